Source: an optimization exercise on an open RTL-to-GDS flow (aim: small area). Production flows keep margins and buffers that such runs may drop. The RTL was checked by simulation tests, not by an equivalence proof against the original design. Order is by start time. A run may have started before the one above it ended, and the first run may already hold edits. Not every run is shown, and edits may drop behaviour that the tests do not exercise. The clock port is modelled as an ideal driver; clocking choices that lean on that would not hold on a real chip.

File: design/flow/config.mk
export PLATFORM = sky130hd
export DESIGN_NAME = uart_apb_master
export DESIGN_NICKNAME = uart_apb_master
export VERILOG_FILES = /design/flow/design.v
export SDC_FILE = /design/flow/constraint.sdc
export NUM_CORES = 4
export LEC_CHECK = 0
export CAP_MARGIN = 20
export CORE_MARGIN = 2
export CORE_UTILIZATION = 40
export SLEW_MARGIN = 20
File: design/flow/constraint.sdc
create_clock -name core_clock -period 20.0 [get_ports {PCLK}]
set_input_delay 4.0000 -clock core_clock [delete_from_list [all_inputs] [get_ports {PCLK}]]
set_output_delay 4.0000 -clock core_clock [all_outputs]
set_load 0.01 [all_outputs]
File: design/flow/design.v
module uart_rx #(
    parameter  FIFO_EA   = 0              
) (
    input  wire        rstn,
    input  wire        clk,
    input  wire        i_uart_rx,
    input  wire        o_tready,
    output reg         o_tvalid,
    output reg  [ 7:0] o_tdata,
    output reg         o_overflow
);
localparam uart_baud    = 50000000 / 115200;
localparam S_IDLE       = 4'b0001;
localparam S_START      = 4'b0010;
localparam S_SEND_BYTE  = 4'b0100;
localparam S_STOP       = 4'b1000;
reg[3:0]                state;
reg[3:0]                next_state;
reg                     rx_q0;
reg                     rx_q1;
wire                    rx_negedge;
reg                     rx_start;                        
reg[3:0]                rx_clk_edge_cnt;          		 
reg                     rx_clk_edge_level;               
reg                     rx_done;
reg[15:0]               rx_clk_cnt;
reg[15:0]               rx_div_cnt;
reg[7:0]                rx_data;
reg                     rx_over;
reg                     rx_rcv_ing;
always @ (posedge clk or negedge rstn) begin
    if (!rstn) begin
        state <= S_IDLE;
    end else begin
        state <= next_state;
    end
end
always @ (*) begin
    case (state)
        S_IDLE: begin
            if (rx_negedge) begin
                next_state = S_START;
            end else begin
                next_state = S_IDLE;
            end
        end
        S_START: begin
            if (rx_clk_edge_cnt == 4'd9) begin
                next_state = S_STOP;
            end else begin
                next_state = S_START;
            end
        end
        S_STOP: begin
            if (rx_over) begin
                next_state = S_IDLE;
            end else begin
                next_state = S_STOP;
            end
        end
        default: begin
            next_state = S_IDLE;
        end
    endcase
end
always @ (posedge clk or negedge rstn) begin
    if (!rstn) begin
        rx_q0 <= 1'b0;
        rx_q1 <= 1'b0;	
    end else begin
        rx_q0 <= i_uart_rx;
        rx_q1 <= rx_q0;
    end
end
assign rx_negedge = rx_q1 & (~rx_q0);
always @ (posedge clk or negedge rstn) begin
    if (!rstn) begin
        rx_start <= 1'b0;
    end else begin
        if (state==S_IDLE && rx_negedge) begin
            rx_start <= 1'b1;
        end else if (state==S_START && rx_clk_edge_cnt == 4'd9) begin
            rx_start <= 1'b0;
        end else if(state==S_STOP) begin
            rx_start <= 1'b0;
        end
    end
end
always @ (posedge clk or negedge rstn) begin
    if (!rstn) begin
        rx_div_cnt <= 16'h0;
    end else begin
        if (rx_start == 1'b1 && rx_clk_edge_cnt == 4'h0) begin
            rx_div_cnt <= {1'b0, uart_baud[15:1]};
        end else begin
            rx_div_cnt <= uart_baud[15:0];
        end
    end
end
always @ (posedge clk or negedge rstn) begin
    if (!rstn) begin
        rx_clk_cnt <= 16'h0;
    end else if (rx_start == 1'b1) begin
        if (rx_clk_cnt == rx_div_cnt) begin
            rx_clk_cnt <= 16'h0;
        end else begin
            rx_clk_cnt <= rx_clk_cnt + 16'h1;
        end
    end else begin
        rx_clk_cnt <= 16'h0;
    end
end
always @ (posedge clk or negedge rstn) begin
    if (!rstn) begin
        rx_clk_edge_cnt <= 4'h0;
        rx_clk_edge_level <= 1'b0;
    end else if (rx_start == 1'b1) begin
        if (rx_clk_cnt == rx_div_cnt) begin
            if (rx_clk_edge_cnt == 4'd9) begin
                rx_clk_edge_cnt <= 4'h0;
                rx_clk_edge_level <= 1'b0;
            end else begin
                rx_clk_edge_cnt <= rx_clk_edge_cnt + 4'h1;
                rx_clk_edge_level <= 1'b1;
            end
        end else begin
            rx_clk_edge_level <= 1'b0;
        end
    end else begin
        rx_clk_edge_cnt <= 4'h0;
        rx_clk_edge_level <= 1'b0;
    end
end
always @ (posedge clk or negedge rstn) begin
    if (!rstn) begin
        rx_data <= 8'h0;
        rx_over <= 1'b0;
    end else begin
        if (rx_start == 1'b1) begin
            if (rx_clk_edge_level == 1'b1) begin
                case (rx_clk_edge_cnt)
                    1: begin
                    end
                    2: begin
                        if (i_uart_rx) begin
                            rx_data <= 8'h80;
                        end else begin
                            rx_data <= 8'h0;
                        end
                    end
                    3, 4, 5, 6, 7, 8, 9: begin
                        rx_data <= {i_uart_rx, rx_data[7:1]};
                        if (rx_clk_edge_cnt == 4'h9) begin
                            rx_over <= 1'b1;
                        end
                    end
                endcase
            end
        end else begin
            rx_data <= 8'h0;
            rx_over <= 1'b0;
        end
    end
end
wire                     f_tvalid = rx_over;
wire [7:0]               f_tdata  = rx_data;
wire f_tready;
generate if (FIFO_EA <= 0) begin           
    assign       f_tready = o_tready;
    always @ (*) o_tvalid = f_tvalid;
    always @ (*) o_tdata  = f_tdata;
end else begin                             
    localparam        EA     = (FIFO_EA <= 2) ? 2 : FIFO_EA;
    reg  [7:0] buffer [ ((1<<EA)-1) : 0 ];
    localparam [EA:0] A_ZERO = {{EA{1'b0}}, 1'b0};
    localparam [EA:0] A_ONE  = {{EA{1'b0}}, 1'b1};
    reg  [EA:0] wptr;
    reg  [EA:0] wptr_d1;
    reg  [EA:0] wptr_d2;
    reg  [EA:0] rptr;
    wire [EA:0] rptr_next = (o_tvalid & o_tready) ? (rptr+A_ONE) : rptr;
    assign f_tready = ( wptr != {~rptr[EA], rptr[EA-1:0]} );
    always @ (posedge clk or negedge rstn)
        if (~rstn) begin
            wptr    <= A_ZERO;
            wptr_d1 <= A_ZERO;
            wptr_d2 <= A_ZERO;
        end else begin
            if (f_tvalid & f_tready)
                wptr <= wptr + A_ONE;
            wptr_d1 <= wptr;
            wptr_d2 <= wptr_d1;
        end
    always @ (posedge clk)
        if (f_tvalid & f_tready)
            buffer[wptr[EA-1:0]] <= f_tdata;
    always @ (posedge clk or negedge rstn)
        if (~rstn) begin
            rptr <= A_ZERO;
            o_tvalid <= 1'b0;
        end else begin
            rptr <= rptr_next;
            o_tvalid <= (rptr_next != wptr_d2);
        end
    always @ (posedge clk)
        o_tdata <= buffer[rptr_next[EA-1:0]];
end endgenerate
always @ (posedge clk or negedge rstn)
    if (~rstn)
        o_overflow <= 1'b0;
    else
        o_overflow <= (f_tvalid & (~f_tready));
endmodule
module uart_tx #(
    parameter  FIFO_EA                   = 0            
) (
    input  wire                    rstn,
    input  wire                    clk,
    output wire                    o_tready,
    input  wire                    i_tvalid,
    input  wire [8-1:0]            i_tdata,
    input  wire [1-1:0]            i_tkeep,
    input  wire                    i_tlast,
    output wire                    o_uart_tx
);
wire                    f_tready;
reg                     f_tvalid;
reg  [8-1:0]            f_tdata;
reg  [  1-1:0]          f_tkeep;
reg                     f_tlast;
generate if (FIFO_EA <= 0) begin           
    assign       o_tready = f_tready;
    always @ (*) f_tvalid = i_tvalid;
    always @ (*) f_tdata  = i_tdata;
    always @ (*) f_tkeep  = i_tkeep;
    always @ (*) f_tlast  = i_tlast;
end else begin                             
    localparam        EA     = (FIFO_EA<=2) ? 2 : FIFO_EA;
    localparam        DW     = ( 1 + 1 + 8 );      
    reg  [DW-1:0] buffer [ ((1<<EA)-1) : 0 ];
    localparam [EA:0] A_ZERO = {{EA{1'b0}}, 1'b0};
    localparam [EA:0] A_ONE  = {{EA{1'b0}}, 1'b1};
    reg  [EA:0] wptr;
    reg  [EA:0] wptr_d1;
    reg  [EA:0] wptr_d2;
    reg  [EA:0] rptr;
    wire [EA:0] rptr_next = (f_tvalid & f_tready) ? (rptr+A_ONE) : rptr;
    assign o_tready = ( wptr != {~rptr[EA], rptr[EA-1:0]} );
    always @ (posedge clk or negedge rstn)
        if (~rstn) begin
            wptr    <= A_ZERO;
            wptr_d1 <= A_ZERO;
            wptr_d2 <= A_ZERO;
        end else begin
            if (i_tvalid & o_tready)
                wptr <= wptr + A_ONE;
            wptr_d1 <= wptr;
            wptr_d2 <= wptr_d1;
        end
    always @ (posedge clk)
        if (i_tvalid & o_tready)
            buffer[wptr[EA-1:0]] <= {i_tlast, i_tkeep, i_tdata};
    always @ (posedge clk or negedge rstn)
        if (~rstn) begin
            rptr <= A_ZERO;
            f_tvalid <= 1'b0;
        end else begin
            rptr <= rptr_next;
            f_tvalid <= (rptr_next != wptr_d2);
        end
    always @ (posedge clk)
        {f_tlast, f_tkeep, f_tdata} <= buffer[rptr_next[EA-1:0]];
end endgenerate
localparam uart_baud    = 50000000 / 115200;
localparam S_IDLE       = 4'b0001;
localparam S_START      = 4'b0010;
localparam S_SEND_BYTE  = 4'b0100;
localparam S_STOP       = 4'b1000;
reg[3:0]                state;
reg[3:0]                next_state;
reg[15:0]               cycle_cnt;
reg                     tx_bit;
reg[3:0]                bit_cnt;
assign f_tready = state==S_STOP && next_state==S_IDLE;
always @ (posedge clk or negedge rstn) begin
    if (!rstn) begin
        state <= S_IDLE;
    end else begin
        state <= next_state;
    end
end
always @ (*) begin
    case (state)
        S_IDLE: begin
            if (f_tvalid) begin
                next_state = S_START;
            end else begin
                next_state = S_IDLE;
            end
        end
        S_START: begin
            if (cycle_cnt == uart_baud[15:0]) begin
                next_state = S_SEND_BYTE;
            end else begin
                next_state = S_START;
            end
        end
        S_SEND_BYTE: begin
            if ((cycle_cnt == uart_baud[15:0]) & (bit_cnt == 4'd7)) begin
                next_state = S_STOP;
            end else begin
                next_state = S_SEND_BYTE;
            end
        end
        S_STOP: begin
            if (cycle_cnt == uart_baud[15:0]) begin
                next_state = S_IDLE;
            end else begin
                next_state = S_STOP;
            end
        end
        default: begin
            next_state = S_IDLE;
        end
    endcase
end
always @ (posedge clk or negedge rstn) begin
    if (!rstn) begin
        cycle_cnt <= 16'h0;
    end else begin
        if (state == S_IDLE) begin
            cycle_cnt <= 16'h0;
        end else begin
            if (cycle_cnt == uart_baud[15:0]) begin
                cycle_cnt <= 16'h0;
            end else begin
                cycle_cnt <= cycle_cnt + 16'h1;
            end
        end
    end
end
always @ (posedge clk or negedge rstn) begin
    if (!rstn) begin
        bit_cnt <= 4'h0;
    end else begin
        case (state)
            S_IDLE: begin
                bit_cnt <= 4'h0;
            end
            S_SEND_BYTE: begin
                if (cycle_cnt == uart_baud[15:0]) begin
                    bit_cnt <= bit_cnt + 4'h1;
                end
            end
        endcase
    end
end
always @ (posedge clk or negedge rstn) begin
    if (!rstn) begin
        tx_bit <= 1'b0;
    end else begin
        case (state)
            S_IDLE, S_STOP: begin
                tx_bit <= 1'b1;
            end
            S_START: begin
                tx_bit <= 1'b0;
            end
            S_SEND_BYTE: begin
                tx_bit <= f_tdata[bit_cnt];
            end
        endcase
    end
end
assign o_uart_tx = tx_bit;
endmodule
module uart_apb_master(
input wire PCLK,
input wire PRESETn,
output wire o_uart_tx,
input wire i_uart_rx,
output reg PSEL,
output reg PENABLE,
output reg PWRITE,
input wire PREADY,
input wire PSLVERR,
output reg [31:0] PADDR,
output reg [31:0] PWDATA,
input wire [31:0] PRDATA
);
        parameter MASTER_RESPONCE_CNT = 9;   
            localparam      [ 1:0] APB_IDLE     = 2'd0;
            localparam      [ 1:0] APB_SETUP  	= 2'd1;
            localparam      [ 1:0] APB_ENABLE 	= 2'd2;
            localparam      [ 1:0] APB_FINISH   = 2'd3;
        wire                    rx_valid;
        wire [ 7:0]             rx_byte;
        wire                    rx_char_w  = (rx_valid && (rx_byte == 8'h57 || rx_byte == 8'h77));     
        wire                    rx_char_r  = (rx_valid && (rx_byte == 8'h52 || rx_byte == 8'h72));     
        wire                    rx_is_hex  = (rx_valid && ((rx_byte>=8'h30 && rx_byte<=8'h39) || (rx_byte>=8'h41 && rx_byte<=8'h46) || (rx_byte>=8'h61 && rx_byte<=8'h66)));     
        wire [3:0] 		   	    rx_hex     = (rx_byte>=8'h30 && rx_byte<=8'h39) ? rx_byte[3:0] : (rx_byte[3:0] + 4'd9);        
        reg             [ 2:0]  apb_c_state,apb_n_state  ;
        reg                   user_w;		     
        reg                   user_r;  	         
        reg  [31:0]           user_addr;	     
        reg  [31:0]           user_wdata;	     
        reg  [31:0]           user_rdata;        
        reg  [31:0] 		  user_wcnt;	     
        reg  [3 :0]           maseter_rcnt;      
          wire user_valid = apb_c_state == APB_IDLE;
            always @(posedge PCLK or negedge PRESETn) begin
                if (!PRESETn) begin
                    user_wcnt <= 0;
                end else if(apb_c_state==APB_FINISH) begin
                    user_wcnt <= 0;
                end else if(rx_valid) begin	
                    user_wcnt <= user_wcnt + 1;
                end else begin
                    user_wcnt <= user_wcnt;  
                end
            end
            always @(posedge PCLK or negedge PRESETn) begin
                if (!PRESETn) begin
                    user_w <= 0;
                end else if(apb_c_state==APB_FINISH && maseter_rcnt == MASTER_RESPONCE_CNT) begin
                    user_w <= 0;
                end else if(apb_c_state==APB_IDLE && rx_char_w) begin
                    user_w <= 1;
                end	else begin
                    user_w <= user_w;  
                end
            end
            always @(posedge PCLK or negedge PRESETn) begin
                if (!PRESETn) begin
                    user_r <= 0;
                end else if(apb_c_state==APB_FINISH && maseter_rcnt == MASTER_RESPONCE_CNT) begin
                    user_r <= 0;
                end else if(apb_c_state==APB_IDLE && rx_char_r) begin
                    user_r <= 1;
                end else begin
                    user_r <= user_r;  
                end
            end
            always @(posedge PCLK or negedge PRESETn) begin
                if (!PRESETn) begin
                    user_addr <= 0;
                end else if(apb_c_state==APB_FINISH && maseter_rcnt == MASTER_RESPONCE_CNT) begin
                    user_addr <= 0;
                end else if(user_wcnt>=1 && user_wcnt<9 && rx_is_hex) begin
                    user_addr <= user_addr<<4 | {28'b0,rx_hex[3:0]};
                end	else begin
                    user_addr <= user_addr;	 
                end
            end
            always @(posedge PCLK or negedge PRESETn) begin
                if (!PRESETn) begin
                    user_wdata <= 0;
                end else if(apb_c_state==APB_FINISH && maseter_rcnt == MASTER_RESPONCE_CNT) begin
                    user_wdata <= 0;
                end else if(user_w && user_wcnt>=9 && user_wcnt<17 && rx_is_hex) begin
                    user_wdata <= user_wdata<<4 | {28'b0,rx_hex[3:0]};		
                end else begin
                    user_wdata <= user_wdata;  
                end
            end
            wire rx_w_rcv_end = user_w && user_wcnt==17;
            wire rx_r_rcv_end = user_r && user_wcnt==9;
            always @(posedge PCLK or negedge PRESETn) begin
                if (!PRESETn) begin
                    apb_c_state <= APB_IDLE;
                end else begin
                    apb_c_state <= apb_n_state;
                end
            end
            always @(*) begin
                case (apb_c_state)
                    APB_IDLE: begin
                        if (rx_w_rcv_end | rx_r_rcv_end) begin
                            apb_n_state = APB_SETUP;
                        end else begin
                            apb_n_state = APB_IDLE;
                        end
                    end
                    APB_SETUP: begin
                        apb_n_state = APB_ENABLE;
                    end
                    APB_ENABLE: begin
                        if (PENABLE && PREADY) begin
                            apb_n_state = APB_FINISH;
                        end else begin
                            apb_n_state = APB_ENABLE;
                        end
                    end
                    APB_FINISH: begin				 
                        if(maseter_rcnt == MASTER_RESPONCE_CNT)   apb_n_state = APB_IDLE;
                        else                    apb_n_state = APB_FINISH;
                    end
                    default: begin
                        apb_n_state = APB_IDLE;
                    end
                endcase
            end
            always @(posedge PCLK) begin
                if (!PRESETn) begin
                    PSEL     <= 0;
                    PENABLE  <= 0;
                    PWRITE   <= 0;
                    PADDR    <= 0;
                    PWDATA   <= 0;
                end else begin
                    case (apb_c_state)
                        APB_IDLE: begin
                            PSEL    <= 0;
                            PENABLE <= 0;
                        end
                        APB_SETUP: begin
                            PSEL   <= 1;
                            PWRITE <= user_w;
                            PADDR  <= user_addr;
                            if (user_w) begin
                                PWDATA <= user_wdata;
                            end	else begin
                                PWDATA <= 0;
                            end
                        end
                        APB_ENABLE: begin
                            if (PENABLE && PREADY) begin
                                PENABLE <= 0;
                                PSEL    <= 0;
                            end else begin
                                PENABLE <= 1;
                            end
                        end
                        APB_FINISH: begin
                            PENABLE <= 0;
                            PSEL <= 0;
                        end
                        default: begin
                            PSEL <= 0;
                            PENABLE <= 0;
                        end
                    endcase
                end
            end
            always @(posedge PCLK) begin
                if (!PRESETn) begin
                    user_rdata <= 0;
                end else if (user_r && PSEL & PENABLE & PREADY) begin
                    user_rdata <= PRDATA;
                end	else begin
                    user_rdata <= user_rdata;
                end
            end 
            reg 			tx_valid;	 
            reg [7:0] 		tx_byte; 	 
            wire 			tx_ready;	 
            always @(posedge PCLK or negedge PRESETn)begin
                if(!PRESETn)begin
                    maseter_rcnt <= 0;
                end else begin
                    if(tx_ready && apb_c_state == APB_FINISH)   maseter_rcnt <= maseter_rcnt + 1;
                    else if(apb_c_state == APB_IDLE)            maseter_rcnt <= 0;
                    else                                    maseter_rcnt <= maseter_rcnt;
                end
            end
            always @(posedge PCLK) begin
                if (!PRESETn) begin
                    tx_valid     <= 0;
                end else if(apb_c_state==APB_IDLE) begin 
                    tx_valid     <= 0;
                end else if(apb_c_state==APB_FINISH) begin
                    tx_valid     <= 1;
                end	else begin
                    tx_valid 	<= 0;
                end
            end 
            always @(posedge PCLK or negedge PRESETn) begin
                if(!PRESETn) begin
                    tx_byte <= 0;
                end else begin
                    case(maseter_rcnt)
                        0: tx_byte <= (user_w ? 8'h77 : 8'h72);  
                        1: tx_byte <= (user_w ? user_wdata[31:28] : user_rdata[31:28]) + ((user_w ? user_wdata[31:28] : user_rdata[31:28]) < 4'd10 ? 8'h30 : 8'h37);
                        2: tx_byte <= (user_w ? user_wdata[27:24] : user_rdata[27:24]) + ((user_w ? user_wdata[27:24] : user_rdata[27:24]) < 4'd10 ? 8'h30 : 8'h37);
                        3: tx_byte <= (user_w ? user_wdata[23:20] : user_rdata[23:20]) + ((user_w ? user_wdata[23:20] : user_rdata[23:20]) < 4'd10 ? 8'h30 : 8'h37);
                        4: tx_byte <= (user_w ? user_wdata[19:16] : user_rdata[19:16]) + ((user_w ? user_wdata[19:16] : user_rdata[19:16]) < 4'd10 ? 8'h30 : 8'h37);
                        5: tx_byte <= (user_w ? user_wdata[15:12] : user_rdata[15:12]) + ((user_w ? user_wdata[15:12] : user_rdata[15:12]) < 4'd10 ? 8'h30 : 8'h37);
                        6: tx_byte <= (user_w ? user_wdata[11:8]  : user_rdata[11:8])  + ((user_w ? user_wdata[11:8]  : user_rdata[11:8])  < 4'd10 ? 8'h30 : 8'h37);
                        7: tx_byte <= (user_w ? user_wdata[7:4]   : user_rdata[7:4])   + ((user_w ? user_wdata[7:4]   : user_rdata[7:4])   < 4'd10 ? 8'h30 : 8'h37);
                        8: tx_byte <= (user_w ? user_wdata[3:0]   : user_rdata[3:0])   + ((user_w ? user_wdata[3:0]   : user_rdata[3:0])   < 4'd10 ? 8'h30 : 8'h37);
                        9: tx_byte <= 8'h24;     
                    endcase
                end
            end
  uart_rx #(
.FIFO_EA(4)
) 
uart_rx1(
    .clk(PCLK),
    .rstn(PRESETn),
    .i_uart_rx(i_uart_rx),
    .o_tready(user_valid),
    .o_tvalid(rx_valid),
    .o_tdata(rx_byte),
    .o_overflow()
);
  uart_tx #(
.FIFO_EA(4)
) 
uart_tx2(
    .clk(PCLK),
    .rstn(PRESETn),
    .i_tvalid(tx_valid),
    .i_tdata(tx_byte),
    .i_tkeep(1'b0),
    .i_tlast(1'b0),
    .o_uart_tx(o_uart_tx),
    .o_tready(tx_ready)
);
endmodule     
File: design/flow/run.sh
#!/bin/bash
# synth_recipe.tcl (not shown) runs the flow's synth.tcl, then flattens the netlist and writes it again
# the make line also repeats each setting of config.mk as NAME=value (left out here)
make -C /OpenROAD-flow-scripts/flow DESIGN_CONFIG=/design/flow/config.mk WORK_HOME=/design/flow/orfs CLKGATE_MAP_FILE= SYNTH_SCRIPT=/design/flow/synth_recipe.tcl finish
==> results of run 1 <==
==> kinds of logic after synthesis <==
family	after synthesis	synth area share
multiplexers	304	0.1273
flip-flops	572	0.5620
XOR/XNOR	103	0.03492
AO/OA/AOI/OAI	348	0.08993
adder cells (fa/ha/maj)	49	0.02532
other	1	0.0001410
buffers and inverters	177	0.02885
AND/OR/NAND/NOR	733	0.1316
==> routing by layer <==
| layer | vias to the layer above | global-route usage | wire length [um] |
|---|---|---|---|
| met5 | - | 0 | 0 |
| li1 | 8372 | - | - |
| met4 | 0 | 0.04545 | 1195 |
| met3 | 80 | 0.02623 | 2322 |
| met2 | 255 | 0.2976 | 29260 |
| met1 | 8739 | 0.2450 | 28300 |
==> cell usage after synthesis, types with 35 or more instances <==
cell	number	area [um2]
o21ai_0	53	265.3
nand3_1	70	350.3
xnor2_1	43	376.6
nor2_1	186	698.2
xor2_1	58	508.0
ha_1	41	513.0
a21boi_0	84	630.6
nand2_1	254	953.4
edfxtp_1	240	7207
and2_1	35	219.0
dfxtp_1	115	2302
a21oi_1	52	260.3
dfrtp_1	215	5380
clkbuf_1	74	277.8
inv_1	55	206.5
a22oi_1	51	382.9
mux2i_1	258	2582
==> path summary, 6_finish.rpt <==
path	start	to	cells after the start
setup / recovery	uart_tx2.tx_bit	o_uart_tx	1
hold / removal	uart_tx2.genblk1.wptr_d1[4]	uart_tx2.genblk1.wptr_d2[4]	0
setup reg to reg	user_w	tx_byte[3]	10
hold reg to reg	uart_tx2.genblk1.wptr_d1[4]	uart_tx2.genblk1.wptr_d2[4]	0
max in group asynchronous	PRESETn	uart_tx2.genblk1.rptr[0]	2
min in group asynchronous	PRESETn	user_wdata[17]	1
==> per-stage QoR <==
stage	utilization	hold WS, ps
CTS	0.4657	345.9
finish	0.4667	344.8
global placement	0.4319	332.1
detailed placement	0.4319	335.5
floorplan	-	331.2
global route	0.4667	353.3
==> registers in the layout (all words and copies together) (netlist names), 7 cells and up <==
signal / count
uart_tx2.f_tdata: 7
user_wcnt: 32
uart_rx1.rx_data: 8
uart_rx1.genblk1.buffer: 128
user_wdata: 32
PADDR: 32
uart_rx1.rx_clk_cnt: 16
user_rdata: 32
user_addr: 32
uart_tx2.genblk1.buffer: 112
uart_tx2.cycle_cnt: 16
tx_byte: 7
PWDATA: 32
uart_rx1.o_tdata: 8
==> layout make-up <==
type | instances | area (um2)
Clock buffer | 78 | 1713
Fill cell | 5870 | 35060
Clock inverter | 34 | 509.2
Timing Repair Buffer | 125 | 1245
Sequential cell | 572 | 14950
Inverter | 56 | 210.2
Multi-Input combinational cell | 1538 | 10970
Tap cell | 864 | 1081
==> results.cfg, run 1 <==
[synthesis]
synthDistinctLibCells = 82
synth_flop_cell = edfxtp_1
netlist_area_um2 = 26590
yosys_warnings = 3
async_flop_share = 0.3794
syn_avg_cell_area_um2 = 11.63
synth_cells = 2287
ys_ff_latch = 572
syn-num-nets = 2373
ys_seq_area_frac = 0.5620
synth_edf_count = 240

[placed_design]
place_ws_ps = 14180
placed_cell_area_um2 = 28400
gp_congestion = 0.9190
dp_cells = 3152
numPortBuffers = 103
dp_hpwl_mm = 40.47

[sta]
fin_setup_tns_ps = 0
fin_skew_ps = 30.53
slew_headroom = 0.2803
max_freq_ghz = 0.1769
period_share = 0.2826
rsz0062_at_grt = no
setup_ws_ps = 14350
timing.final.max_slew_violations = 0
hold_viol = 0
period_needed_ps = 5652
worst_slew_pin_slew_ps = 1076
setup_viol = 0

[flow_run]
maxCapViolCount = 0

[grt]
grt_pass1_wl_mm = 96.83
antenna_found_initial = 0
overflow = 0
grt_pass1_vias = 17390
grt_use_total = 0.1786
grt_max_degree = 164

[worst_setup_path]
cp.arrival_ps = 1650
worst-path-buf-inv = 1
crit_required_ps = 16000
critPathMaxStageDelay_ps = 610
crit_slowest_cell = clkdlybuf4s50_1
rrSetupSlack_ps = 16160
cp_top_family = buffers and inverters
path_max_fanout = 4
critPathCaptureType = output pin
worstSetupPathType = reg2out
cp-start-kind = flip-flop
path_cells = clkdlybuf4s50_1

[cells_and_area]
mostFrequentLayoutCells = 258 x mux2i_1, 254 x nand2_1, 240 x edfxtp_1
antennaDiodeCount = 0
nNetsFinal = 2438
syn2layout_area_growth_pct = 15.39
final_layout_size_suffix_gt1_frac = 0.08156
final_area_um2 = 30680
final_common_cell = mux2i_1
instances_no_fill = 3267

[routing]
wl_mm = 61.08
vias = 17450
drt_drc_violations_left = 0
first_iter_violations = 1188
wl_per_cell_um = 18.70
ant_nets = 0
post_drt_via_cell_ratio = 5.340
firstDrtPassIters = 5

[floorplan]
die_h_um = 261.8
rows = 94
io_pins = 105
initial_core_util = 0.4044
coreArea_um2 = 65750
dieWidth_um = 261.8
die_area_um2 = 68550

[cts]
post_cts_buffers = 0
cts-htree-levels = 2
cts.sinks = 572
ctsHoldBuffers = 0
cts_tree = built
cts.clk_slew.worst_paths_ps = 60
clk_latency_ps = 640
cts_buffer_depth = 3
cts_buffers = 59
root_buffer = clkbuf_16
cts.repair.resized = 0

[min_path]
hold_class = reg2reg

[run_status]
status = complete, no violations
Power of run 1 is not shown: the default activity estimate is doubtful for this run.
==> run 2: changes to the inputs <==
==> design/flow/design.v (replaced) <==
module uart_apb_master(
input wire PCLK,
input wire PRESETn,
output wire o_uart_tx,
input wire i_uart_rx,
output wire PSEL,
output wire PENABLE,
output wire PWRITE,
input wire PREADY,
input wire PSLVERR,
output wire [31:0] PADDR,
output wire [31:0] PWDATA,
input wire [31:0] PRDATA
);
  localparam [2:0] S_RXIDLE = 3'd0;
  localparam [2:0] S_RXBIT  = 3'd1;
  localparam [2:0] S_MOVE   = 3'd2;
  localparam [2:0] S_SETUP  = 3'd3;
  localparam [2:0] S_ACCESS = 3'd4;
  localparam [2:0] S_TX     = 3'd5;
  reg  [2:0]  st;
  reg  [8:0]  tmr;       
  reg  [3:0]  bitcnt;    
  reg  [4:0]  charcnt;   
  reg         wflag;
  reg  [31:0] a;
  reg  [31:0] d;
  wire tick     = (tmr == 9'd434);
  wire s_rxidle = (st == S_RXIDLE);
  wire s_rxbit  = (st == S_RXBIT);
  wire s_move   = (st == S_MOVE);
  wire s_setup  = (st == S_SETUP);
  wire s_access = (st == S_ACCESS);
  wire s_tx     = (st == S_TX);
  wire cmd_end  = wflag ? charcnt[4] : charcnt[3];
  wire rx_shift = s_rxbit & tick & (bitcnt >= 4'd1) & (bitcnt <= 4'd4);
  wire rx_corr  = s_rxbit & tick & (bitcnt == 4'd5) & ~i_uart_rx;
  wire capture  = s_access & PREADY & ~wflag;
  wire tx_shift = s_tx & (bitcnt == 4'd9) & (tmr[8:2] == 7'd0) & (charcnt != 5'd0);
  wire shift    = rx_shift | s_move | capture | tx_shift;
  wire sin      = s_rxbit & i_uart_rx;
  wire [31:0] prd;
  genvar g;
  generate
    for (g = 0; g < 32; g = g + 1) begin : perm
      assign prd[(g & ~3) | (3 - (g & 3))] = PRDATA[g];
      assign PADDR[g]  = a[(g & ~3) | (3 - (g & 3))];
      assign PWDATA[g] = d[(g & ~3) | (3 - (g & 3))];
    end
  endgenerate
  always @(posedge PCLK) begin
    if (shift) begin
      a <= {a[30:0], d[31]};
      d <= {d[30:0], sin} | (capture ? prd : 32'd0);
    end else if (rx_corr) begin
      d[3] <= ~d[3];
      d[2] <= d[2] ^ d[3];
      d[1] <= d[1] | (d[2] & d[3]);
      d[0] <= 1'b1;
    end
  end
  always @(posedge PCLK) begin
    if (s_rxbit & tick & (bitcnt == 4'd1) & (charcnt == 5'd0))
      wflag <= i_uart_rx;
  end
  always @(posedge PCLK) begin
    if (s_rxidle) begin
      tmr    <= 9'd217;
      bitcnt <= 4'd0;
    end else if (s_move) begin
      tmr    <= tmr + 9'd1;
    end else if (s_access) begin
      tmr    <= 9'd0;
      bitcnt <= 4'd0;
    end else if (tick) begin
      tmr    <= 9'd0;
      bitcnt <= (bitcnt == 4'd9) ? 4'd0 : bitcnt + 4'd1;
    end else begin
      tmr    <= tmr + 9'd1;
    end
  end
  always @(posedge PCLK or negedge PRESETn) begin
    if (!PRESETn) begin
      st      <= S_RXIDLE;
      charcnt <= 5'd0;
    end else begin
      case (st)
        S_RXIDLE: if (!i_uart_rx) st <= S_RXBIT;
        S_RXBIT: if (tick && bitcnt == 4'd9) begin
          charcnt <= charcnt + 5'd1;
          if (charcnt != 5'd0 && cmd_end) st <= wflag ? S_SETUP : S_MOVE;
          else st <= S_RXIDLE;
        end
        S_MOVE: if (tmr[4:0] == 5'd31) st <= S_SETUP;
        S_SETUP: st <= S_ACCESS;
        S_ACCESS: if (PREADY) begin
          st      <= S_TX;
          charcnt <= 5'd0;
        end
        S_TX: if (tick && bitcnt == 4'd9) begin
          charcnt <= charcnt + 5'd1;
          if (charcnt == 5'd9) begin
            st      <= S_RXIDLE;
            charcnt <= 5'd0;
          end
        end
        default: st <= S_RXIDLE;
      endcase
    end
  end
  wire [3:0] nib = {d[28], d[29], d[30], d[31]};
  wire [7:0] hexch = (nib < 4'd10) ? {4'h3, nib} : (8'h37 + {4'd0, nib});
  wire [7:0] txch = (charcnt == 5'd0) ? (wflag ? 8'h77 : 8'h72) :
                    (charcnt == 5'd9) ? 8'h24 : hexch;
  wire txbit = (bitcnt == 4'd0) ? 1'b0 :
               (bitcnt == 4'd9) ? 1'b1 : txch[bitcnt - 4'd1];
  assign o_uart_tx = s_tx ? txbit : 1'b1;
  assign PSEL      = s_setup | s_access;
  assign PENABLE   = s_access;
  assign PWRITE    = wflag;
endmodule
==> results.cfg, run 2 <==
[run_status]
status = complete, no violations

[worst_setup_path]
cp.arrival_ps = 2870
critPathMaxStageDelay_ps = 580
worstSetupPathType = reg2out
cp_top_family = compound AO/OA/AOI/OAI gates
crit_slowest_cell = dfxtp_1
worst-path-buf-inv = 2
rrSetupSlack_ps = 17060
crit_required_ps = 16000
r2r_cells = 7
r2r_start = bitcnt[0]
cp-start-kind = flip-flop
path_max_fanout = 13
worstReg2RegEnd = a[4]
path_cells = inv_1 -> ha_1 -> a21o_1 -> a2111oi_0 -> o32a_1 -> clkdlybuf4s50_1
critPathCaptureType = output pin

[synthesis]
synth_mux_area_frac = 0.01054
synth-simple-area-share = 0.1252
synth_xor_xnor_area_share = 0.01845
synth_compound_area_frac = 0.1393
synth_cells = 311
netlist_area_um2 = 3799
synth.most_common_cell = edfxtp_1
synthAdderAreaFrac = 0.03953
yosys-top-cells-count = 65 x edfxtp_1, 28 x a21o_1, 25 x nor2_1
synth_top_area_cell = edfxtp_1
synth_top_family_by_area = compound AO/OA/AOI/OAI gates
async_flop_share = 0.09302
ys_seq_area_frac = 0.6350
synth_top_area_frac = 0.5138
syn-num-nets = 360
synthDistinctLibCells = 45
yosys_warnings = 1
synth_edf_count = 65
synth_area_leaders = edfxtp_1 51%, dfxtp_1 6.9%, a21o_1 5.5%, dfrtp_1 5.3%, ha_1 4.0%
ys_ff_latch = 86
synth_flop_cell = edfxtp_1
syn_avg_cell_area_um2 = 12.21

[routing]
firstDrtPassIters = 4
ant_nets = 0
vias = 2804
first_iter_violations = 120
wl_per_cell_um = 14.93
wl_mm = 8.198
post_drt_via_cell_ratio = 5.107
drt_drc_violations_left = 0

[cts]
cts_buffer_depth = 2
post_cts_buffers = 0
ctsHoldBuffers = 0
cts_buffers = 9
root_buffer = clkbuf_8
cts.repair.resized = 0
cts.clk_slew.worst_paths_ps = 90
cts.sinks = 86
cts-htree-levels = 3
clk_latency_ps = 350
cts_tree = built

[cells_and_area]
final_layout_size_suffix_gt1_frac = 0.05476
antennaDiodeCount = 0
syn2layout_area_growth_pct = 36.40
mostFrequentLayoutCells = 103 x clkdlybuf4s50_1, 65 x edfxtp_1, 28 x a21o_1
nNetsFinal = 464
final_common_cell = clkdlybuf4s50_1

[flow_run]
maxCapViolCount = 0

[floorplan]
rows = 35
coreArea_um2 = 9240
die_area_um2 = 10290
io_pins = 105
dieWidth_um = 101.5
initial_core_util = 0.4111
die_h_um = 101.5

[sta]
timing.final.max_slew_violations = 0
max_freq_ghz = 0.1455
fin_setup_tns_ps = 0
setup_viol = 0
period_needed_ps = 6873
fin_skew_ps = 10.01
period_share = 0.3436
hold_viol = 0
slew_headroom = 0.5332
rsz0062_at_grt = no
worst_slew_pin_slew_ps = 697.7

[placed_design]
numPortBuffers = 103
gp_congestion = 0.8289
dp_hpwl_mm = 5.787

[min_path]
hp-start = a[26]
holdPathEnd = a[27]
hold_class = reg2reg
hold_depth = 0

[grt]
antenna_found_initial = 0
grt_use_total = 0.1586
overflow = 0
grt_pass1_wl_mm = 12.70
grt_max_degree = 37
grt_pass1_vias = 2636
==> run 2: cell count changes in the layout (fill, tap and decap cells not counted), moves of 53 or more <==
cell	delta
clkbuf_16	-63
nor2_1	-160
mux2i_1	-254
dfrtp_1	-205
nand3_1	-61
xor2_1	-53
a21boi_0	-83
dfxtp_1	-102
edfxtp_1	-175
nand2_1	-244
==> run 2: cell families (layout without fill, tap and decap cells) <==
group                      Yosys count  count (layout)
buffers and inverters               32             141
adders and majority gates           12              12
muxes                                4               4
and+or+nand+nor                     87              87
DFF                                 86              86
xor gates and xnor gates             8               8
AOI/OAI and AO/OA                   82              82
==> run 2: final cells by class <==
cell class                 instances  area (um2)
fill                             807        4059
sequential                        86        2412
multi-input combinational        193        1270
timing repair buffer             106        1054
tap                              129       161.4
clock buffer                      11       131.4
clock inverter                     5       81.33
inverter                          19       71.32
==> run 2: per-stage QoR <==
step / worst slack, ps / hold WS (ps) / util / cells / cell area, um2
after global routing: 12960 / 462.3 / 0.5607 / 549 / 5181
after detailed placement: 13480 / 431.2 / 0.5377 / 533 / 4969
after floorplan: 13790 / 475.3 / - / 311 / 3799
after CTS: 13100 / 451.7 / 0.5607 / 549 / 5181
after global placement: 13510 / 429.7 / 0.5377 / 533 / 4969
final: 13130 / 452.5 / 0.5607 / 549 / 5181
==> run 2: metal layers <==
metal	routed length (um)	track usage
met3	416	0.03658
met4	90	0.05301
met5	0	0
met1	3976	0.2197
met2	3714	0.2476
==> run 2: how the worst max path moves through the flow <==
stage / end / start / depth (start not counted)
after floorplan: d[1] / PREADY / 5
after global placement: o_uart_tx / bitcnt[0] / 6
after detailed placement: o_uart_tx / bitcnt[0] / 6
after CTS: o_uart_tx / bitcnt[0] / 6
after global routing: o_uart_tx / bitcnt[0] / 6
final: o_uart_tx / bitcnt[0] / 6
==> run 2: worst reg2reg max path: cells and delay by family, from the launching register on <==
kind                       cells  cell delay, ps
AOI/OAI and AO/OA              1             130
adders and majority gates      1             290
buffers and inverters          3             810
DFF                            1             580
and+or+nand+nor                2             780
Power of run 2 is not shown: the default activity estimate is doubtful for this run.
==> run 3: changes to the inputs <==
==> design/flow/flow/run.sh (new file) <==
#!/bin/bash
# Standard ORFS layout; only the port buffer cell and the clock tree options differ.
set -euo pipefail
bash standard.sh \
  BUFFER_PORTS_ARGS="-buffer_cell sky130_fd_sc_hd__buf_1" \
  CTS_ARGS="-sink_clustering_enable -repair_clock_nets -dont_use_dummy_load" \
  finish > flow_make.log 2>&1
==> design/flow/standard.sh (new file) <==
#!/bin/bash
# synth_recipe.tcl (not shown) runs the flow's synth.tcl, then flattens the netlist and writes it again
# the make line also repeats each setting of config.mk as NAME=value (left out here)
make -C /OpenROAD-flow-scripts/flow DESIGN_CONFIG=/design/flow/config.mk WORK_HOME=/design/flow/orfs CLKGATE_MAP_FILE= SYNTH_SCRIPT=/design/flow/synth_recipe.tcl "${@:-finish}"
removed: design/flow/run.sh
==> results.cfg, run 3 <==
[synthesis]
yosys-top-cells-count = 65 x edfxtp_1, 28 x a21o_1, 25 x nor2_1
synth_top_area_frac = 0.5138
async_flop_share = 0.09302
synth_flop_cell = edfxtp_1
synthDistinctLibCells = 45
ys_ff_latch = 86
netlist_area_um2 = 3799
synth_cells = 311
synth_edf_count = 65
yosys_warnings = 1
syn-num-nets = 360
synth_area_leaders = edfxtp_1 51%, dfxtp_1 6.9%, a21o_1 5.5%, dfrtp_1 5.3%, ha_1 4.0%
syn_avg_cell_area_um2 = 12.21
synth_top_area_cell = edfxtp_1
synth.most_common_cell = edfxtp_1
ys_seq_area_frac = 0.6350

[cells_and_area]
final_common_cell = buf_1
mostFrequentLayoutCells = 103 x buf_1, 65 x edfxtp_1, 28 x a21o_1
final_layout_size_suffix_gt1_frac = 0.04358
final_util = 0.4814
antennaDiodeCount = 0
syn2layout_area_growth_pct = 17.09
nNetsFinal = 464

[cts]
cts.repair.resized = 0
post_cts_buffers = 0
cts_tree = built
cts_buffers = 9
ctsHoldBuffers = 0
cts.clk_slew.worst_paths_ps = 80
clk_latency_ps = 350
cts-htree-levels = 3
root_buffer = clkbuf_8
cts.sinks = 86
cts_buffer_depth = 2

[worst_setup_path]
path_max_fanout = 13
critPathMaxStageDelay_ps = 570
worstReg2RegEnd = a[0]
critPathLaunch = bitcnt[0]
cp-endpoint = o_uart_tx
worst-path-buf-inv = 2
cp-start-kind = flip-flop
worstSetupPathType = reg2out
rrSetupSlack_ps = 17180
r2r_start = bitcnt[0]
r2r_cells = 7
cp.arrival_ps = 2520
crit_slowest_cell = dfxtp_1
crit_required_ps = 16000
cp_top_family = compound AO/OA/AOI/OAI gates
path_cells = inv_1 -> ha_1 -> a21o_1 -> a2111oi_0 -> o32a_1 -> buf_1
critPathCaptureType = output pin
cp.depth = 6

[sta]
hold_viol = 0
fin_setup_tns_ps = 0
period_share = 0.3260
timing.final.max_slew_violations = 0
slew_headroom = 0.5534
fin_skew_ps = 26.20
period_needed_ps = 6519
max_freq_ghz = 0.1534
worst_slew_pin_slew_ps = 662.9
rsz0062_at_grt = no
setup_viol = 0
holdWs_ps = 444.3

[routing]
vias = 2767
ant_nets = 0
drt_drc_violations_left = 0
first_iter_violations = 141
firstDrtPassIters = 4
post_drt_via_cell_ratio = 5.105
wl_per_cell_um = 13.97
wl_mm = 7.573

[run_status]
status = complete, no violations

[grt]
grt_max_degree = 50
antenna_found_initial = 0
grt_use_total = 0.1450
grt_pass1_vias = 2399
overflow = 0
grt_pass1_wl_mm = 11.59

[floorplan]
io_pins = 105
dieWidth_um = 101.5
initial_core_util = 0.4111
rows = 35
die_area_um2 = 10290
die_h_um = 101.5
coreArea_um2 = 9240

[min_path]
hold_class = reg2reg

[placed_design]
dp_hpwl_mm = 5.464
numPortBuffers = 103
gp_congestion = 0.7417

[flow_run]
maxCapViolCount = 0
## run 3: cell counts after synthesis
Identical to the previous run, type by type.
## run 3: cell families after synthesis
kind of cell,Yosys count,share of synthesized area
and+or+nand+nor,87,0.1252
DFF,86,0.6350
AOI/OAI and AO/OA,82,0.1393
buffers and inverters,32,0.03195
adders and majority gates,12,0.03952
xor gates and xnor gates,8,0.01844
muxes,4,0.01054
## run 3: area by class of cell
type	instances	area, um2
Fill cell	883	4792
Multi-Input combinational cell	193	1270
Sequential cell	86	2412
Tap cell	129	161.4
Clock buffer	9	123.9
Inverter	19	71.32
Timing Repair Buffer	106	409.1
## run 3: worst min-delay path by stage
stage            endpoint        from  depth (start not counted)  slack (ps)
2_1_floorplan  charcnt[4]  charcnt[4]                          1         480
3_3_place_gp         a[2]        a[1]                          0         430
3_5_place_dp        a[22]       a[21]                          0         430
4_1_cts             a[18]       a[17]                          0         450
5_1_grt             a[18]       a[17]                          0         460
6_report            a[16]       a[15]                          0         440
## run 3: per-stage QoR
step | instances | cell area, um2 | worst slack [ps]
after floorplan | 311 | 3799 | 13790
after global placement | 533 | 4324 | 13890
after detailed placement | 533 | 4324 | 13830
after CTS | 542 | 4448 | 13460
after global routing | 542 | 4448 | 13280
final | 542 | 4448 | 13480
## run 3: worst register-to-register path, delay by kind of cell (launching register included)
family | cells | cell delay (ps)
fa+ha+maj | 1 | 280
simple gates | 2 | 600
flops | 1 | 570
compound gates | 1 | 120
buf+inv | 3 | 860
## run 3: per-layer routing
layer | vias up | GRT usage | wire length [um]
met4 | 0 | 0.04366 | 44
met3 | 4 | 0.04417 | 477
met1 | 1314 | 0.2010 | 3650
met5 | - | 0 | 0
met2 | 97 | 0.2206 | 3401
li1 | 1352 | - | -
Power of run 3 is not shown: the default activity estimate is doubtful for this run.
==> run 4: changes to the inputs <==
==> design/flow/design.v (replaced) <==
module uart_apb_master(
input wire PCLK,
input wire PRESETn,
output wire o_uart_tx,
input wire i_uart_rx,
output wire PSEL,
output wire PENABLE,
output wire PWRITE,
input wire PREADY,
input wire PSLVERR,
output wire [31:0] PADDR,
output wire [31:0] PWDATA,
input wire [31:0] PRDATA
);
  localparam [2:0] S_RX     = 3'b000;
  localparam [2:0] S_MOVE   = 3'b001;
  localparam [2:0] S_TX     = 3'b010;
  localparam [2:0] S_SETUP  = 3'b100;
  localparam [2:0] S_ACCESS = 3'b110;
  reg  [2:0]  st;
  reg  [8:0]  tmr;       
  reg  [3:0]  bitcnt;    
  reg  [4:0]  charcnt;   
  reg         wflag;
  reg  [31:0] a;
  reg  [31:0] d;
  wire tick     = (tmr == 9'd434);
  wire s_rx     = (st == S_RX);
  wire s_move   = (st == S_MOVE);
  wire s_tx     = (st == S_TX);
  wire s_setup  = (st == S_SETUP);
  wire s_access = (st == S_ACCESS);
  wire rx_wait  = s_rx & (bitcnt == 4'd0) & i_uart_rx;    
  wire b_end    = tick & (bitcnt == 4'd7);                
  wire cmd_end  = (charcnt != 5'd0) & (wflag ? charcnt[4] : charcnt[3]);
  wire tx_first = (charcnt[3:0] == 4'd0);
  wire tx_last  = charcnt[3] & charcnt[0];
  wire rx_shift = s_rx & tick & (bitcnt[3:2] == 2'b11);
  wire rx_corr  = s_rx & tick & (bitcnt == 4'd11) & ~i_uart_rx;
  wire capture  = s_access & PREADY & ~wflag;
  wire tx_shift = s_tx & (bitcnt == 4'd7) & (tmr[8:2] == 7'd0) & ~tx_first;
  wire shift    = rx_shift | (s_move & ~tmr[5]) | capture | tx_shift;
  wire sin      = bitcnt[3] & i_uart_rx;
  wire [31:0] prd;
  genvar g;
  generate
    for (g = 0; g < 32; g = g + 1) begin : perm
      assign prd[(g & ~3) | (3 - (g & 3))] = PRDATA[g];
      assign PADDR[g]  = a[(g & ~3) | (3 - (g & 3))];
      assign PWDATA[g] = d[(g & ~3) | (3 - (g & 3))];
    end
  endgenerate
  always @(posedge PCLK) begin
    if (shift) begin
      a <= {a[30:0], d[31]};
      d <= {d[30:0], sin} | (capture ? prd : 32'd0);
    end else if (rx_corr) begin
      d[3] <= ~d[3];
      d[2] <= d[2] ^ d[3];
      d[1] <= d[1] | (d[2] & d[3]);
      d[0] <= 1'b1;
    end
  end
  always @(posedge PCLK) begin
    if (s_rx & tick & (bitcnt == 4'd15) & (charcnt == 5'd0))
      wflag <= i_uart_rx;
  end
  always @(posedge PCLK) begin
    if (rx_wait)
      tmr <= 9'd217;
    else if (tick | s_access)
      tmr <= 9'd0;
    else
      tmr <= tmr + 9'd1;
  end
  always @(posedge PCLK or negedge PRESETn) begin
    if (!PRESETn)
      bitcnt <= 4'd0;
    else if (s_access | b_end)
      bitcnt <= 4'd0;
    else if (tick)
      bitcnt <= bitcnt - 4'd1;
  end
  always @(posedge PCLK or negedge PRESETn) begin
    if (!PRESETn) begin
      st      <= S_RX;
      charcnt <= 5'd0;
    end else begin
      case (st)
        S_RX: if (b_end) begin
          charcnt <= charcnt + 5'd1;
          if (cmd_end) st <= wflag ? S_SETUP : S_MOVE;
        end
        S_MOVE: if (tmr[5]) st <= S_SETUP;
        S_SETUP: st <= S_ACCESS;
        S_ACCESS: if (PREADY) begin
          st      <= S_TX;
          charcnt <= 5'd0;
        end
        S_TX: if (b_end) begin
          charcnt <= charcnt + 5'd1;
          if (tx_last) begin
            st      <= S_RX;
            charcnt <= 5'd0;
          end
        end
        default: st <= S_RX;
      endcase
    end
  end
  wire [3:0] n = {d[28], d[29], d[30], d[31]};
  wire letter = n[3] & (n[2] | n[1]);
  wire [3:0] v = letter ? (n + 4'd7) : n;
  wire [7:0] hexch = {1'b0, letter, ~letter, ~letter, v};
  wire [7:0] txch = tx_first ? {5'b01110, wflag, 1'b1, wflag} :
                    tx_last  ? 8'h24 : hexch;
  wire txbit = bitcnt[3] ? txch[~bitcnt[2:0]] : bitcnt[0];
  assign o_uart_tx = ~s_tx | txbit;
  assign PSEL      = st[2];
  assign PENABLE   = st[2] & st[1];
  assign PWRITE    = wflag;
endmodule
==> results.cfg, run 4 <==
[synthesis]
synth_xor_xnor_area_share = 0.02144
synth_compound_area_frac = 0.1266
synth_edf_count = 65
netlist_area_um2 = 3676
ys_seq_area_frac = 0.6617
synth_cells = 285
synthDistinctLibCells = 49
synth_top_area_frac = 0.5310
synth_top_area_cell = edfxtp_1
synth_mux_area_frac = 0.01396
synthAdderAreaFrac = 0.03063
syn_avg_cell_area_um2 = 12.90
synth-simple-area-share = 0.1167
synth_top_family_by_area = compound AO/OA/AOI/OAI gates
synth.most_common_cell = edfxtp_1
yosys-top-cells-count = 65 x edfxtp_1, 27 x a21o_1, 24 x nor2_1
yosys_warnings = 1
syn-num-nets = 331
async_flop_share = 0.1395
ys_ff_latch = 86
synth_area_leaders = edfxtp_1 53%, dfrtp_1 8.2%, a21o_1 5.5%, dfxtp_1 4.9%, ha_1 3.1%
synth_flop_cell = edfxtp_1

[routing]
post_drt_via_cell_ratio = 5.278
firstDrtPassIters = 4
drt_drc_violations_left = 0
vias = 2623
wl_mm = 7.591
wl_per_cell_um = 15.27
first_iter_violations = 102
ant_nets = 0

[sta]
hold_viol = 0
timing.final.max_slew_violations = 0
fin_setup_tns_ps = 0
worst_slew_pin_slew_ps = 705.4
slew_headroom = 0.5297
setup_viol = 0
period_needed_ps = 6264
max_freq_ghz = 0.1596
fin_skew_ps = 31.45
rsz0062_at_grt = no
period_share = 0.3132

[grt]
grt_pass1_wl_mm = 11.93
grt-busiest-layer = met2
grt_use_met3 = 0.03412
overflow = 0
antenna_found_initial = 0
grt_use_total = 0.1531
met2_usage = 0.2349
grt_pass1_vias = 2473
grt_max_degree = 36
grtUsageMet1 = 0.2082

[worst_setup_path]
rrSetupSlack_ps = 17210
path_cells = inv_1 -> ha_1 -> nor3b_1 -> a31oi_1 -> a41oi_1 -> a311oi_1 -> a211o_1 -> buf_1
path_max_fanout = 7
crit_required_ps = 16000
worst-path-buf-inv = 2
worstSetupPathType = reg2out
cp_top_family = compound AO/OA/AOI/OAI gates
crit_slowest_cell = dfrtp_1
cp-start-kind = flip-flop
critPathMaxStageDelay_ps = 450
cp.arrival_ps = 2260
critPathCaptureType = output pin

[cts]
root_buffer = clkbuf_8
cts.clk_slew.worst_paths_ps = 100
cts-htree-levels = 3
clk_latency_ps = 360
cts.repair.resized = 0
post_cts_buffers = 0
cts.sinks = 86
ctsHoldBuffers = 0
cts_buffers = 9
cts_buffer_depth = 2
cts_tree = built

[cells_and_area]
antennaDiodeCount = 0
nNetsFinal = 437
final_common_cell = buf_1
syn2layout_area_growth_pct = 16.68
mostFrequentLayoutCells = 103 x buf_1, 65 x edfxtp_1, 27 x a21o_1
final_util = 0.4871
final_layout_size_suffix_gt1_frac = 0.05913

[flow_run]
maxCapViolCount = 0

[placed_design]
numPortBuffers = 103
dp_hpwl_mm = 5.412
gp_congestion = 0.7854

[floorplan]
dieWidth_um = 99.87
die_h_um = 99.87
rows = 34
io_pins = 105
die_area_um2 = 9973
initial_core_util = 0.4174
coreArea_um2 = 8806

[run_status]
status = complete, no violations

[min_path]
hold_class = reg2reg
## run 4: changes by cell type after synthesis, moves of 5 or more
cell,previous run,this run
a21oi_1,15,9
o21ai_0,16,11
nand2_1,11,21
inv_1,19,13
## run 4: final timing paths
| check | from | endpoint | cells after the start |
|---|---|---|---|
| worst max-delay path | charcnt[0] | o_uart_tx | 8 |
| worst min-delay path | a[20] | a[21] | 0 |
| worst max register to register | bitcnt[1] | d[0] | 7 |
| worst min register to register | a[20] | a[21] | 0 |
| max in group asynchronous | PRESETn | bitcnt[2] | 1 |
| min in group asynchronous | PRESETn | bitcnt[3] | 1 |
## run 4: cell type report
| type | instances | area (um2) |
|---|---|---|
| tap | 108 | 135.1 |
| sequential | 86 | 2432 |
| multi-input combinational | 175 | 1140 |
| clock buffer | 9 | 123.9 |
| inverter | 13 | 48.80 |
| fill | 841 | 4517 |
| timing repair buffer | 106 | 409.1 |
## run 4: through the flow
stage	hold slack, ps	instance area (um2)	std cells	worst slack, ps
after floorplan	487.1	3676	285	12570
after global placement	430.0	4165	488	14160
after detailed placement	433.8	4165	488	14110
after CTS	442.2	4289	497	13740
after global routing	458.7	4289	497	13580
final	440.9	4289	497	13740
## run 4: worst reg2reg max path, delay by kind of cell, from the launching register on
| kind | cells | cell delay [ps] |
|---|---|---|
| AND/OR/NAND/NOR | 5 | 1370 |
| flip-flops | 1 | 520 |
| adder cells (fa/ha/maj) | 1 | 230 |
| buffers and inverters | 1 | 370 |
## run 4: cell families after synthesis
family | after synthesis
buf+inv | 24
flops | 86
mux | 5
fa+ha+maj | 9
xor+xnor | 9
simple gates | 86
compound gates | 66
## run 4: per-layer routing
metal  vias up  share of wire
met2        79           0.45
li1       1261              -
met1      1268           0.48
met3        15          0.054
met4         0          0.018
met5         -              0
Power of run 4 is not shown: the default activity estimate is doubtful for this run.
==> run 5: changes to the inputs <==
==> design/flow/design.v (replaced) <==
module uart_apb_master(
input wire PCLK,
input wire PRESETn,
output wire o_uart_tx,
input wire i_uart_rx,
output wire PSEL,
output wire PENABLE,
output wire PWRITE,
input wire PREADY,
input wire PSLVERR,
output wire [31:0] PADDR,
output wire [31:0] PWDATA,
input wire [31:0] PRDATA
);
  reg  [8:0]  tmr;       
  reg  [3:0]  bitcnt;    
  reg  [4:0]  phase;
  reg         wflag;
  reg  [31:0] a;
  reg  [31:0] d;
  wire tick     = (tmr == 9'd434);
  wire s_tx     = phase[4] & (phase[3] | (phase[2] & phase[1]));
  wire s_sel    = phase[4] & ~phase[3] & phase[2] & ~phase[1];
  wire s_access = s_sel & phase[0];
  wire s_rx     = ~s_tx & ~s_sel;
  wire rx_wait  = s_rx & (bitcnt == 4'd0) & i_uart_rx;    
  wire b_end    = tick & (bitcnt == 4'd7);                
  wire cmd_last = s_rx & (wflag ? phase[4] : phase[3]);   
  wire tx_first = (phase[3:0] == 4'd6);
  wire rx_shift = s_rx & tick & (bitcnt[3:2] == 2'b11);
  wire rx_corr  = s_rx & tick & (bitcnt == 4'd11) & ~i_uart_rx;
  wire move     = cmd_last & ~wflag & (bitcnt == 4'd7) & (tmr[8:5] == 4'd0);
  wire capture  = s_access & PREADY & ~wflag;
  wire tx_shift = s_tx & (bitcnt == 4'd7) & (tmr[8:2] == 7'd0) & ~tx_first;
  wire shift    = rx_shift | move | capture | tx_shift;
  wire sin      = bitcnt[3] & i_uart_rx;
  wire [31:0] prd;
  genvar g;
  generate
    for (g = 0; g < 32; g = g + 1) begin : perm
      assign prd[(g & ~3) | (3 - (g & 3))] = PRDATA[g];
      assign PADDR[g]  = a[(g & ~3) | (3 - (g & 3))];
      assign PWDATA[g] = d[(g & ~3) | (3 - (g & 3))];
    end
  endgenerate
  always @(posedge PCLK) begin
    if (shift) begin
      a <= {a[30:0], d[31]};
      d <= {d[30:0], sin} | (capture ? prd : 32'd0);
    end else if (rx_corr) begin
      d[3] <= ~d[3];
      d[2] <= d[2] ^ d[3];
      d[1] <= d[1] | (d[2] & d[3]);
      d[0] <= 1'b1;
    end
  end
  always @(posedge PCLK) begin
    if (s_rx & tick & (bitcnt == 4'd15) & (phase == 5'd0))
      wflag <= i_uart_rx;
  end
  always @(posedge PCLK) begin
    if (rx_wait)
      tmr <= 9'd217;
    else if (tick | s_access)
      tmr <= 9'd0;
    else
      tmr <= tmr + 9'd1;
  end
  always @(posedge PCLK or negedge PRESETn) begin
    if (!PRESETn)
      bitcnt <= 4'd0;
    else if (s_access | b_end)
      bitcnt <= 4'd0;
    else if (tick)
      bitcnt <= bitcnt - 4'd1;
  end
  always @(posedge PCLK or negedge PRESETn) begin
    if (!PRESETn)
      phase <= 5'd0;
    else if (b_end & cmd_last)
      phase <= 5'd20;
    else if (b_end | (s_sel & (~phase[0] | PREADY)))
      phase <= phase + 5'd1;
  end
  wire [3:0] n = {d[28], d[29], d[30], d[31]};
  wire letter = n[3] & (n[2] | n[1]);
  wire [3:0] v = letter ? (n + 4'd7) : n;
  wire [7:0] hexch = {1'b0, letter, ~letter, ~letter, v};
  wire [7:0] txch = tx_first ? {5'b01110, wflag, 1'b1, wflag} :
                    (&phase[3:0]) ? 8'h24 : hexch;
  wire txbit = bitcnt[3] ? txch[~bitcnt[2:0]] : bitcnt[0];
  assign o_uart_tx = ~s_tx | txbit;
  assign PSEL      = s_sel;
  assign PENABLE   = s_access;
  assign PWRITE    = wflag;
endmodule
==> design/flow/flow/run.sh (replaced) <==
#!/bin/bash
# Standard synthesis, then an area-oriented re-mapping of its combinational
# logic (registers untouched), then the standard ORFS layout with buf_1 port
# buffers and a clock tree without dummy loads.
set -euo pipefail
R=orfs/results/sky130hd/uart_apb_master/base
LIB=$FLOW_HOME/platforms/sky130hd/lib/sky130_fd_sc_hd__tt_025C_1v80.lib

bash standard.sh synth > flow_synth.log 2>&1

cp $LIB lib.lib
yosys -q -p "read_liberty -ignore_miss_func lib.lib; write_verilog -noattr models_all.v" > models.log 2>&1
awk '/^module /{buf=""; keep=1} {buf=buf $0 "\n"} /always|^ *reg /{keep=0} /^endmodule/{if(keep) printf "%s", buf}' models_all.v > comb_models.v
cp $R/1_2_yosys.v std.v
yosys -s flow/resyn.ys > resyn.log 2>&1
cp new.v $R/1_2_yosys.v
rm -f $R/1_synth.odb $R/1_synth.sdc

bash standard.sh \
  BUFFER_PORTS_ARGS="-buffer_cell sky130_fd_sc_hd__buf_1" \
  CTS_ARGS="-sink_clustering_enable -repair_clock_nets -dont_use_dummy_load" \
  PRE_GLOBAL_PLACE_TCL="$PWD/flow/downsize.tcl" \
  finish > flow_make.log 2>&1
==> design/flow/flow/downsize.tcl (new file) <==
# Swap every combinational cell to the smallest drive strength of the same function.
set n 0
foreach inst [get_cells *] {
  set m [get_property $inst ref_name]
  if {[regexp {^(sky130_fd_sc_hd__)([a-z0-9]+)_([0-9]+)$} $m -> pfx base drv]} {
    if {[regexp {^(df|edf|sdf|sedf|dl|tap|fill|decap|conb|clk)} $base]} continue
    foreach d {0 1 2} {
      if {$d >= $drv} break
      set cand [get_lib_cells -quiet ${pfx}${base}_${d}]
      if {[llength $cand]} {
        replace_cell $inst $cand
        incr n
        break
      }
    }
  }
}
puts "downsized $n cells"
==> design/flow/flow/resyn.abc (new file) <==
&get -n
&st
&syn2
&dch -f
&nf -R 1000
&put
mfs2
&get -n
&st
&dch -f
&nf -R 1000
&put
==> design/flow/flow/resyn.ys (new file) <==
# Re-map the combinational logic of the standard synthesis netlist for area.
# Registers are liberty black boxes here, so they keep their cells and names.
read_liberty -lib lib.lib
read_verilog -overwrite comb_models.v
read_verilog std.v
hierarchy -top uart_apb_master
flatten
rename -hide w:*.*
techmap
opt_expr
opt_clean -purge
abc -liberty lib.lib -dont_use *probe* -dont_use *lpflow* -script flow/resyn.abc
read_liberty -lib -overwrite lib.lib
opt_clean -purge
splitnets
opt_clean -purge
hilomap -singleton -hicell sky130_fd_sc_hd__conb_1 HI -locell sky130_fd_sc_hd__conb_1 LO
opt_clean -purge
check -assert -mapped
stat -liberty lib.lib
write_verilog -noattr -nohex -nodec new.v
==> results.cfg, run 5 <==
[run_status]
status = complete, no violations

[cells_and_area]
nNetsFinal = 397
final_layout_size_suffix_gt1_frac = 0.03631
antennaDiodeCount = 0
final_common_cell = buf_1
mostFrequentLayoutCells = 103 x buf_1, 65 x edfxtp_1, 27 x a21o_1
syn2layout_area_growth_pct = 20.21

[worst_setup_path]
path_max_fanout = 5
crit_slowest_cell = edfxtp_1
worstSetupPathType = reg2out
path_cells = nand2b_1 -> o21ai_0 -> nand2_1 -> nand2_1 -> o21ai_0 -> a32oi_1 -> nand3_1 -> o311ai_0 -> buf_1
crit_required_ps = 16000
critPathMaxStageDelay_ps = 450
cp.arrival_ps = 2100
cp-start-kind = flip-flop
critPathCaptureType = output pin

[sta]
setup_viol = 0
fin_skew_ps = 24.62
period_needed_ps = 6101
hold_viol = 0
worst_slew_pin_slew_ps = 725.9
slew_headroom = 0.5143
period_share = 0.3050
timing.final.max_slew_violations = 0
max_freq_ghz = 0.1639
fin_setup_tns_ps = 0
rsz0062_at_grt = no

[floorplan]
dieWidth_um = 94.39
rows = 32
io_pins = 105
die_h_um = 94.39
die_area_um2 = 8909
coreArea_um2 = 7807
initial_core_util = 0.4186

[grt]
grt_max_degree = 36
grt_pass1_wl_mm = 10.45
grt_pass1_vias = 2044
overflow = 0
antenna_found_initial = 0
grt_use_total = 0.1539

[synthesis]
yosys_warnings = 1
syn_avg_cell_area_um2 = 13.39
synth_cells = 244
netlist_area_um2 = 3268
syn-num-nets = 281

[cts]
cts_tree = built
cts_buffer_depth = 2
root_buffer = clkbuf_8
cts.repair.resized = 0
cts_buffers = 9
clk_latency_ps = 340
cts-htree-levels = 3
cts.sinks = 83
cts.clk_slew.worst_paths_ps = 80
ctsHoldBuffers = 0
post_cts_buffers = 0

[flow_run]
maxCapViolCount = 0

[placed_design]
dp_hpwl_mm = 4.730
numPortBuffers = 103
gp_congestion = 0.8001

[routing]
wl_mm = 6.722
post_drt_via_cell_ratio = 5.135
vias = 2362
drt_drc_violations_left = 0
firstDrtPassIters = 5
ant_nets = 0
wl_per_cell_um = 14.61
first_iter_violations = 107

[min_path]
hold_class = reg2reg
-- run 5: layout make-up --
cell class	instances	area (um2)
clock buffers	9	123.9
fillers	752	3879
inverters	4	15.01
multi-input cells	157	903.4
flip-flops and latches	83	2357
well taps	102	127.6
repair buffers	105	401.6
-- run 5: critical path: cells and delay by family, from the launching register on --
kind	cells	cell delay [ps]
simple gates	4	430
compound gates	4	660
buf+inv	1	210
flops	1	450
-- run 5: per-layer routing --
| layer | GRT usage | wire length, um | up-vias |
|---|---|---|---|
| li1 | - | - | 1164 |
| met5 | 0 | 0 | - |
| met4 | 0.05435 | 89 | 0 |
| met2 | 0.2214 | 2947 | 84 |
| met3 | 0.03352 | 505 | 9 |
| met1 | 0.2311 | 3181 | 1105 |
-- run 5: final timing paths --
path / from / endpoint / slack (ps) / depth (start not counted)
worst max-delay path: d[30] / o_uart_tx / 13900 / 9
worst min-delay path: a[25] / a[26] / 450 / 0
worst max register to register: phase[3] / d[2] / 16580 / 9
worst min register to register: a[25] / a[26] / 450 / 0
max in group asynchronous: PRESETn / bitcnt[0] / 16020 / 1
min in group asynchronous: PRESETn / phase[0] / 3610 / 1
-- run 5: metrics by stage --
step	std cells	utilization	worst slack, ps	hold WS, ps	cell area, um2
floorplan	244	-	12030	472.2	3268
global placement	451	0.4873	13560	432.3	3805
detailed placement	451	0.4873	13510	433.3	3805
CTS	460	0.5032	13870	455.3	3929
global route	460	0.5032	13690	463.0	3929
finish	460	0.5032	13900	451.4	3929
Power of run 5 is not shown: the default activity estimate is doubtful for this run.
==> run 6: changes to the inputs <==
--- a/design/flow/design.v
+++ b/design/flow/design.v
@@ -14,4 +14,4 @@
 );
-  reg  [8:0]  tmr;       
-  reg  [3:0]  bitcnt;    
+  reg  [8:0]  tmr;
+  reg  [3:0]  bitcnt;
   reg  [4:0]  phase;
@@ -20,3 +20,3 @@
   reg  [31:0] d;
-  wire tick     = (tmr == 9'd434);
+  wire tick     = tmr[8] & tmr[7] & tmr[5] & tmr[4] & tmr[1];   
   wire s_tx     = phase[4] & (phase[3] | (phase[2] & phase[1]));
@@ -24,9 +24,9 @@
   wire s_access = s_sel & phase[0];
-  wire s_rx     = ~s_tx & ~s_sel;
-  wire rx_wait  = s_rx & (bitcnt == 4'd0) & i_uart_rx;    
-  wire b_end    = tick & (bitcnt == 4'd7);                
-  wire cmd_last = s_rx & (wflag ? phase[4] : phase[3]);   
-  wire tx_first = (phase[3:0] == 4'd6);
-  wire rx_shift = s_rx & tick & (bitcnt[3:2] == 2'b11);
-  wire rx_corr  = s_rx & tick & (bitcnt == 4'd11) & ~i_uart_rx;
+  wire rx_wait  = ~s_tx & (bitcnt == 4'd0) & i_uart_rx;   
+  wire b_end    = tick & (bitcnt == 4'd7);                 
+  wire cmd_last = ~s_tx & (wflag ? phase[4] : phase[3]);   
+  wire tx_first = ~phase[3] & ~phase[0];                   
+  wire tx_last  = phase[3] & phase[2] & phase[1] & phase[0];
+  wire rx_shift = ~s_tx & tick & bitcnt[3] & bitcnt[2];
+  wire rx_corr  = ~s_tx & tick & (bitcnt == 4'd11) & ~i_uart_rx;
   wire move     = cmd_last & ~wflag & (bitcnt == 4'd7) & (tmr[8:5] == 4'd0);
@@ -57,10 +57,10 @@
   always @(posedge PCLK) begin
-    if (s_rx & tick & (bitcnt == 4'd15) & (phase == 5'd0))
-      wflag <= i_uart_rx;
+    if (phase == 5'd0)
+      wflag <= d[3];
   end
   always @(posedge PCLK) begin
-    if (rx_wait)
-      tmr <= 9'd217;
-    else if (tick | s_access)
+    if (tick | s_access)
       tmr <= 9'd0;
+    else if (rx_wait)
+      tmr <= 9'd256;
     else
@@ -89,3 +89,3 @@
   wire [7:0] txch = tx_first ? {5'b01110, wflag, 1'b1, wflag} :
-                    (&phase[3:0]) ? 8'h24 : hexch;
+                    tx_last  ? 8'h24 : hexch;
   wire txbit = bitcnt[3] ? txch[~bitcnt[2:0]] : bitcnt[0];
--- a/design/flow/flow/run.sh
+++ b/design/flow/flow/run.sh
@@ -20,4 +20,5 @@
   BUFFER_PORTS_ARGS="-buffer_cell sky130_fd_sc_hd__buf_1" \
-  CTS_ARGS="-sink_clustering_enable -repair_clock_nets -dont_use_dummy_load" \
+  CTS_ARGS="${X_CTS_ARGS:--sink_clustering_enable -repair_clock_nets -dont_use_dummy_load -buf_list sky130_fd_sc_hd__clkbuf_4}" \
   PRE_GLOBAL_PLACE_TCL="$PWD/flow/downsize.tcl" \
+  POST_CTS_TCL="$PWD/flow/post_cts.tcl" \
   finish > flow_make.log 2>&1
==> design/flow/flow/post_cts.tcl (new file) <==
# Upsize the clock tree's leaf buffers that drive more than 10 register clock
# pins from clkbuf_4 to clkbuf_8, to keep the clock-pin slew well under limit.
set block [ord::get_db_block]
set db [ord::get_db]
set clk [$block findNet PCLK]
foreach it [$clk getITerms] {
  set root [$it getInst]
  if {![string match "*clkbuf*" [[$root getMaster] getName]]} continue
  foreach rt [$root getITerms] {
    if {[[$rt getMTerm] getIoType] ne "OUTPUT"} continue
    foreach lt [[$rt getNet] getITerms] {
      set leaf [$lt getInst]
      if {$leaf eq $root || ![string match "*clkbuf*" [[$leaf getMaster] getName]]} continue
      foreach ot [$leaf getITerms] {
        if {[[$ot getMTerm] getIoType] ne "OUTPUT"} continue
        set n [expr {[llength [[$ot getNet] getITerms]] - 1}]
        if {$n > 10} {
          $leaf swapMaster [$db findMaster sky130_fd_sc_hd__clkbuf_8]
          puts "post_cts: [$leaf getName] drives $n pins, now clkbuf_8"
        }
      }
    }
  }
}
detailed_placement
estimate_parasitics -placement
==> design/flow/flow/resyn.abc (replaced) <==
&get -n
&st
&deepsyn -J 2000 -T 100
&dch -f
&nf -R 1000
&put
--- a/design/flow/config.mk
+++ b/design/flow/config.mk
@@ -9,3 +9,3 @@
 export CORE_MARGIN = 2
-export CORE_UTILIZATION = 40
+export CORE_UTILIZATION = 75
 export SLEW_MARGIN = 20
==> results.cfg, run 6 <==
[routing]
ant_nets = 0
drt_drc_violations_left = 0
post_drt_via_cell_ratio = 6.669
vias = 2561
wl_mm = 8.480
first_iter_violations = 380
firstDrtPassIters = 6
wl_per_cell_um = 22.08

[worst_setup_path]
r2r_start = phase[1]
path_common_cell = o21ai_0
r2r_cells = 8
worst-path-buf-inv = 1
cp_top_family = compound AO/OA/AOI/OAI gates
path_max_fanout = 5
rrSetupSlack_ps = 16750
crit_required_ps = 16000
path_cells = o21ai_0 -> or2_0 -> a32oi_1 -> nor3b_1 -> a211oi_1 -> o21ai_0 -> buf_1
worstSetupPathType = reg2out
critPathCaptureType = output pin
worstReg2RegEnd = d[1]
cp-start-kind = flip-flop
critPathMaxStageDelay_ps = 490
crit_slowest_cell = edfxtp_1
cp.arrival_ps = 2410

[cells_and_area]
nNetsFinal = 373
final_layout_size_suffix_gt1_frac = 0.03892
instances_no_fill = 384
antennaDiodeCount = 0
final_area_um2 = 3764
mostFrequentLayoutCells = 103 x buf_1, 65 x edfxtp_1, 28 x a21o_1
syn2layout_area_growth_pct = 17.87
final_common_cell = buf_1
n_fill_cell = 133

[placed_design]
gp_congestion = 0.8791
dp_hpwl_mm = 5.844
numPortBuffers = 103
placed_cell_area_um2 = 3671
dp_cells = 375

[sta]
slew_headroom = 0.4333
period_needed_ps = 6413
period_share = 0.3207
max_freq_ghz = 0.1559
worst_slew_pin_slew_ps = 849.2
fin_setup_tns_ps = 0
rsz0062_at_grt = no
setup_viol = 0
timing.final.max_slew_violations = 0
fin_skew_ps = 33.09
hold_viol = 0

[grt]
grt_use_total = 0.3676
grt_pass1_vias = 2374
grt_max_degree = 60
antenna_found_initial = 0
grt_pass1_wl_mm = 13.03
overflow = 0

[min_path]
hold_class = reg2reg
hold_depth = 0
hp-start = a[2]
holdPathEnd = a[3]

[synthesis]
yosys_warnings = 1
syn_avg_cell_area_um2 = 14.51
synth_cells = 220
syn-num-nets = 257
netlist_area_um2 = 3193

[floorplan]
dieWidth_um = 69.25
rows = 23
io_pins = 105
initial_core_util = 0.7869
die_h_um = 69.25
die_area_um2 = 4796
coreArea_um2 = 4058

[flow_run]
maxCapViolCount = 0

[cts]
cts_tree = built
cts.clk_slew.worst_paths_ps = 100
clk_latency_ps = 440
cts.sinks = 83

[run_status]
status = complete, no violations
==> run 6: metal layers <==
layer	share of wire	routed length, um	up-vias	global-route usage
met5	0	0	-	0
met4	0.043	365	0	0.1547
met3	0.11	951	53	0.1047
met2	0.51	4312	246	0.6186
met1	0.34	2851	1191	0.4494
li1	-	-	1071	-
==> run 6: worst max-delay path by stage <==
stage,startpoint,end,cells after the start
2_1_floorplan,PREADY,d[2],3
3_3_place_gp,PREADY,d[1],6
3_5_place_dp,d[29],o_uart_tx,7
5_1_grt,d[29],o_uart_tx,7
6_report,d[29],o_uart_tx,7
==> run 6: worst register-to-register path: cells and delay by family (launching register included) <==
family                 cells  cell delay (ps)
AOI/OAI and AO/OA          3              890
buffers and inverters      1              650
and+or+nand+nor            4             1000
DFF                        1              460
==> run 6: metrics by stage <==
stage,utilization,worst slack (ps),hold WS [ps]
3_3_place_gp,0.9047,14210,429.0
5_1_grt,0.9275,13430,452.5
6_report,0.9275,13590,438.0
2_1_floorplan,-,10410,433.2
3_5_place_dp,0.9047,14130,436.5
==> run 6: cell type report <==
| class | instances | area (um2) | area share |
|---|---|---|---|
| clock buffer | 9 | 92.59 | 0.02460 |
| inverter | 1 | 3.754 | 0.0009973 |
| multi-input combinational | 136 | 845.8 | 0.2247 |
| sequential | 83 | 2357 | 0.6263 |
| tap | 50 | 62.56 | 0.01662 |
| timing repair buffer | 105 | 401.6 | 0.1067 |
Power of run 6 is not shown: the default activity estimate is doubtful for this run.
==> run 7: changes to the inputs <==
--- a/design/flow/flow/run.sh
+++ b/design/flow/flow/run.sh
@@ -14,4 +14,19 @@
 cp $R/1_2_yosys.v std.v
-yosys -s flow/resyn.ys > resyn.log 2>&1
-cp new.v $R/1_2_yosys.v
+# four seeds of the re-mapping in parallel; keep the smallest netlist
+for S in 0 7 33 61; do
+  mkdir -p rs_$S
+  sed "s/SEED/$S/" flow/resyn.abc > rs_$S/resyn.abc
+  (cd rs_$S && yosys -s ../flow/resyn.ys > resyn.log 2>&1) &
+done
+wait
+best=""
+for S in 0 7 33 61; do
+  a=$(grep "Chip area" rs_$S/resyn.log | tail -1 | awk '{print $NF}') || true
+  echo "seed $S area ${a:-failed}" >> resyn_pick.log
+  if [[ -n "$a" && -f rs_$S/new.v ]] && { [[ -z "$best" ]] || awk -v x="$a" -v y="$ba" 'BEGIN{exit !(x<y)}'; }; then
+    best=$S; ba=$a
+  fi
+done
+echo "picked seed $best" >> resyn_pick.log
+cp rs_$best/new.v $R/1_2_yosys.v
 rm -f $R/1_synth.odb $R/1_synth.sdc
==> design/flow/flow/resyn.abc (replaced) <==
&get -n
&st
&deepsyn -T 100 -S SEED
&dch -f
&nf -R 1000
&put
==> design/flow/flow/resyn.ys (replaced) <==
# Re-map the combinational logic of the standard synthesis netlist for area.
# Registers are liberty black boxes here, so they keep their cells and names.
read_liberty -lib ../lib.lib
read_verilog -overwrite ../comb_models.v
read_verilog ../std.v
hierarchy -top uart_apb_master
flatten
rename -hide w:*.*
techmap
opt_expr
opt_clean -purge
abc -liberty ../lib.lib -dont_use *probe* -dont_use *lpflow* -script resyn.abc
read_liberty -lib -overwrite ../lib.lib
opt_clean -purge
splitnets
opt_clean -purge
hilomap -singleton -hicell sky130_fd_sc_hd__conb_1 HI -locell sky130_fd_sc_hd__conb_1 LO
opt_clean -purge
check -assert -mapped
stat -liberty ../lib.lib
write_verilog -noattr -nohex -nodec new.v
==> results.cfg, run 7 <==
[run_status]
status = complete, no violations

[floorplan]
die_h_um = 69.16
rows = 23
initial_core_util = 0.7848
dieWidth_um = 69.16
io_pins = 105
die_area_um2 = 4783
coreArea_um2 = 4058

[cts]
cts.clk_slew.worst_paths_ps = 100
cts_tree = built
cts.sinks = 83
clk_latency_ps = 460

[synthesis]
syn_avg_cell_area_um2 = 14.47
yosys_warnings = 1
synth_cells = 220
syn-num-nets = 257
netlist_area_um2 = 3184

[worst_setup_path]
rrSetupSlack_ps = 16350
worstReg2RegEnd = d[2]
crit_slowest_cell = dfrtp_1
worst-path-buf-inv = 2
critPathLaunch = phase[0]
cp-endpoint = o_uart_tx
critPathCaptureType = output pin
worstSetupPathType = reg2out
crit_required_ps = 16000
cp-start-kind = flip-flop
cp.arrival_ps = 2430
r2r_start = phase[1]
path_max_fanout = 8
cp.depth = 8
path_cells = nand4_1 -> clkinv_1 -> nor2_1 -> o22ai_1 -> a311oi_1 -> o21ai_0 -> nand3_1 -> buf_1
cp_top_family = compound AO/OA/AOI/OAI gates
r2r_cells = 9
critPathMaxStageDelay_ps = 490

[routing]
post_drt_via_cell_ratio = 6.706
wl_mm = 8.608
wl_per_cell_um = 22.42
vias = 2575
ant_nets = 0
firstDrtPassIters = 5
first_iter_violations = 287
drt_drc_violations_left = 0

[flow_run]
maxCapViolCount = 0

[cells_and_area]
antennaDiodeCount = 0
instances_no_fill = 384
final_layout_size_suffix_gt1_frac = 0.03892
nNetsFinal = 373
syn2layout_area_growth_pct = 17.96
final_common_cell = buf_1
n_fill_cell = 136
mostFrequentLayoutCells = 103 x buf_1, 65 x edfxtp_1, 28 x a21o_1

[sta]
worst_slew_pin_slew_ps = 912.3
setup_viol = 0
fin_setup_tns_ps = 0
timing.final.max_slew_violations = 0
slew_headroom = 0.3918
period_share = 0.3217
fin_skew_ps = 48.76
rsz0062_at_grt = no
period_needed_ps = 6434
hold_viol = 0
max_freq_ghz = 0.1554

[placed_design]
dp_cells = 375
dp_hpwl_mm = 5.539
numPortBuffers = 103
gp_congestion = 0.8951

[grt]
grt_pass1_wl_mm = 13.18
grt_use_total = 0.3766
grt_pass1_vias = 2428
grt_max_degree = 34
antenna_found_initial = 0
overflow = 0

[min_path]
hold_class = reg2reg
==> run 7: cell type report <==
type                       instances  area, um2  share of cell area
sequential                        83       2357              0.6276
timing repair buffer             105      414.1              0.1103
clock buffer                       9      92.59             0.02465
tap                               50      62.56             0.01666
inverter                           5      18.77            0.004997
multi-input combinational        132      810.8              0.2159
==> run 7: through the flow <==
step           area, um2  setup slack, ps  hold slack, ps    util
2_1_floorplan       3184            12770           433.2       -
3_3_place_gp        3643            13530           431.7  0.8979
3_5_place_dp        3664            13690           435.1  0.9029
5_1_grt             3756            13480           463.9  0.9257
6_report            3756            13570           450.9  0.9257
==> run 7: per-layer routing <==
metal | GRT usage | vias to the layer above | part of all wire
li1 | - | 1079 | -
met2 | 0.6335 | 236 | 0.51
met4 | 0.1721 | 0 | 0.047
met5 | 0 | - | 0
met3 | 0.1228 | 47 | 0.11
met1 | 0.4411 | 1213 | 0.33
==> run 7: worst min path at each step <==
stage          startpoint     end  cells after the start
2_1_floorplan      tmr[0]  tmr[0]                      1
6_report             a[4]    a[5]                      0
3_3_place_gp         a[8]    a[9]                      0
3_5_place_dp         a[8]    a[9]                      0
5_1_grt              a[4]    a[5]                      0
==> run 7: worst reg2reg max path, cell delays in order, from the launching register on <==
cell	delay, ps
dfrtp_1	460
a21oi_1	120
and3_1	230
and2_0	350
nand2_1	210
nor2_2	60
buf_4	240
a221oi_1	770
inv_2	530
a41o_1	420
Power of run 7 is not shown: the default activity estimate is doubtful for this run.
==> run 8: changes to the inputs <==
--- a/design/flow/flow/post_cts.tcl
+++ b/design/flow/flow/post_cts.tcl
@@ -1,5 +1,16 @@
-# Upsize the clock tree's leaf buffers that drive more than 10 register clock
-# pins from clkbuf_4 to clkbuf_8, to keep the clock-pin slew well under limit.
 set block [ord::get_db_block]
 set db [ord::get_db]
+estimate_parasitics -placement
+proc leaf_slew {net} {
+  set worst 0
+  foreach it [$net getITerms] {
+    if {[[$it getMTerm] getIoType] ne "INPUT"} continue
+    set pin [get_pins "[[$it getInst] getName]/[[$it getMTerm] getName]"]
+    foreach p {slew_max_rise slew_max_fall} {
+      set s [get_property $pin $p]
+      if {$s > $worst} { set worst $s }
+    }
+  }
+  return $worst
+}
 set clk [$block findNet PCLK]
@@ -15,6 +26,9 @@
         if {[[$ot getMTerm] getIoType] ne "OUTPUT"} continue
+        set s [leaf_slew [$ot getNet]]
         set n [expr {[llength [[$ot getNet] getITerms]] - 1}]
-        if {$n > 10} {
+        if {$s > 0.095} {
           $leaf swapMaster [$db findMaster sky130_fd_sc_hd__clkbuf_8]
-          puts "post_cts: [$leaf getName] drives $n pins, now clkbuf_8"
+          puts "post_cts: [$leaf getName] drives $n pins, estimated slew $s ns, now clkbuf_8"
+        } else {
+          puts "post_cts: [$leaf getName] drives $n pins, estimated slew $s ns, kept"
         }
==> results.cfg, run 8 <==
[min_path]
hp-start = a[4]
hold_class = reg2reg
holdPathEnd = a[5]
hold_depth = 0

[sta]
slew_headroom = 0.4264
worst_slew_pin_slew_ps = 860.4
timing.final.max_slew_violations = 0
period_needed_ps = 6431
setup_viol = 0
fin_skew_ps = 34.84
rsz0062_at_grt = no
hold_viol = 0
fin_setup_tns_ps = 0
period_share = 0.3215
max_freq_ghz = 0.1555

[floorplan]
initial_core_util = 0.7848
rows = 23
die_area_um2 = 4783
coreArea_um2 = 4058
dieWidth_um = 69.16
die_h_um = 69.16
io_pins = 105

[worst_setup_path]
rrSetupSlack_ps = 16380
critPathCaptureType = output pin
worstReg2RegEnd = d[0]
cp-start-kind = flip-flop
crit_required_ps = 16000
worst-path-buf-inv = 2
critPathMaxStageDelay_ps = 490
cp.arrival_ps = 2430
r2r_cells = 9
path_max_fanout = 8
r2r_start = phase[1]
cp_top_family = compound AO/OA/AOI/OAI gates
path_cells = nand4_1 -> clkinv_1 -> nor2_1 -> o22ai_1 -> a311oi_1 -> o21ai_0 -> nand3_1 -> buf_1
worstSetupPathType = reg2out
crit_slowest_cell = dfrtp_1

[cts]
clk_latency_ps = 440
cts_tree = built
cts.clk_slew.worst_paths_ps = 100
cts.sinks = 83

[cells_and_area]
nNetsFinal = 373
antennaDiodeCount = 0
mostFrequentLayoutCells = 103 x buf_1, 65 x edfxtp_1, 28 x a21o_1
syn2layout_area_growth_pct = 18.35
final_layout_size_suffix_gt1_frac = 0.03892
final_common_cell = buf_1

[grt]
antenna_found_initial = 0
grt_pass1_wl_mm = 13.77
overflow = 0
grt_use_total = 0.3942
grt_pass1_vias = 2454
grt_max_degree = 34

[run_status]
status = complete, no violations

[routing]
ant_nets = 0
first_iter_violations = 370
firstDrtPassIters = 5
wl_per_cell_um = 23.69
drt_drc_violations_left = 0
vias = 2656
post_drt_via_cell_ratio = 6.917
wl_mm = 9.096

[synthesis]
synth_cells = 220
syn-num-nets = 257
netlist_area_um2 = 3184
syn_avg_cell_area_um2 = 14.47
yosys_warnings = 1

[flow_run]
maxCapViolCount = 0

[placed_design]
dp_hpwl_mm = 5.539
numPortBuffers = 103
gp_congestion = 0.8951
[run 8: routing by layer]
metal | global-route usage | part of all wire
met1 | 0.4697 | 0.32
met2 | 0.6741 | 0.52
met3 | 0.08772 | 0.11
met4 | 0.2026 | 0.050
met5 | 0 | 0
[run 8: worst max-delay path by stage]
stage                  start         to  cells past startpoint
floorplan             PREADY       d[0]                      5
global placement      PREADY       d[0]                      7
detailed placement    PREADY       d[0]                      7
global route        phase[0]  o_uart_tx                      8
finish              phase[0]  o_uart_tx                      8
[run 8: stage by stage]
stage	std cells	area, um2	util	hold WS, ps	setup WS [ps]
final	384	3769	0.9288	453.9	13570
after global routing	384	3769	0.9288	464.0	13500
after detailed placement	375	3664	0.9029	435.1	13690
after global placement	374	3643	0.8979	431.7	13530
after floorplan	220	3184	-	433.2	12770
[run 8: final cells by class]
cell class,instances,area (um2)
well taps,50,62.56
multi-input cells,132,810.8
clock buffers,9,105.1
inverters,5,18.77
fillers,129,289.0
flip-flops and latches,83,2357
repair buffers,105,414.1
Power of run 8 is not shown: the default activity estimate is doubtful for this run.
==> run 9: changes to the inputs <==
--- a/design/flow/design.v
+++ b/design/flow/design.v
@@ -46,4 +46,7 @@
   always @(posedge PCLK) begin
+    if (rx_shift | move)
+      a <= {a[30:0], d[31]};
+  end
+  always @(posedge PCLK) begin
     if (shift) begin
-      a <= {a[30:0], d[31]};
       d <= {d[30:0], sin} | (capture ? prd : 32'd0);
==> results.cfg, run 9 <==
[floorplan]
die_area_um2 = 4792
die_h_um = 69.23
io_pins = 105
coreArea_um2 = 4058
dieWidth_um = 69.23
rows = 23
initial_core_util = 0.7863

[cells_and_area]
mostFrequentLayoutCells = 103 x buf_1, 65 x edfxtp_1, 28 x a21o_1
n_fill_cell = 128
final_layout_size_suffix_gt1_frac = 0.03881
antennaDiodeCount = 0
final_common_cell = buf_1
nNetsFinal = 374
syn2layout_area_growth_pct = 17.92

[synthesis]
syn-num-nets = 258
synth_cells = 221
syn_avg_cell_area_um2 = 14.44
yosys_warnings = 1
netlist_area_um2 = 3191

[grt]
grt_use_total = 0.3660
overflow = 0
grt_max_degree = 34
antenna_found_initial = 0
grt_pass1_vias = 2431
grt_pass1_wl_mm = 13.03

[cts]
cts_tree = built
cts.sinks = 83
clk_latency_ps = 430
cts.clk_slew.worst_paths_ps = 80

[placed_design]
dp_hpwl_mm = 5.703
place_ws_ps = 12700
gp_congestion = 0.9173
numPortBuffers = 103

[routing]
first_iter_violations = 406
wl_mm = 8.279
ant_nets = 0
post_drt_via_cell_ratio = 6.595
wl_per_cell_um = 21.50
drt_drc_violations_left = 0
firstDrtPassIters = 6
vias = 2539

[worst_setup_path]
crit_required_ps = 16000
worstSetupPathType = reg2out
path_cells = o21ai_0 -> o21ai_0 -> a21oi_1 -> o221ai_1 -> a32oi_1 -> o311ai_0 -> buf_1
critPathCaptureType = output pin
critPathMaxStageDelay_ps = 490
crit_slowest_cell = edfxtp_1
path_max_fanout = 7
cp.arrival_ps = 2430
path_common_cell = o21ai_0
cp-start-kind = flip-flop
cp_top_family = compound AO/OA/AOI/OAI gates
worst-path-buf-inv = 1

[sta]
hold_viol = 0
setup_ws_ps = 13570
fin_setup_tns_ps = 0
rsz0062_at_grt = no
setup_viol = 0
worst_slew_pin_slew_ps = 958.0
fin_skew_ps = 24.35
period_needed_ps = 6433
max_freq_ghz = 0.1555
slew_headroom = 0.3574
timing.final.max_slew_violations = 0
period_share = 0.3216

[flow_run]
maxCapViolCount = 0

[min_path]
hold_class = reg2reg

[run_status]
status = complete, no violations
[run 9: worst paths after layout]
| kind | start | endpoint | slack, ps | cells after the start |
|---|---|---|---|---|
| max | d[30] | o_uart_tx | 13570 | 7 |
| min | a[11] | a[12] | 460 | 0 |
| max reg2reg | phase[2] | d[11] | 16130 | 9 |
| min reg2reg | a[11] | a[12] | 460 | 0 |
| max in group asynchronous | PRESETn | bitcnt[2] | 16140 | 1 |
| min in group asynchronous | PRESETn | phase[2] | 3520 | 1 |
[run 9: metrics by stage]
stage,hold slack [ps],utilization,cell area (um2),cells
global placement,429.1,0.9013,3657,376
detailed placement,430.8,0.9013,3657,376
global route,469.3,0.9272,3762,385
floorplan,433.6,-,3191,221
finish,456.3,0.9272,3762,385
[run 9: area by class of cell]
type                       instances  area (um2)  share of cell area
clock buffer                       9       98.84             0.02627
sequential                        83        2357              0.6265
timing repair buffer             105       401.6              0.1068
inverter                           4       15.01            0.003991
multi-input combinational        134       827.0              0.2198
tap                               50       62.56             0.01663
[run 9: layer usage]
layer / global-route usage / wire length, um / part of all wire / vias up
li1: - / - / - / 1082
met1: 0.4747 / 2962 / 0.36 / 1196
met2: 0.5769 / 4159 / 0.50 / 230
met3: 0.1061 / 885 / 0.11 / 31
met4: 0.1721 / 272 / 0.033 / 0
met5: 0 / 0 / 0 / -
Power of run 9 is not shown: the default activity estimate is doubtful for this run.

[afterwards: timing with drivers on the ports]
No port has a modelled driver above. Below, the same layouts with a new extraction and two added sets of constraints.
Step 1 (the two cells are an assumption about what drives the block):
set clk [get_ports {PCLK}]
set_driving_cell -lib_cell sky130_fd_sc_hd__clkbuf_16 $clk
set_driving_cell -lib_cell sky130_fd_sc_hd__buf_2 [delete_from_list [all_inputs] $clk]
Step 2 also shifts input and output timing later by t, the mid clock arrival at the registers, as if the neighbouring blocks saw the same clock.
Slacks: no drivers / after step 1 / after step 2; pairs: no drivers / after step 1.
| run | shift t [ns] | setup slack, ns | latest minus earliest clock arrival (ns) | worst register clock-pin slew, ns |
|---|---|---|---|---|
| run 1 | 0.689 | 14.348 / 14.288 / 14.302 | 0.031 / 0.031 | 0.06 / 0.06 |
| run 2 | 0.373 | 13.127 / 13.097 / 13.470 | 0.010 / 0.010 | 0.09 / 0.09 |
| run 3 | 0.370 | 13.481 / 13.448 / 13.818 | 0.026 / 0.026 | 0.09 / 0.09 |
| run 4 | 0.377 | 13.736 / 13.706 / 14.083 | 0.031 / 0.032 | 0.10 / 0.10 |
| run 5 | 0.359 | 13.899 / 13.871 / 13.579 | 0.025 / 0.025 | 0.08 / 0.08 |
| run 6 | 0.448 | 13.587 / 13.560 / 14.008 | 0.033 / 0.033 | 0.10 / 0.10 |
| run 7 | 0.463 | 13.566 / 13.540 / 13.522 | 0.049 / 0.049 | 0.12 / 0.12 |
| run 8 | 0.450 | 13.569 / 13.542 / 13.586 | 0.035 / 0.035 | 0.10 / 0.10 |
| run 9 | 0.446 | 13.567 / 13.540 / 13.253 | 0.024 / 0.025 | 0.10 / 0.10 |
After both steps setup and hold are still met in every run listed. The setup slack of run 5, which loses most, moves by -0.028 ns with the drivers and by -0.320 ns with both steps.
